Background: an optimization exercise with open tools, aiming at small area and a short achievable clock period. Do not read the settings as production practice. At most, simulation tests tie the RTL to the original design; equivalence was not proved. Order is by start time. A run may have started before the one above it ended, and the first run may already hold edits. Some runs may be left out. An edit can pass the tests and still lose a function that they never use. Function not checked in runs 2 and 3: the RTL went through the layout flow alone. Power is estimated from default activity; no workload was simulated.

==> design.v <==
module ctrl( 
    input [6:0]Op,   
    input [6:0]Funct7,   
    input [2:0]Funct3,     
    input Zero,
    output RegWrite,  
    output MemWrite,  
    output [2:0]EXTOp,     
    output [4:0]ALUOp,     
    output [2:0]NPCOp,     
    output ALUSrc,    
    output [2:0]DMType,  
    output [1:0]WDSel     
    );
    wire rtype = ~Op[6] & Op[5] & Op[4] & ~Op[3] & ~Op[2] & Op[1] & Op[0];  
    wire i_add = rtype&~Funct7[6]&~Funct7[5]&~Funct7[4]&~Funct7[3]&~Funct7[2]&~Funct7[1]&~Funct7[0]&~Funct3[2]&~Funct3[1]&~Funct3[0];  
    wire i_sub = rtype&~Funct7[6]&Funct7[5]&~Funct7[4]&~Funct7[3]&~Funct7[2]&~Funct7[1]&~Funct7[0]&~Funct3[2]&~Funct3[1]&~Funct3[0];  
    wire i_sll = rtype&~Funct7[6]&~Funct7[5]&~Funct7[4]&~Funct7[3]&~Funct7[2]&~Funct7[1]&~Funct7[0]&~Funct3[2]&~Funct3[1]&Funct3[0];  
    wire i_slt = rtype&~Funct7[6]&~Funct7[5]&~Funct7[4]&~Funct7[3]&~Funct7[2]&~Funct7[1]&~Funct7[0]&~Funct3[2]&Funct3[1]&~Funct3[0];  
    wire i_sltu = rtype&~Funct7[6]&~Funct7[5]&~Funct7[4]&~Funct7[3]&~Funct7[2]&~Funct7[1]&~Funct7[0]&~Funct3[2]&Funct3[1]&Funct3[0];  
    wire i_xor = rtype&~Funct7[6]&~Funct7[5]&~Funct7[4]&~Funct7[3]&~Funct7[2]&~Funct7[1]&~Funct7[0]&Funct3[2]&~Funct3[1]&~Funct3[0];  
    wire i_srl = rtype&~Funct7[6]&~Funct7[5]&~Funct7[4]&~Funct7[3]&~Funct7[2]&~Funct7[1]&~Funct7[0]&Funct3[2]&~Funct3[1]&Funct3[0];  
    wire i_sra = rtype&~Funct7[6]&Funct7[5]&~Funct7[4]&~Funct7[3]&~Funct7[2]&~Funct7[1]&~Funct7[0]&Funct3[2]&~Funct3[1]&Funct3[0];  
    wire i_or = rtype&~Funct7[6]&~Funct7[5]&~Funct7[4]&~Funct7[3]&~Funct7[2]&~Funct7[1]&~Funct7[0]&Funct3[2]&Funct3[1]&~Funct3[0];  
    wire i_and = rtype&~Funct7[6]&~Funct7[5]&~Funct7[4]&~Funct7[3]&~Funct7[2]&~Funct7[1]&~Funct7[0]&Funct3[2]&Funct3[1]&Funct3[0];  
    wire itype_l = ~Op[6] & ~Op[5] & ~Op[4] & ~Op[3] & ~Op[2] & Op[1] & Op[0];  
    wire i_lb = itype_l & ~Funct3[2] & ~Funct3[1] & ~Funct3[0];  
    wire i_lh = itype_l & ~Funct3[2] & ~Funct3[1] & Funct3[0];   
    wire i_lw = itype_l & ~Funct3[2] & Funct3[1] & ~Funct3[0];   
    wire i_lbu = itype_l & Funct3[2] & ~Funct3[1] & ~Funct3[0];  
    wire i_lhu = itype_l & Funct3[2] & ~Funct3[1] & Funct3[0];  
    wire itype_r = ~Op[6] & ~Op[5] & Op[4] & ~Op[3] & ~Op[2] & Op[1] & Op[0];  
    wire i_addi = itype_r & ~Funct3[2] & ~Funct3[1] & ~Funct3[0];  
    wire i_slti = itype_r & ~Funct3[2] & Funct3[1] & ~Funct3[0];  
    wire i_sltiu = itype_r & ~Funct3[2] & Funct3[1] & Funct3[0];  
    wire i_xori = itype_r & Funct3[2] & ~Funct3[1] & ~Funct3[0];  
    wire i_ori = itype_r & Funct3[2] & Funct3[1] & ~Funct3[0];  
    wire i_andi = itype_r & Funct3[2] & Funct3[1] & Funct3[0];  
    wire itype_rs = itype_r & ~Funct3[1] & Funct3[0];  
    wire i_slli = itype_rs & ~Funct3[2];  
    wire i_srli = itype_rs & Funct3[2] & ~Funct7[5];  
    wire i_srai = itype_rs & Funct3[2] & Funct7[5];  
    wire stype = ~Op[6] & Op[5] & ~Op[4] & ~Op[3] & ~Op[2] & Op[1] & Op[0];  
    wire i_sw = stype & ~Funct3[2] & Funct3[1] & ~Funct3[0];  
    wire i_sb = stype & ~Funct3[2] & ~Funct3[1] & ~Funct3[0];  
    wire i_sh = stype & ~Funct3[2] & ~Funct3[1] & Funct3[0];  
    wire sbtype = Op[6] & Op[5] & ~Op[4] & ~Op[3] & ~Op[2] & Op[1] & Op[0];  
    wire i_beq = sbtype & ~Funct3[2] & ~Funct3[1] & ~Funct3[0];  
    wire i_bne = sbtype & ~Funct3[2] & ~Funct3[1] & Funct3[0];  
    wire i_blt = sbtype & Funct3[2] & ~Funct3[1] & ~Funct3[0];  
    wire i_bge = sbtype & Funct3[2] & ~Funct3[1] & Funct3[0];  
    wire i_bltu = sbtype & Funct3[2] & Funct3[1] & ~Funct3[0];  
    wire i_bgeu = sbtype & Funct3[2] & Funct3[1] & Funct3[0];  
    wire i_auipc =  ~Op[6] & ~Op[5] & Op[4] & ~Op[3] & Op[2] & Op[1] & Op[0];  
    assign RegWrite   = rtype | itype_r | itype_l | i_auipc ;  
    assign MemWrite   = stype;               
    assign ALUSrc     = itype_r | stype | itype_l | i_auipc;  
    assign WDSel[0] = itype_l;
    assign WDSel[1] = 1'b0;
    assign ALUOp[0] = i_add | i_addi | stype | itype_l;
    assign ALUOp[1] = i_add | i_addi | stype | itype_l | i_auipc;
    assign ALUOp[2] = i_sub | sbtype | i_srl | i_srli;
    assign ALUOp[3] = itype_rs | i_sll | i_srl | i_sra;
    assign ALUOp[4] = i_sra | i_srai;
    assign EXTOp[0] = stype | itype_rs | i_auipc;
    assign EXTOp[1] = itype_l | itype_r;
    assign EXTOp[2] = sbtype | i_auipc;
    assign DMType[2] = i_lbu;
    assign DMType[1] = i_lb | i_sb | i_lhu;
    assign DMType[0] = i_lh | i_sh | i_lb | i_sb;
    assign NPCOp[0] = ~Zero & i_bne;
    assign NPCOp[1] = 1'b0;
    assign NPCOp[2] = 1'b0;
endmodule
module EXT( 
    input [4:0] iimm_shamt,
    input [11:0]	iimm,  
    input [11:0]	simm,  
    input [11:0]	bimm,  
    input [19:0]	uimm,
    input [2:0]	 EXTOp,
    output reg [31:0] immout
    );
always @(*)
    case (EXTOp)
        3'b011:   immout<={27'b0,iimm_shamt[4:0]};
        3'b010:	if (iimm[11]>0) immout<={20'b11111111111111111111,iimm[11:0]};
                                else immout<={20'b0,iimm[11:0]};
        3'b001:	if (simm[11]>0) immout<={20'b11111111111111111111,simm[11:0]};
                                else immout<={20'b0,simm[11:0]};
        3'b100:    if (bimm[11]>0) immout<={19'b1111111111111111111,bimm[11:0],1'b0};
                                 else immout<={19'b0,bimm[11:0],1'b0};
        3'b101:	immout <= {uimm[19:0], 12'b0};
        default:	        immout <= 32'b0;
    endcase
endmodule
module alu(
    input signed[31:0] A, B,
    input [5:0]rom_addr,
    input [4:0]ALUOp,
    output reg signed[31:0] C,
    output reg [7:0]Zero
    );
    always @(*) begin
            case(ALUOp)
                5'b00011: C = A + B;
                5'b00010: C = (rom_addr << 2) + B;
                5'b00001: C = B;
                5'b00100: C = A - B;
                5'b01000: C = A << B;
                5'b01100: C = A >> B;
                5'b11000: C = A >>> B;
                default: C = 32'h00000000;
            endcase
            Zero = (C==0) ? 1 : 0;
    end
endmodule
module RF(
    input clk,
    input rstn,
    input RFWr,
    input [4:0]A1, A2, A3,
    input [31:0]WD,
    output [31:0]RD1, RD2,
    input [4:0]A4,
    output [31:0]RD4
    );
    reg [31:0] rf[31:1];
    integer i;
    always @(posedge clk or negedge rstn)
        if(!rstn) begin
            for(i = 1; i < 32; i = i+1)
                rf[i] <= i;
        end
        else if(RFWr) begin
            if(A3 != 5'b00000) rf[A3] <= WD;
        end
    assign RD1 = (A1 != 0) ? rf[A1] : 0;
    assign RD2 = (A2 != 0) ? rf[A2] : 0;
    assign RD4 = (A4 != 0) ? rf[A4] : 0;
endmodule
module dm(
    input clk,
    input rstn,
    input DMWr,
    input [5:0]addr,
    input [31:0]din,
    input [2:0]DMType,
    output reg [31:0]dout,
    input [2:0]addr2,
    output [7:0]dout2
);
reg [7:0] dmem[6:0];
integer i;
wire [6:0] a0 = {1'b0, addr};
wire [6:0] a1 = a0 + 7'd1;
wire [6:0] a2 = a0 + 7'd2;
wire [6:0] a3 = a0 + 7'd3;
wire [7:0] b0 = (a0 < 7'd7) ? dmem[a0[2:0]] : 8'h00;
wire [7:0] b1 = (a1 < 7'd7) ? dmem[a1[2:0]] : 8'h00;
wire [7:0] b2 = (a2 < 7'd7) ? dmem[a2[2:0]] : 8'h00;
wire [7:0] b3 = (a3 < 7'd7) ? dmem[a3[2:0]] : 8'h00;
always @(posedge clk or negedge rstn)
    if(!rstn) begin
        for(i = 0; i < 7; i = i+1)
            dmem[i] <= 8'h00;
    end
    else if(DMWr == 1'b1)
        case(DMType)
            3'b011: begin
                if(a0 < 7'd7) dmem[a0[2:0]] <= din[7:0];
            end
            3'b001: begin
                if(a0 < 7'd7) dmem[a0[2:0]] <= din[7:0];
                if(a1 < 7'd7) dmem[a1[2:0]] <= din[15:8];
            end
            3'b000: begin
                if(a0 < 7'd7) dmem[a0[2:0]] <= din[7:0];
                if(a1 < 7'd7) dmem[a1[2:0]] <= din[15:8];
                if(a2 < 7'd7) dmem[a2[2:0]] <= din[23:16];
                if(a3 < 7'd7) dmem[a3[2:0]] <= din[31:24];
            end
            default: ;
        endcase
always @(*)
    case(DMType)
        3'b011: dout = {{24{b0[7]}}, b0};
        3'b100: dout = {24'b0, b0};
        3'b001: dout = {{16{b1[7]}}, b1, b0};
        3'b010: dout = {16'b0, b1, b0};
        3'b000: dout = {b3, b2, b1, b0};
        default: dout = 32'h00000000;
    endcase
assign dout2 = (addr2 < 3'd7) ? dmem[addr2] : 8'h00;
endmodule
module SCPU_TOP(
    input clk,
    input rstn,
    input run,                    
    input hold,                   
    output [5:0]pc,               
    input [31:0]instr,            
    input [4:0]dbg_reg_addr,      
    output [31:0]dbg_reg_data,
    input [2:0]dbg_dm_addr,       
    output [7:0]dbg_dm_data
    );
    wire [31:0]immout;
    wire [2:0]NPCOp;
    reg [5:0]rom_addr;
    always @(posedge clk or negedge rstn) begin
        if(!rstn) rom_addr <= 6'b000000;
        else if(!hold && run == 1'b1)
            if (rom_addr == 6'b111111) rom_addr <= 6'b000000;
            else 
                case(NPCOp)
                    3'b000: rom_addr <= rom_addr + 1'b1;
                    3'b001: rom_addr <= rom_addr + (immout >> 2);
                    default: rom_addr <= rom_addr;
                endcase
        else rom_addr <= rom_addr;    
    end
    assign pc = rom_addr;
    wire [31:0]inst_in;
    wire [6:0]Op;
    wire [6:0]Funct7;
    wire [2:0]Funct3;
    wire RegWrite;
    wire MemWrite;
    wire [2:0]EXTOp;
    wire [4:0]ALUOp;
    wire ALUSrc;
    wire [2:0]DMType;
    wire [1:0]WDSel;
    wire [4:0]rs1;
    wire [4:0]rs2;
    wire [4:0]rd;
    reg [31:0]WD;
    wire [31:0]RD1;
    wire [31:0]RD2;
    wire [31:0]aluout;
    wire Zero;
    wire [31:0]dout;
    wire [4:0]iimm_shamt;
    wire [11:0]iimm;
    wire [11:0]simm;
    wire [11:0]bimm;
    wire [19:0]uimm;
    assign inst_in = instr;
    assign Op = inst_in[6:0];   
    assign Funct7 = inst_in[31:25];  
    assign Funct3 = inst_in[14:12];  
    assign rs1 = inst_in[19:15];   
    assign rs2 = inst_in[24:20];   
    assign rd = inst_in[11:7];   
    assign iimm_shamt = inst_in[24:20];
    assign iimm = inst_in[31:20];
    assign simm = {inst_in[31:25], inst_in[11:7]};
    assign bimm = {inst_in[31], inst_in[7], inst_in[30:25], inst_in[11:8]};
    assign uimm = inst_in[31:12];
    wire [31:0]B;
    assign B = (ALUSrc) ? immout : RD2;
    always @(*)
    begin
        case(WDSel)
            2'b00: WD = aluout;
            2'b01: WD = dout;
            default: WD = aluout;
        endcase
    end
    RF U_RF(
        .clk(clk),
        .rstn(rstn),
        .RFWr(RegWrite && !hold),
        .A1(rs1),
        .A2(rs2),
        .A3(rd),
        .WD(WD),
        .RD1(RD1),
        .RD2(RD2),
        .A4(dbg_reg_addr),
        .RD4(dbg_reg_data)
    );
    alu U_alu(
        .A(RD1),
        .B(B),
        .rom_addr(rom_addr),
        .ALUOp(ALUOp),
        .C(aluout),
        .Zero(Zero)
    );
    dm U_DM(
        .clk(clk),
        .rstn(rstn),
        .DMWr(MemWrite && !hold),
        .addr(aluout[5:0]),
        .din(RD2),
        .DMType(DMType),
        .dout(dout),
        .addr2(dbg_dm_addr),
        .dout2(dbg_dm_data)
    );
    EXT U_EXT(
        .iimm_shamt(iimm_shamt),
        .iimm(iimm),
        .simm(simm),
        .bimm(bimm),
        .uimm(uimm),
        .EXTOp(EXTOp),
        .immout(immout)
    );
    ctrl U_CTRL(
        .Op(Op),
        .Funct3(Funct3),
        .Funct7(Funct7),
        .Zero(Zero),
        .RegWrite(RegWrite),
        .MemWrite(MemWrite),
        .EXTOp(EXTOp),
        .ALUOp(ALUOp),
        .NPCOp(NPCOp),
        .ALUSrc(ALUSrc),
        .DMType(DMType),
        .WDSel(WDSel)
    );
endmodule
==> run.sh <==
#!/bin/bash
# synth_recipe.tcl (not shown) runs the flow's synth.tcl, then flattens the netlist and writes it again
# the make line also repeats each setting of config.mk as NAME=value (left out here)
make -C /OpenROAD-flow-scripts/flow DESIGN_CONFIG=/design/flow/config.mk WORK_HOME=/design/flow/orfs CLKGATE_MAP_FILE= SYNTH_SCRIPT=/design/flow/synth_recipe.tcl finish
==> config.mk <==
export PLATFORM = sky130hd
export DESIGN_NAME = SCPU_TOP
export DESIGN_NICKNAME = SCPU_TOP
export VERILOG_FILES = /design/flow/design.v
export SDC_FILE = /design/flow/constraint.sdc
export NUM_CORES = 4
export LEC_CHECK = 0
export CAP_MARGIN = 20
export CELL_PAD_IN_SITES_DETAIL_PLACEMENT = 2
export CELL_PAD_IN_SITES_GLOBAL_PLACEMENT = 4
export CORE_MARGIN = 2
export CORE_UTILIZATION = 20
export PLACE_DENSITY = 0.3
export SLEW_MARGIN = 20
==> constraint.sdc <==
create_clock -name core_clock -period 12.0 [get_ports {clk}]
set_input_delay 2.4000 -clock core_clock [delete_from_list [all_inputs] [get_ports {clk}]]
set_output_delay 2.4000 -clock core_clock [all_outputs]
set_load 0.01 [all_outputs]
==> flow_summary.ini, run 1 <==
[critical_path]
r2r-start = U_RF.rf[10][0]$_DFFE_PN0P_
path_max_fanout = 10
rrSetupSlack_ns = 2.15
endpoint_kind = register
path_class = in2reg
critPathLaunch = instr[23]
cp_common_cell = buf_4
cp.arrival_ns = 12.48
cp-start-kind = input port
worstPathRequired_ns = 12.81
r2r_end = rom_addr[5]$_DFFE_PN0P_
crit_slowest_cell = a2111oi_1
cp-endpoint = rom_addr[5]$_DFFE_PN0P_
max_stage_delay_ns = 0.52
reg2regPathDepth = 44

[synth]
synth.yosys.seq_area_share = 0.364
synth_cell_type_count = 110
synthesis.area_per_instance_um2 = 8.33
ys.flop_type = dfrtp_1
synth_cells = 8743
syn_nets = 8847
synth_seq_cells = 1054
synth_area_um2 = 72800
synth-edff-count = 0
ys_warn_count = 8
async_flop_share = 1.00

[drt]
ant_nets = 0
wl_per_cell_um = 53.8
via_per_inst = 6.37
wirelength_mm = 771
drc = 0
drt_first_pass_iters = 7
num_vias = 91319
drtIter0Drc = 11660

[global_routing]
grt_start_max_net_pins = 132
overflow = 0
antenna_found_initial = 113
grt_pass1_wl_mm = 990
grt.total_usage = 0.403
grt_pass1_vias = 90846

[timing]
tightest_slew_ns = 1.34
maxSlewViolCount = 0
fmax_mhz = 85.7
layout_setup_ws_ns = 0.329
hold_ws_ns = 0.541
slew_headroom = 0.105
setup_viol = 0
fin_crit_ns = 11.67
skew_ns = 0.0868
final.setup.tns_ns = 0
min_period_over_period = 0.973
hold_viol = 0

[clock_tree]
post_cts_buffers = 0
holdBufCountCts = 0
cts_tree = done
path_clk_slew_ns = 0.05
cts_buffers = 152
ctsResizeCount = 0
clock_latency_ns = 0.94
clockBufferDepth = 4
cts_root_buffer = clkbuf_16
clock_sinks = 1054
cts_max_level = 4

[finish]
final_cell_mix = nand2_1 (1237), buf_4 (1135), dfrtp_1 (974), o21ai_0 (915), a22oi_1 (756)
regArea_um2 = 26500
fin_nets = 9466
syn2layout_area_growth_pct = 29.1
finalNonFillerCells = 14330
multi_input_area_um2 = 44200
drive_gt1_frac = 0.222
layout_commonest_cell = nand2_1
fillers = 40743

[placement]
pre_cts_ws_ns = -0.700
gp_congestion = 1.01
hpwl_mm = 569
portBuffers = 89
place_inst = 14002

[power_and_ir_drop]
p_leak_nw = 40.2
internal_power_mw = 6.84
comb_power_share = 0.148
switching_share = 0.316
p_clk_frac = 0.484
seqPwrFrac = 0.368
ir_worst_vdd_mv = 0.0932
switchingPower_mw = 3.16
power.density_nw_per_um2 = 106

[floorplanning]
core_um2 = 362000
io_pins = 90
die_w_um = 607
die_area_um2 = 369000
initial_utilization = 0.201
fp.dieH_um = 607
rows = 221

[job]
maxCapViolations = 0

[worst_hold_path]
hold_path_class = reg2reg

[outcome]
status = complete, no violations
cells in the mapped netlist, drive strengths merged, types with 39 or more instances:
library cell  count  area [µm²]
a2111oi         161        1470
a211oi           54         428
a21oi           220        1100
a221oi          167        1460
a222oi           76         761
a22o            117        1020
a22oi           756        5680
a31oi            66         419
and3            504        3150
buf             163         866
clkbuf          713        2680
dfrtp           974       24400
dfstp            80        2100
ha               57         713
inv              76         285
mux2            200        2260
mux2i           191        1910
nand2          1272        4780
nand2b           39         244
nand3           248        1240
nand3b           41         308
nand4           182        1140
nor2            356        1340
nor3             78         407
nor4             65         422
o211ai           39         293
o21ai          1030        5160
o22ai            69         438
o31ai            79         593
or4              50         375
registers in the layout, indices dropped and copies added, names as in the netlist:
signal / count
U_RF.rf: 992
U_DM.dmem: 56
rom_addr: 6
kinds of logic after synthesis:
family                   synth area share
buffers and inverters              0.0526
XOR/XNOR                          0.00758
AND/OR/NAND/NOR                     0.207
flip-flops                          0.364
AO/OA/AOI/OAI                       0.299
adder cells (fa/ha/maj)            0.0106
multiplexers                       0.0597
stage by stage:
step	power [mW]	cell area [µm²]	utilization
floorplan	4.20	72800	-
CTS	10.0	93800	0.259
detailed placement	5.18	88800	0.245
finish	10.0	94000	0.259
global route	10.2	93900	0.259
global placement	5.17	88600	0.245
worst min path at each step:
stage | endpoint | slack (ns) | cells past startpoint | startpoint
final | U_RF.rf[23][2]$_DFFE_PN1P_ | 0.54 | 2 | U_RF.rf[23][2]$_DFFE_PN1P_
after global routing | U_RF.rf[15][0]$_DFFE_PN1P_ | 0.56 | 2 | U_RF.rf[15][0]$_DFFE_PN1P_
after CTS | U_RF.rf[15][0]$_DFFE_PN1P_ | 0.54 | 2 | U_RF.rf[15][0]$_DFFE_PN1P_
after detailed placement | U_RF.rf[15][0]$_DFFE_PN1P_ | 0.53 | 2 | U_RF.rf[15][0]$_DFFE_PN1P_
after global placement | U_RF.rf[23][2]$_DFFE_PN1P_ | 0.51 | 2 | U_RF.rf[23][2]$_DFFE_PN1P_
after floorplan | U_RF.rf[11][0]$_DFFE_PN1P_ | 0.47 | 2 | U_RF.rf[11][0]$_DFFE_PN1P_
layout make-up:
cell class,count,share of cell area
timing repair buffer,1341,0.126
sequential,1054,0.282
clock inverter,66,0.00852
inverter,77,0.00307
tap,4794,0.0638
multi-input combinational,6736,0.470
antenna,55,0.00146
clock buffer,207,0.0453
per-layer routing:
| metal | track usage | vias up | wire, µm |
|---|---|---|---|
| li1 | - | 34796 | - |
| met1 | 0.506 | 49004 | 313000 |
| met2 | 0.633 | 5589 | 342000 |
| met3 | 0.0731 | 1904 | 55200 |
| met4 | 0.265 | 26 | 60200 |
| met5 | 0 | - | 181 |
power groups by stage:
stage | Sequential, mW | Clock (mW) | Combinational [mW]
after floorplan | 3.70 | 0 | 0.504
after global placement | 3.75 | 0 | 1.42
after detailed placement | 3.75 | 0 | 1.43
after CTS | 3.68 | 4.91 | 1.44
after global routing | 3.68 | 5.05 | 1.50
final | 3.68 | 4.84 | 1.48
critical path, delay by kind of cell:
kind	cells	cell delay, ns
compound gates	12	3.08
buf+inv	7	1.06
mux	1	0.29
xor+xnor	2	0.35
simple gates	22	4.50
fa+ha+maj	3	0.74
==> inputs of run 2 (changes only) <==
==> design.v (replaced) <==
module ctrl(
    input [31:0] instr,
    output reg_wr,        
    output mem_wr,        
    output bne,           
    output sel_add,       
    output sub,           
    output use_imm,       
    output sel_sll,
    output sel_sr,        
    output arith,         
    output sh_reg,        
    output sel_ld,
    output sel_aui,
    output [2:0] ld_f3,
    output st_b,          
    output st_h           
    );
    wire [6:0] op = instr[6:0];
    wire [2:0] f3 = instr[14:12];
    wire [6:0] f7 = instr[31:25];
    wire rtype   = op == 7'b0110011;
    wire itype_l = op == 7'b0000011;
    wire itype_r = op == 7'b0010011;
    wire stype   = op == 7'b0100011;
    wire sbtype  = op == 7'b1100011;
    wire auipc   = op == 7'b0010111;
    wire f7z = f7 == 7'b0000000;
    wire f7s = f7 == 7'b0100000;
    assign reg_wr  = rtype | itype_r | itype_l | auipc;
    assign mem_wr  = stype;
    assign bne     = sbtype & (f3 == 3'b001);
    assign sub     = rtype & f7s & (f3 == 3'b000);
    assign sel_add = (rtype & (f7z | f7s) & (f3 == 3'b000)) | (itype_r & (f3 == 3'b000));
    assign use_imm = ~rtype;
    assign sel_sll = (rtype & f7z & (f3 == 3'b001)) | (itype_r & (f3 == 3'b001));
    assign sel_sr  = (rtype & (f7z | f7s) & (f3 == 3'b101)) | (itype_r & (f3 == 3'b101));
    assign arith   = f7[5];
    assign sh_reg  = rtype;
    assign sel_ld  = itype_l;
    assign sel_aui = auipc;
    assign ld_f3   = f3;
    assign st_b    = f3 == 3'b000;
    assign st_h    = f3 == 3'b001;
endmodule
module EXT(
    input [31:0] instr,
    output [31:0] iimm,
    output [5:0] mimm
    );
    wire store = instr[5];    
    assign iimm = {{20{instr[31]}}, instr[31:20]};
    assign mimm = store ? {instr[25], instr[11:7]} : instr[25:20];
endmodule
module alu(
    input [31:0] A,
    input [31:0] R2,        
    input [31:0] imm,       
    input use_imm,
    input sub,
    input [4:0] shamt,      
    input sh_reg,           
    input left,             
    input arith,
    output [31:0] sum,
    output [31:0] shl,
    output [31:0] shr
    );
    wire [31:0] B = use_imm ? imm : (sub ? ~R2 : R2);
    assign sum = A + B + {31'd0, sub};
    wire [4:0] s = sh_reg ? R2[4:0] : shamt;
    wire big = sh_reg & (|R2[31:5]);
    wire fill = arith & ~left & A[31];
    wire [31:0] Arev;
    genvar i;
    generate for (i = 0; i < 32; i = i + 1) begin : g_rev
        assign Arev[i] = A[31 - i];
    end endgenerate
    wire [31:0] x = left ? Arev : A;
    wire [31:0] r = $signed({fill, x}) >>> s;
    wire [31:0] rr = big ? {32{fill}} : r;
    assign shr = rr;
    generate for (i = 0; i < 32; i = i + 1) begin : g_out
        assign shl[i] = rr[31 - i];
    end endgenerate
endmodule
module RF(
    input clk,
    input rstn,
    input RFWr,
    input [4:0]A1, A2, A3,
    input [31:0]WD,
    output [31:0]RD1, RD2,
    input [4:0]A4,
    output [31:0]RD4
    );
    reg [31:0] rf[31:1];
    reg [31:1] wr;
    wire [31:0] we = RFWr ? (32'd1 << A3) : 32'd0;
    genvar g;
    generate for (g = 1; g < 32; g = g + 1) begin : g_reg
        always @(posedge clk)
            rf[g] <= ({32{we[g]}} & WD) | ({32{~we[g]}} & rf[g]);
        always @(posedge clk or negedge rstn)
            if (!rstn) wr[g] <= 1'b0;
            else wr[g] <= wr[g] | we[g];
    end endgenerate
    wire [31:0] oh1 = 32'd1 << A1;
    wire [31:0] oh2 = 32'd1 << A2;
    wire [31:0] oh4 = 32'd1 << A4;
    reg [31:0] v1, v2, v4;
    integer k;
    always @(*) begin
        v1 = 32'd0; v2 = 32'd0; v4 = 32'd0;
        for (k = 1; k < 32; k = k + 1) begin
            v1 = v1 | ({32{oh1[k] & wr[k]}} & rf[k]);
            v2 = v2 | ({32{oh2[k] & wr[k]}} & rf[k]);
            v4 = v4 | ({32{oh4[k] & wr[k]}} & rf[k]);
        end
    end
    assign RD1 = v1 | ({32{~|(oh1[31:1] & wr)}} & {27'd0, A1});
    assign RD2 = v2 | ({32{~|(oh2[31:1] & wr)}} & {27'd0, A2});
    assign RD4 = v4 | ({32{~|(oh4[31:1] & wr)}} & {27'd0, A4});
endmodule
module dm(
    input clk,
    input rstn,
    input DMWr,
    input [5:0] addr,
    input [31:0] din,
    input st_b,
    input st_h,
    input [2:0] ld_f3,
    output [31:0] dout,
    input [2:0] addr2,
    output [7:0] dout2
    );
    reg [7:0] dmem[6:0];
    reg [31:0] wrot;
    always @(*)
        case (addr[1:0])
            2'd0: wrot = din;
            2'd1: wrot = {din[23:0], din[31:24]};
            2'd2: wrot = {din[15:0], din[31:16]};
            default: wrot = {din[7:0], din[31:8]};
        endcase
    genvar j;
    generate for (j = 0; j < 7; j = j + 1) begin : g_byte
        wire [5:0] d = j - addr;    
        wire hit = (addr <= j) & (st_b ? (d == 6'd0) : st_h ? (d <= 6'd1) : (d <= 6'd3));
        always @(posedge clk or negedge rstn)
            if (!rstn) dmem[j] <= 8'h00;
            else if (DMWr && hit) dmem[j] <= wrot[8*(j%4) +: 8];
    end endgenerate
    wire [7:0] r0 = (addr == 6'd0) ? dmem[0] : (addr <= 6'd4) ? dmem[4] : 8'h00;
    wire [7:0] r1 = (addr <= 6'd1) ? dmem[1] : (addr <= 6'd5) ? dmem[5] : 8'h00;
    wire [7:0] r2 = (addr <= 6'd2) ? dmem[2] : (addr <= 6'd6) ? dmem[6] : 8'h00;
    wire [7:0] r3 = (addr <= 6'd3) ? dmem[3] : 8'h00;
    reg [31:0] w;
    always @(*)
        case (addr[1:0])
            2'd0: w = {r3, r2, r1, r0};
            2'd1: w = {r0, r3, r2, r1};
            2'd2: w = {r1, r0, r3, r2};
            default: w = {r2, r1, r0, r3};
        endcase
    wire word = ld_f3[1];
    wire half = ~ld_f3[1] & ld_f3[0];
    wire sgn  = ~ld_f3[2];
    wire s8  = sgn & w[7];
    wire s16 = sgn & w[15];
    assign dout[7:0]   = w[7:0];
    assign dout[15:8]  = word | half ? w[15:8] : {8{s8}};
    assign dout[31:16] = word ? w[31:16] : half ? {16{s16}} : {16{s8}};
    assign dout2 = (addr2 < 3'd7) ? dmem[addr2] : 8'h00;
endmodule
module SCPU_TOP(
    input clk,
    input rstn,
    input run,                    
    input hold,                   
    output [5:0]pc,               
    input [31:0]instr,            
    input [4:0]dbg_reg_addr,      
    output [31:0]dbg_reg_data,
    input [2:0]dbg_dm_addr,       
    output [7:0]dbg_dm_data
    );
    wire reg_wr, mem_wr, bne, sel_add, sub, use_imm, sel_sll, sel_sr;
    wire arith, sh_reg, sel_ld, sel_aui, st_b, st_h;
    wire [2:0] ld_f3;
    wire [31:0] iimm;
    wire [5:0] mimm;
    wire [31:0] RD1, RD2, sum, shl, shr, dout;
    ctrl U_CTRL(
        .instr(instr), .reg_wr(reg_wr), .mem_wr(mem_wr), .bne(bne),
        .sel_add(sel_add), .sub(sub), .use_imm(use_imm), .sel_sll(sel_sll),
        .sel_sr(sel_sr), .arith(arith), .sh_reg(sh_reg), .sel_ld(sel_ld),
        .sel_aui(sel_aui), .ld_f3(ld_f3), .st_b(st_b), .st_h(st_h)
    );
    EXT U_EXT(.instr(instr), .iimm(iimm), .mimm(mimm));
    reg [5:0] rom_addr;
    assign pc = rom_addr;
    wire [31:0] WD = ({32{sel_add}} & sum)
                   | ({32{sel_sll}} & shl)
                   | ({32{sel_sr}}  & shr)
                   | ({32{sel_ld}}  & dout)
                   | ({32{sel_aui}} & {instr[31:12], 4'd0, rom_addr, 2'd0});
    RF U_RF(
        .clk(clk), .rstn(rstn), .RFWr(reg_wr && !hold),
        .A1(instr[19:15]), .A2(instr[24:20]), .A3(instr[11:7]),
        .WD(WD), .RD1(RD1), .RD2(RD2),
        .A4(dbg_reg_addr), .RD4(dbg_reg_data)
    );
    alu U_alu(
        .A(RD1), .R2(RD2), .imm(iimm), .use_imm(use_imm), .sub(sub),
        .shamt(instr[24:20]), .sh_reg(sh_reg), .left(~instr[14]), .arith(arith),
        .sum(sum), .shl(shl), .shr(shr)
    );
    wire [5:0] maddr = RD1[5:0] + mimm;
    dm U_DM(
        .clk(clk), .rstn(rstn), .DMWr(mem_wr && !hold), .addr(maddr),
        .din(RD2), .st_b(st_b), .st_h(st_h), .ld_f3(ld_f3), .dout(dout),
        .addr2(dbg_dm_addr), .dout2(dbg_dm_data)
    );
    wire taken = bne & (RD1 != RD2);
    wire [5:0] boff = {instr[27:25], instr[11:9]};
    always @(posedge clk or negedge rstn)
        if (!rstn) rom_addr <= 6'd0;
        else if (!hold && run) begin
            if (rom_addr == 6'd63) rom_addr <= 6'd0;
            else if (taken) rom_addr <= rom_addr + boff;
            else rom_addr <= rom_addr + 6'd1;
        end
endmodule
==> config.mk (replaced) <==
export PLATFORM = sky130hd
export DESIGN_NAME = SCPU_TOP
export DESIGN_NICKNAME = SCPU_TOP
export VERILOG_FILES = /design/flow/design.v
export SDC_FILE = /design/flow/constraint.sdc
export NUM_CORES = 4
export LEC_CHECK = 0
export CAP_MARGIN = 20
export CORE_MARGIN = 2
export CORE_UTILIZATION = 50
export PLACE_DENSITY = 0.6
export SETUP_SLACK_MARGIN = 5
export SLEW_MARGIN = 20
==> flow_summary.ini, run 2 <==
[placement]
portBuffers = 89
pre_cts_ws_ns = 1.22
hpwl_mm = 309
place_area_um2 = 68300
gp_congestion = 1.25

[synth]
synth_area_leaders = edfxtp_1 (47%), a22oi_1 (5.9%), and3_1 (5.6%), nand3_1 (4.5%), dfrtp_1 (3.6%)
synth_seq_cells = 1085
muxShareOfSynthArea = 0.0335
synth_cell_type_count = 100
synth.yosys.seq_area_share = 0.503
synth-edff-count = 992
ys_warn_count = 5
yosys.area_share.simple = 0.203
synth_fa_ha_area_frac = 0.0101
synthXorXnorAreaFrac = 0.0126
synth.most_common_cell = edfxtp_1
synth_cells = 5930
synthesis.area_per_instance_um2 = 10.8
ys.flop_type = edfxtp_1
syn_nets = 6023
synth_area_um2 = 63800
synth.top_cell.area_share = 0.467
synth_top_cell_by_area = edfxtp_1
synth_compound_area_frac = 0.194
async_flop_share = 0.0857
synth_top_family_by_area = simple AND/OR/NAND/NOR gates
netlist_top_cells_count = edfxtp_1 (992), and3_1 (576), nand3_1 (572)

[outcome]
status = did not finish
haltStage = global routing (5_1_grt)
tool.error = [ERROR GRT-0116] Global routing finished with congestion. Check the congestion regions in the DRC Viewer.

[global_routing]
grt_pass1_vias = 83121
grt.total_usage = 0.891
grt_pass1_wl_mm = 807
grt_start_max_net_pins = 71
overflow = 813

[clock_tree]
cts_max_level = 3
cts_root_buffer = clkbuf_16
holdBufCountCts = 0
clock_sinks = 1085
clockBufferDepth = 3
cts_buffers = 112

[floorplanning]
rows = 131
fp.dieH_um = 361
io_pins = 90
initial_utilization = 0.502
die_w_um = 361
[run 2: how the worst min path moves through the flow]
| stage | cells after the start | slack [ns] | endpoint | from |
|---|---|---|---|---|
| after floorplan | 1 | 0.46 | U_RF.wr[16]$_DFF_PN0_ | U_RF.wr[16]$_DFF_PN0_ |
| after global placement | 1 | 0.54 | U_DM.dmem[5][3]$_DFFE_PN0P_ | U_DM.dmem[5][3]$_DFFE_PN0P_ |
| after detailed placement | 1 | 0.55 | U_DM.dmem[5][1]$_DFFE_PN0P_ | U_DM.dmem[5][1]$_DFFE_PN0P_ |
| after CTS | 1 | 0.56 | U_DM.dmem[5][1]$_DFFE_PN0P_ | U_DM.dmem[5][1]$_DFFE_PN0P_ |
[run 2: what timing repair did]
action | 4_1_cts
gates resized for setup | 1358
cloned | 110
setup buffers | 475
setup endpoints to repair | 1094
pin swaps | 303
[run 2: metal layers]
layer  overflow  global-route usage
met5         12               0.689
met4        280               0.827
met3        130               0.841
met2        299               0.948
met1         92               0.918
[run 2: cells by family after synthesis]
family | Yosys count
AO/OA/AOI/OAI | 1590
XOR/XNOR | 92
adder cells (fa/ha/maj) | 49
buffers and inverters | 646
flip-flops | 1085
multiplexers | 195
AND/OR/NAND/NOR | 2273
[run 2: through the flow]
step,instances,hold WS (ns)
after detailed placement,7476,0.547
after floorplan,5930,0.458
after CTS,8273,0.561
after global placement,7472,0.538
[run 2: power groups by stage]
stage	Sequential (mW)	Clock [mW]	Combinational, mW
2_1_floorplan	4.18	0	0.444
3_3_place_gp	4.19	0	0.789
3_5_place_dp	4.19	0	0.788
4_1_cts	4.11	3.59	1.09
==> inputs of run 3 (changes only) <==
--- a/design.v
+++ b/design.v
@@ -68,5 +68,5 @@
     );
     wire [31:0] B = use_imm ? imm : (sub ? ~R2 : R2);
-    assign sum = A + B + {31'd0, sub};
+    ksadd U_ADD(.a(A), .b(B), .cin(sub), .s(sum));
     wire [4:0] s = sh_reg ? R2[4:0] : shamt;
     wire big = sh_reg & (|R2[31:5]);
@@ -84,4 +84,28 @@
         assign shl[i] = rr[31 - i];
     end endgenerate
+endmodule
+module ksadd(
+    input [31:0] a,
+    input [31:0] b,
+    input cin,
+    output [31:0] s
+    );
+    wire [32:0] g [0:5];
+    wire [32:0] p [0:5];
+    assign g[0] = {a & b, cin};
+    assign p[0] = {a ^ b, 1'b0};
+    genvar l, i;
+    generate for (l = 0; l < 5; l = l + 1) begin : g_lvl
+        for (i = 0; i < 33; i = i + 1) begin : g_bit
+            if (i >= (1 << l)) begin : g_op
+                assign g[l+1][i] = g[l][i] | (p[l][i] & g[l][i - (1 << l)]);
+                assign p[l+1][i] = p[l][i] & p[l][i - (1 << l)];
+            end else begin : g_pass
+                assign g[l+1][i] = g[l][i];
+                assign p[l+1][i] = p[l][i];
+            end
+        end
+    end endgenerate
+    assign s = p[0][32:1] ^ g[5][31:0];
 endmodule
 module RF(
--- a/config.mk
+++ b/config.mk
@@ -8,6 +8,6 @@
 export CAP_MARGIN = 20
 export CORE_MARGIN = 2
-export CORE_UTILIZATION = 50
-export PLACE_DENSITY = 0.6
+export CORE_UTILIZATION = 38
+export PLACE_DENSITY = 0.5
 export SETUP_SLACK_MARGIN = 5
 export SLEW_MARGIN = 20
==> flow_summary.ini, run 3 <==
[clock_tree]
cts_max_level = 3
clock_sinks = 1085
clockBufferDepth = 3
cts_root_buffer = clkbuf_16
cts_buffers = 121

[floorplanning]
die_w_um = 412
io_pins = 90
initial_utilization = 0.383
fp.dieH_um = 412
rows = 149

[synth]
syn_nets = 5939
synth.yosys.seq_area_share = 0.507
synth_cell_type_count = 112
netlist_top_cells_count = edfxtp_1 (992), a22oi_1 (761), and3_1 (492)
synth_seq_cells = 1085
synth_area_um2 = 63300
synth_area_leaders = edfxtp_1 (47%), a22oi_1 (9.0%), and3_1 (4.9%), dfrtp_1 (3.7%), clkbuf_1 (2.6%)
async_flop_share = 0.0857
synthesis.area_per_instance_um2 = 10.8
ys_warn_count = 6
synth.most_common_cell = edfxtp_1
synth.top_cell.area_share = 0.470
synth-edff-count = 992
synth_cells = 5846
ys.flop_type = edfxtp_1
synth_top_cell_by_area = edfxtp_1

[placement]
place_inst = 7967
gp_congestion = 1.19
portBuffers = 89
place_area_um2 = 68800
hpwl_mm = 347

[global_routing]
grt_start_max_net_pins = 59
overflow = 3
grt.total_usage = 0.682

[outcome]
tool.error = [ERROR GRT-0232] Routing congestion too high. Check the congestion heatmap in the GUI.
status = did not finish
haltStage = global routing (5_1_grt)
-- run 3: cell types whose count changed after synthesis, sizes merged, moves of 20 or more --
cell,previous run,this run
nand3,572,267
a22oi,504,763
nand2,203,362
nor3,75,202
nand4,254,144
and3,576,496
a22o,163,117
or4,30,69
o21ai,157,123
or3,48,14
a221oi,156,129
a21oi,106,130
nor2,173,193
-- run 3: worst min path at each step --
stage                          startpoint                     to  slack (ns)  cells past startpoint
CTS                 U_RF.wr[27]$_DFF_PN0_  U_RF.wr[27]$_DFF_PN0_        0.57                      1
detailed placement  U_RF.wr[17]$_DFF_PN0_  U_RF.wr[17]$_DFF_PN0_        0.54                      1
global placement    U_RF.wr[17]$_DFF_PN0_  U_RF.wr[17]$_DFF_PN0_        0.54                      1
floorplan           U_RF.wr[25]$_DFF_PN0_  U_RF.wr[25]$_DFF_PN0_        0.46                      1
-- run 3: power by group through the flow --
stage	logic, mW	registers (mW)	clock network, mW
3_3_place_gp	0.820	4.19	0
4_1_cts	1.06	4.11	4.01
3_5_place_dp	0.817	4.19	0
2_1_floorplan	0.449	4.18	0
-- run 3: stage by stage --
stage / util / setup slack (ns)
3_5_place_dp: 0.417 / 0.670
3_3_place_gp: 0.416 / 0.800
4_1_cts: 0.496 / 4.32
2_1_floorplan: - / 4.01
-- run 3: routing by layer --
metal | overflow | track usage
met4 | 0 | 0.651
met2 | 0 | 0.820
met3 | 0 | 0.560
met1 | 3 | 0.679
met5 | 0 | 0.404
-- run 3: timing repair --
| action | 4_1_cts |
|---|---|
| gates cloned | 81 |
| setup endpoints to repair | 1094 |
| buffers inserted | 394 |
| hold buffers | 0 |
| pin swaps | 209 |
| hold endpoints to repair | 0 |
| gates resized for setup | 1082 |
-- run 3: cells by family after synthesis --
family          count (synthesis)  synth area share
compound gates               1750             0.214
mux                           188            0.0334
flops                        1085             0.507
simple gates                 2056             0.180
xor+xnor                       92            0.0127
fa+ha+maj                      50            0.0102
buf+inv                       625            0.0425
==> inputs of run 4 (changes only) <==
--- a/design.v
+++ b/design.v
@@ -78,5 +78,6 @@
     end endgenerate
     wire [31:0] x = left ? Arev : A;
-    wire [31:0] r = $signed({fill, x}) >>> s;
+    wire [63:0] xs = {{32{fill}}, x} >> s;
+    wire [31:0] r = xs[31:0];
     wire [31:0] rr = big ? {32{fill}} : r;
     assign shr = rr;
@@ -119,11 +120,13 @@
     output [31:0]RD4
     );
-    reg [31:0] rf[31:1];
+    wire [31:0] rf[31:1];
     reg [31:1] wr;
     wire [31:0] we = RFWr ? (32'd1 << A3) : 32'd0;
     genvar g;
     generate for (g = 1; g < 32; g = g + 1) begin : g_reg
+        reg [31:0] x;
         always @(posedge clk)
-            rf[g] <= ({32{we[g]}} & WD) | ({32{~we[g]}} & rf[g]);
+            if (we[g]) x <= WD;
+        assign rf[g] = x;
         always @(posedge clk or negedge rstn)
             if (!rstn) wr[g] <= 1'b0;
@@ -151,5 +154,6 @@
     input rstn,
     input DMWr,
-    input [5:0] addr,
+    input [5:0] x,
+    input [5:0] y,
     input [31:0] din,
     input st_b,
@@ -161,40 +165,47 @@
     );
     reg [7:0] dmem[6:0];
-    reg [31:0] wrot;
-    always @(*)
-        case (addr[1:0])
-            2'd0: wrot = din;
-            2'd1: wrot = {din[23:0], din[31:24]};
-            2'd2: wrot = {din[15:0], din[31:16]};
-            default: wrot = {din[7:0], din[31:8]};
-        endcase
-    genvar j;
+    wire [6:0] e;
+    genvar j, k;
+    generate for (j = 0; j < 7; j = j + 1) begin : g_e
+        wire [5:0] t = j - y;
+        assign e[j] = (x == t);
+    end endgenerate
     generate for (j = 0; j < 7; j = j + 1) begin : g_byte
-        wire [5:0] d = j - addr;    
-        wire hit = (addr <= j) & (st_b ? (d == 6'd0) : st_h ? (d <= 6'd1) : (d <= 6'd3));
+        wire [3:0] ek;
+        for (k = 0; k < 4; k = k + 1) begin : g_k
+            if (k <= j) begin : g_in
+                assign ek[k] = e[j - k];
+            end else begin : g_out
+                assign ek[k] = 1'b0;
+            end
+        end
+        wire hit = ek[0] | (~st_b & ek[1]) | (~st_b & ~st_h & (ek[2] | ek[3]));
+        wire [7:0] wd = ({8{ek[0]}} & din[7:0]) | ({8{ek[1]}} & din[15:8]) |
+                        ({8{ek[2]}} & din[23:16]) | ({8{ek[3]}} & din[31:24]);
         always @(posedge clk or negedge rstn)
             if (!rstn) dmem[j] <= 8'h00;
-            else if (DMWr && hit) dmem[j] <= wrot[8*(j%4) +: 8];
-    end endgenerate
-    wire [7:0] r0 = (addr == 6'd0) ? dmem[0] : (addr <= 6'd4) ? dmem[4] : 8'h00;
-    wire [7:0] r1 = (addr <= 6'd1) ? dmem[1] : (addr <= 6'd5) ? dmem[5] : 8'h00;
-    wire [7:0] r2 = (addr <= 6'd2) ? dmem[2] : (addr <= 6'd6) ? dmem[6] : 8'h00;
-    wire [7:0] r3 = (addr <= 6'd3) ? dmem[3] : 8'h00;
-    reg [31:0] w;
-    always @(*)
-        case (addr[1:0])
-            2'd0: w = {r3, r2, r1, r0};
-            2'd1: w = {r0, r3, r2, r1};
-            2'd2: w = {r1, r0, r3, r2};
-            default: w = {r2, r1, r0, r3};
-        endcase
+            else if (DMWr && hit) dmem[j] <= wd;
+    end endgenerate
+    wire [7:0] b [0:3];
+    generate for (k = 0; k < 4; k = k + 1) begin : g_ld
+        wire [55:0] terms;
+        for (j = 0; j < 7; j = j + 1) begin : g_j
+            if (j >= k) begin : g_in
+                assign terms[8*j +: 8] = {8{e[j - k]}} & dmem[j];
+            end else begin : g_out
+                assign terms[8*j +: 8] = 8'h00;
+            end
+        end
+        assign b[k] = terms[7:0] | terms[15:8] | terms[23:16] | terms[31:24] |
+                      terms[39:32] | terms[47:40] | terms[55:48];
+    end endgenerate
     wire word = ld_f3[1];
     wire half = ~ld_f3[1] & ld_f3[0];
     wire sgn  = ~ld_f3[2];
-    wire s8  = sgn & w[7];
-    wire s16 = sgn & w[15];
-    assign dout[7:0]   = w[7:0];
-    assign dout[15:8]  = word | half ? w[15:8] : {8{s8}};
-    assign dout[31:16] = word ? w[31:16] : half ? {16{s16}} : {16{s8}};
+    wire s8  = sgn & b[0][7];
+    wire s16 = sgn & b[1][7];
+    assign dout[7:0]   = b[0];
+    assign dout[15:8]  = word | half ? b[1] : {8{s8}};
+    assign dout[31:16] = word ? {b[3], b[2]} : half ? {16{s16}} : {16{s8}};
     assign dout2 = (addr2 < 3'd7) ? dmem[addr2] : 8'h00;
 endmodule
@@ -242,7 +253,6 @@
         .sum(sum), .shl(shl), .shr(shr)
     );
-    wire [5:0] maddr = RD1[5:0] + mimm;
     dm U_DM(
-        .clk(clk), .rstn(rstn), .DMWr(mem_wr && !hold), .addr(maddr),
+        .clk(clk), .rstn(rstn), .DMWr(mem_wr && !hold), .x(RD1[5:0]), .y(mimm),
         .din(RD2), .st_b(st_b), .st_h(st_h), .ld_f3(ld_f3), .dout(dout),
         .addr2(dbg_dm_addr), .dout2(dbg_dm_data)
--- a/config.mk
+++ b/config.mk
@@ -7,7 +7,10 @@
 export LEC_CHECK = 0
 export CAP_MARGIN = 20
+export CELL_PAD_IN_SITES_DETAIL_PLACEMENT = 1
+export CELL_PAD_IN_SITES_GLOBAL_PLACEMENT = 2
 export CORE_MARGIN = 2
-export CORE_UTILIZATION = 38
-export PLACE_DENSITY = 0.5
+export CORE_UTILIZATION = 25
+export PLACE_DENSITY = 0.33
 export SETUP_SLACK_MARGIN = 5
 export SLEW_MARGIN = 20
+export TNS_END_PERCENT = 0
==> flow_summary.ini, run 4 <==
[outcome]
status = finished with violations
violatedChecks = antenna violations

[critical_path]
path_max_fanout = 31
max_stage_delay_ns = 0.73
cp-start-kind = input port
path_class = in2reg
cp_common_cell = buf_4
crit_slowest_cell = and2_1
cp.arrival_ns = 8.53
cp_top_family = simple AND/OR/NAND/NOR gates
endpoint_kind = register
path_buf_inv = 6
worstPathRequired_ns = 12.58
path_cells = buf_16, buf_12, nor2_4, buf_12, and2_1, a22oi_1, and4_1, o2111ai_2, buf_4, a21bo_2, buf_4, nor2_1, a311oi_1, or2_2, o21ai_0, or3b_2, nand4_1, buf_4

[drt]
drtIter0Drc = 18090
via_per_inst = 7.88
ant_nets = 8
drt_first_pass_iters = 13
drc = 0
num_vias = 83654
wirelength_mm = 713
wl_per_cell_um = 67.2

[timing]
maxSlewViolCount = 0
fmax_mhz = 126
tightest_slew_ns = 1.25
hold_viol = 0
fin_crit_ns = 7.95
setup_viol = 0
min_period_over_period = 0.663
skew_ns = 0.0909
final.setup.tns_ns = 0
slew_headroom = 0.157
rsz0062_at_grt = true

[power_and_ir_drop]
p_clk_frac = 0.478
switching_share = 0.284
ir_worst_vdd_mv = 0.117
seqPwrFrac = 0.416
finalPower_mw = 9.88
power.density_nw_per_um2 = 116
p_leak_nw = 32.4
switchingPower_mw = 2.81
comb_power_share = 0.106
internal_power_mw = 7.07

[synth]
synth_area_um2 = 65800
synth.yosys.seq_area_share = 0.488
synthesis.area_per_instance_um2 = 10.4
ys_warn_count = 5
synth-edff-count = 992
async_flop_share = 0.0857
synth_seq_cells = 1085
synth.top_cell.area_share = 0.453
netlist_top_cells_count = edfxtp_1 (992), and3_1 (794), nand3_1 (775)
ys.flop_type = edfxtp_1
synth_area_leaders = edfxtp_1 (45%), and3_1 (7.5%), nand3_1 (5.9%), a22oi_1 (4.5%), dfrtp_1 (3.5%)
syn_nets = 6394
synth_top_cell_by_area = edfxtp_1
synth_cell_type_count = 106
synth_cells = 6303
synth.most_common_cell = edfxtp_1

[finish]
final_cell_mix = edfxtp_1 (992), nand3_1 (771), and3_1 (735), buf_4 (626), a22oi_1 (397)
top_register = U_RF.g.x
largest_reg_flops = 992
layout_commonest_cell = edfxtp_1
fin_nets = 6822
fillers = 28643
fin_area_um2 = 85100
drive_gt1_frac = 0.241
syn2layout_area_growth_pct = 29.3
reg_top3 = U_RF.g.x: 992 flops, U_DM.dmem: 56 flops, U_RF.wr: 31 flops

[clock_tree]
clock_latency_ns = 0.92
cts_root_buffer = clkbuf_16
cts_tree = done
cts_buffers = 153
cts_max_level = 4
clockBufferDepth = 4
path_clk_slew_ns = 0.05
clock_sinks = 1085

[global_routing]
antenna_found_initial = 179
overflow = 0
grt_pass1_vias = 72692
grt_pass1_wl_mm = 872
grt.total_usage = 0.511
grt_start_max_net_pins = 76

[placement]
portBuffers = 89
hpwl_mm = 446
place_area_um2 = 73900
gp_congestion = 1.04

[floorplanning]
rows = 188
die_w_um = 517
core_um2 = 262000
die_area_um2 = 267000
io_pins = 90
initial_utilization = 0.251
fp.dieH_um = 517

[worst_hold_path]
hold_path_class = reg2reg

[job]
maxCapViolations = 0
## run 4: final timing paths
kind	startpoint	to	slack, ns	cells past startpoint
max	instr[24]	U_RF.g_reg[3].x[13]$_DFFE_PP_	4.05	18
max in group asynchronous	rstn	U_DM.dmem[5][7]$_DFFE_PN0P_	8.94	2
min in group asynchronous	rstn	rom_addr[5]$_DFFE_PN0P_	1.69	1
min	U_DM.dmem[0][5]$_DFFE_PN0P_	U_DM.dmem[0][5]$_DFFE_PN0P_	0.52	2
min reg2reg	U_DM.dmem[0][5]$_DFFE_PN0P_	U_DM.dmem[0][5]$_DFFE_PN0P_	0.52	2
max reg2reg	U_RF.wr[14]$_DFF_PN0_	U_RF.g_reg[9].x[30]$_DFFE_PP_	5.09	27
## run 4: worst register-to-register path, cell delays in order, from the launching register on
cell       delay (ns)
dfrtp_1          0.35
buf_4            0.58
nand2_1          0.50
nor3_1           0.99
a2111oi_0        0.21
nand4_1          0.16
buf_4            0.16
nor2_4           0.05
buf_12           0.14
xor2_1           0.21
o21ai_0          0.12
ha_1             0.37
o21a_1           0.15
o21ai_1          0.09
nor3_1           0.16
o211ai_1         0.11
buf_4            0.17
a31oi_4          0.23
a2111oi_4        0.12
o211ai_1         0.34
nand4b_1         0.14
buf_4            0.19
o21ai_1          0.21
xor2_1           0.11
nand2_1          0.14
o311ai_4         0.13
buf_12           0.19
bufbuf_16        0.35
## run 4: cells by family after synthesis
family / synth area share
AND/OR/NAND/NOR: 0.234
flip-flops: 0.488
buffers and inverters: 0.0424
multiplexers: 0.0217
XOR/XNOR: 0.0152
adder cells (fa/ha/maj): 0.00916
AO/OA/AOI/OAI: 0.190
## run 4: through the flow
stage	utilization	instances	hold slack [ns]	setup slack (ns)
2_1_floorplan	-	6303	0.460	4.61
3_3_place_gp	0.282	9766	0.487	0.408
3_5_place_dp	0.282	9767	0.511	0.751
4_1_cts	0.317	10274	0.520	4.42
5_1_grt	0.323	10394	0.546	4.17
6_report	0.325	10615	0.524	4.05
## run 4: routing by layer
layer	vias to the layer above	track usage	share of wire
met5	-	0.0159	0.0016
met4	51	0.475	0.11
met3	3619	0.256	0.15
met2	10254	0.699	0.39
met1	42552	0.572	0.35
li1	27178	-	-
## run 4: final cells by class
type	instances	area (µm²)	share of cell area
antenna	260	651	0.00765
timing repair buffer	904	8930	0.105
clock inverter	79	797	0.00937
multi-input combinational	4522	33900	0.398
sequential	1085	32100	0.378
clock buffer	185	4050	0.0476
tap	3515	4400	0.0517
inverter	65	244	0.00287
## run 4: timing repair
item / CTS / global route
cloned: 26 / 10
pin swaps: 113 / 42
hold buffers: 0 / 0
resized for setup: 592 / 117
setup buffers: 217 / 70
endpoints found under the setup margin: 1531 / 1578
## run 4: power groups by stage
stage	registers (mW)	logic, mW	clock network (mW)
floorplan	4.18	0.366	0
global placement	4.18	0.862	0
detailed placement	4.18	0.857	0
global route	4.11	1.02	4.80
finish	4.11	1.04	4.73
CTS	4.11	0.950	4.70
==> inputs of run 5 (changes only) <==
==> flow/run.sh (new file) <==
#!/bin/bash
# Standard ORFS flow, except that the combinational logic of the standard
# synthesis is re-mapped by ABC (flow/remap.abc) before floorplanning.
# Registers (instances, names, cell types) are left exactly as the
# standard synthesis made them.
set -euo pipefail
R=orfs/results/sky130hd/SCPU_TOP/base
O=orfs/objects/sky130hd/SCPU_TOP/base
LIB=$FLOW_HOME/platforms/sky130hd/lib/sky130_fd_sc_hd__tt_025C_1v80.lib

# 1. standard synthesis
bash standard.sh synth > synth_std.log 2>&1

# 2. re-map the combinational cells
python3 flow/mkcells.py $LIB comb_cells.v > mkcells.log 2>&1
DU=""
for c in probe_p_8 probec_p_8 lpflow_bleeder_1 lpflow_clkbufkapwr_1 lpflow_clkbufkapwr_16 \
    lpflow_clkbufkapwr_2 lpflow_clkbufkapwr_4 lpflow_clkbufkapwr_8 lpflow_clkinvkapwr_1 \
    lpflow_clkinvkapwr_16 lpflow_clkinvkapwr_2 lpflow_clkinvkapwr_4 lpflow_clkinvkapwr_8 \
    lpflow_decapkapwr_12 lpflow_decapkapwr_3 lpflow_decapkapwr_4 lpflow_decapkapwr_6 \
    lpflow_decapkapwr_8 lpflow_inputiso0n_1 lpflow_inputiso0p_1 lpflow_inputiso1n_1 \
    lpflow_inputiso1p_1 lpflow_inputisolatch_1 lpflow_isobufsrc_1 lpflow_isobufsrc_16 \
    lpflow_isobufsrc_2 lpflow_isobufsrc_4 lpflow_isobufsrc_8 lpflow_isobufsrckapwr_16 \
    lpflow_lsbuf_lh_hl_isowell_tap_1 lpflow_lsbuf_lh_hl_isowell_tap_2 \
    lpflow_lsbuf_lh_hl_isowell_tap_4 lpflow_lsbuf_lh_isowell_4 lpflow_lsbuf_lh_isowell_tap_1 \
    lpflow_lsbuf_lh_isowell_tap_2 lpflow_lsbuf_lh_isowell_tap_4; do
  DU="$DU -dont_use sky130_fd_sc_hd__$c"
done
cp $R/1_2_yosys.v synth_std.v
cat > remap.ys <<EOY
read_liberty -lib $LIB
read_verilog -overwrite comb_cells.v
read_verilog synth_std.v
hierarchy -check -top $FLOW_TOP
flatten
opt -purge
techmap
opt -fast -purge
abc -script flow/remap.abc -liberty $LIB $DU -constr $O/abc.constr -D 4000
opt_clean -purge
setundef -zero
splitnets
opt_clean -purge
hilomap -singleton -hicell sky130_fd_sc_hd__conb_1 HI -locell sky130_fd_sc_hd__conb_1 LO
insbuf -buf sky130_fd_sc_hd__buf_4 A X
read_liberty -lib -ignore_redef $LIB
check -assert -mapped
stat -liberty $LIB
write_verilog -noattr -nohex -nodec remapped.v
EOY
yosys -l remap.log -s remap.ys > /dev/null 2>&1
cp remapped.v $R/1_2_yosys.v
rm -f $R/1_synth.odb $R/1_synth.sdc

# 3. the rest of the standard flow
bash standard.sh "BUFFER_PORTS_ARGS=-buffer_cell sky130_fd_sc_hd__buf_4" finish > flow_std.log 2>&1
==> flow/mkcells.py (new file) <==
# Writes Verilog models of the liberty's combinational cells (from their
# "function" attributes), so Yosys can re-map the synthesized logic.
import re, sys
txt = open(sys.argv[1]).read()
out = []
for c in re.split(r'\n\s*cell\s*\(', txt)[1:]:
    name = re.match(r'\s*"?(\w+)"?\s*\)', c).group(1)
    if re.search(r'\bff\s*\(|\blatch\s*\(|statetable', c):
        continue
    ins, outs, ok = [], [], True
    for pm in re.finditer(r'pin\s*\(\s*"?(\w+)"?\s*\)\s*\{', c):
        pn, start = pm.group(1), pm.end()
        nxt = c.find('pin (', start)
        chunk = c[start: nxt if nxt > 0 else len(c)]
        d = re.search(r'direction\s*:\s*"?(\w+)"?', chunk)
        if not d:
            continue
        if d.group(1) == 'input':
            ins.append(pn)
        elif d.group(1) == 'output':
            f = re.search(r'function\s*:\s*"([^"]*)"', chunk)
            if not f:
                ok = False
                break
            outs.append((pn, f.group(1)))
        else:
            ok = False
            break
    if not ok or not outs:
        continue
    def conv(f):
        f = f.replace('!', '~').replace('+', '|').replace('*', '&')
        f = re.sub(r'\)\s*\(', ')&(', f)
        f = re.sub(r'(\w)\s+(?=[\w(~])', r'\1&', f)
        return f
    s = 'module %s(%s);\n' % (name, ', '.join(ins + [o for o, _ in outs]))
    for i in ins:
        s += '  input %s;\n' % i
    for o, f in outs:
        s += '  output %s;\n  assign %s = %s;\n' % (o, o, conv(f))
    out.append(s + 'endmodule\n')
open(sys.argv[2], 'w').write('\n'.join(out))
==> flow/remap.abc (new file) <==
&get -n
&st
&dch
&nf -p
&put
buffer -c
topo
stime -c
upsize -c
dnsize -c
==> standard.sh (new file) <==
#!/bin/bash
# synth_recipe.tcl (not shown) runs the flow's synth.tcl, then flattens the netlist and writes it again
# the make line also repeats each setting of config.mk as NAME=value (left out here)
make -C /OpenROAD-flow-scripts/flow DESIGN_CONFIG=/design/flow/config.mk WORK_HOME=/design/flow/orfs CLKGATE_MAP_FILE= SYNTH_SCRIPT=/design/flow/synth_recipe.tcl "${@:-finish}"
--- a/config.mk
+++ b/config.mk
@@ -11,4 +11,5 @@
 export CORE_MARGIN = 2
 export CORE_UTILIZATION = 25
+export CTS_BUF_LIST = sky130_fd_sc_hd__clkbuf_8
 export PLACE_DENSITY = 0.33
 export SETUP_SLACK_MARGIN = 5
removed: run.sh
==> flow_summary.ini, run 5 <==
[placement]
hpwl_mm = 362
gp_congestion = 0.979
portBuffers = 89

[timing]
slew_headroom = 0.193
skew_ns = 0.0947
fin_crit_ns = 7.50
tightest_slew_ns = 1.21
final.setup.tns_ns = 0
maxSlewViolCount = 0
rsz0062_at_grt = true
setup_viol = 0
fmax_mhz = 133
min_period_over_period = 0.625
hold_ws_ns = 0.548
hold_viol = 0

[synth]
synth_cells = 5407
synth_area_um2 = 60400
syn_nets = 5451
synthesis.area_per_instance_um2 = 11.2
ys_warn_count = 5

[critical_path]
endpoint_kind = register
path_cells = buf_6, nor3b_4, buf_4, and2_2, buf_6, a2111oi_0, nand4_1, or3_1, buf_4, nand3_1, nand2_1, nor2_1, or2_2, nor2_1, nor2_1, a221o_1, inv_1, a222oi_1, o311ai_4, buf_12, buf_12
rrSetupSlack_ns = 5.36
max_stage_delay_ns = 0.91
cp.arrival_ns = 8.26
cp_top_family = simple AND/OR/NAND/NOR gates
r2r_end = U_RF.g_reg[26].x[29]$_DFFE_PP_
crit_slowest_cell = a2111oi_0
reg2regPathDepth = 24
cp_common_cell = nor2_1
worstPathRequired_ns = 12.75
path_max_fanout = 19
path_buf_inv = 7
cp-start-kind = input port
r2r-start = U_RF.wr[22]$_DFF_PN0_
path_class = in2reg

[global_routing]
grt.total_usage = 0.471
overflow = 0
grt_pass1_vias = 64378
grt_pass1_wl_mm = 743
antenna_found_initial = 100
grt_start_max_net_pins = 56

[floorplanning]
die_w_um = 496
rows = 180
die_area_um2 = 246000
core_um2 = 240000
io_pins = 90
fp.dieH_um = 496
initial_utilization = 0.251

[power_and_ir_drop]
power.density_nw_per_um2 = 112
p_leak_nw = 27.0
ir_worst_vdd_mv = 0.0806

[clock_tree]
cts_buffers = 204
clock_latency_ns = 1.08
clockBufferDepth = 3
cts_max_level = 4
clock_sinks = 1085
cts_root_buffer = clkbuf_8
path_clk_slew_ns = 0.06
cts_tree = done

[drt]
drt_first_pass_iters = 13
num_vias = 69941
wirelength_mm = 597
ant_nets = 0
wl_per_cell_um = 63.2
drc = 0
via_per_inst = 7.41
drtIter0Drc = 15372

[finish]
top_register = U_RF.g.x
reg_top3 = U_RF.g.x: 992 flops, U_DM.dmem: 56 flops, U_RF.wr: 31 flops
drive_gt1_frac = 0.273
largest_reg_flops = 992
fin_nets = 6028
layout_commonest_cell = edfxtp_1
final_cell_mix = edfxtp_1 (992), buf_4 (616), a22oi_1 (560), nand2_1 (429), a222oi_1 (326)
syn2layout_area_growth_pct = 29.1
fillers = 26072

[outcome]
status = complete, no violations

[job]
maxCapViolations = 0

[worst_hold_path]
hold_path_class = reg2reg
hold_path_end = U_DM.dmem[0][0]$_DFFE_PN0P_
hp-start = U_DM.dmem[0][0]$_DFFE_PN0P_
hold-path-cell-count = 1
## run 5: report_power, final
part	switching (mW)	total (mW)	internal [mW]
combinational	0.520	0.759	0.239
sequential	0.0363	4.12	4.09
clock	1.94	3.88	1.94
## run 5: worst max path at each step
stage,from,end,slack [ns],cells past startpoint
floorplan,instr[17],U_RF.g_reg[10].x[25]$_DFFE_PP_,4.35,22
global placement,instr[18],U_RF.g_reg[15].x[27]$_DFFE_PP_,1.64,18
detailed placement,instr[18],U_RF.g_reg[24].x[27]$_DFFE_PP_,1.62,18
CTS,dbg_reg_addr[1],dbg_reg_data[1],4.80,10
global route,instr[16],U_RF.g_reg[13].x[0]$_DFFE_PP_,4.61,18
finish,instr[17],U_RF.g_reg[15].x[3]$_DFFE_PP_,4.50,21
## run 5: per-stage QoR
step / utilization / power (mW) / setup slack (ns) / cells / instance area, µm²
2_1_floorplan: - / 4.49 / 4.35 / 5407 / 60800
3_3_place_gp: 0.275 / 4.82 / 1.64 / 8502 / 66200
3_5_place_dp: 0.276 / 4.81 / 1.62 / 8515 / 66400
4_1_cts: 0.320 / 8.74 / 4.80 / 9315 / 76900
5_1_grt: 0.324 / 8.91 / 4.61 / 9368 / 77800
6_report: 0.325 / 8.76 / 4.50 / 9445 / 78000
## run 5: timing repair
action / 4_1_cts / 5_1_grt
hold buffers: 0 / 0
setup buffers: 378 / 32
gates resized for setup: 567 / 98
pin swaps: 162 / 57
endpoints found under the setup margin: 1086 / 1067
hold endpoints to repair: 0 / 0
gates cloned: 35 / 3
## run 5: layout make-up
| class | instances | area, µm² | area share |
|---|---|---|---|
| clock buffer | 206 | 2840 | 0.0363 |
| inverter | 31 | 129 | 0.00165 |
| multi-input combinational | 3799 | 28300 | 0.363 |
| antenna | 95 | 238 | 0.00305 |
| clock inverter | 181 | 1300 | 0.0166 |
| sequential | 1085 | 32100 | 0.412 |
| timing repair buffer | 863 | 9110 | 0.117 |
| tap | 3185 | 3990 | 0.0511 |
## run 5: layer usage
layer / track usage / vias to the layer above / part of all wire
met3: 0.192 / 2483 / 0.13
met5: 0.00946 / - / 0.0020
met2: 0.670 / 7296 / 0.41
li1: - / 23909 / -
met4: 0.404 / 38 / 0.11
met1: 0.545 / 36215 / 0.36
## run 5: worst reg2reg max path, stage by stage (launching register included)
cell and delay, ns:
dfrtp_1 0.85, and3b_2 0.57, and2_4 0.32, buf_4 0.15, buf_12 0.11, buf_4 0.37
a22oi_1 0.14, nand3_1 0.18, a2111oi_4 0.07, nor3b_4 0.18, buf_4 0.23, a31o_2 0.29
a211oi_4 0.28, o211ai_1 0.20, a211oi_2 0.41, o2111a_2 0.33, o31ai_4 0.10, a31oi_4 0.23
a31oi_4 0.14, o21a_4 0.28, o211ai_1 0.25, and3_1 0.25, o31ai_4 0.07, buf_12 0.18
buf_16 0.19
==> inputs of run 6 (changes only) <==
--- a/config.mk
+++ b/config.mk
@@ -7,10 +7,10 @@
 export LEC_CHECK = 0
 export CAP_MARGIN = 20
-export CELL_PAD_IN_SITES_DETAIL_PLACEMENT = 1
-export CELL_PAD_IN_SITES_GLOBAL_PLACEMENT = 2
+export CELL_PAD_IN_SITES_DETAIL_PLACEMENT = 2
+export CELL_PAD_IN_SITES_GLOBAL_PLACEMENT = 4
 export CORE_MARGIN = 2
-export CORE_UTILIZATION = 25
+export CORE_UTILIZATION = 20
 export CTS_BUF_LIST = sky130_fd_sc_hd__clkbuf_8
-export PLACE_DENSITY = 0.33
+export PLACE_DENSITY = 0.3
 export SETUP_SLACK_MARGIN = 5
 export SLEW_MARGIN = 20
==> flow_summary.ini, run 6 <==
[outcome]
status = complete, no violations

[critical_path]
crit_slowest_cell = a222oi_1
cp_top_family = simple AND/OR/NAND/NOR gates
path_class = in2out
cp.arrival_ns = 5.16
max_stage_delay_ns = 0.59
worstPathRequired_ns = 9.60
path_cells = buf_8, and3b_2, and3_4, buf_12, a222oi_1, and4_1, nand4_1, buf_4
endpoint_kind = primary output
path_buf_inv = 3
path_max_fanout = 18
cp-start-kind = input port

[clock_tree]
clock_sinks = 1085
path_clk_slew_ns = 0.06
cts_root_buffer = clkbuf_8
cts_max_level = 4
clockBufferDepth = 4
cts_tree = done
clock_latency_ns = 1.15
cts_buffers = 225
holdBufCountCts = 0

[timing]
min_period_over_period = 0.630
final.setup.tns_ns = 0
skew_ns = 0.179
slew_headroom = 0.197
fmax_mhz = 132
setup_viol = 0
tightest_slew_ns = 1.21
rsz0062_at_grt = true
hold_viol = 0
maxSlewViolCount = 0
fin_crit_ns = 7.56

[global_routing]
antenna_found_initial = 111
grt_pass1_wl_mm = 815
grt_start_max_net_pins = 55
overflow = 0
grt.total_usage = 0.415
grt_pass1_vias = 66286

[placement]
hpwl_mm = 419
gp_congestion = 0.925
portBuffers = 89

[synth]
syn_nets = 5451
synth_area_um2 = 60400
synthesis.area_per_instance_um2 = 11.2
ys_warn_count = 5
synth_cells = 5407

[drt]
drt_first_pass_iters = 13
ant_nets = 0
num_vias = 68945
drtIter0Drc = 13269
via_per_inst = 6.65
drc = 0
wl_per_cell_um = 63.8
wirelength_mm = 662

[finish]
final_util = 0.270
top_register = U_RF.g.x
largest_reg_flops = 992
reg_top3 = U_RF.g.x: 992 flops, U_DM.dmem: 56 flops, U_RF.wr: 31 flops
fin_nets = 6234
drive_gt1_frac = 0.298
final_cell_mix = edfxtp_1 (992), buf_4 (776), a22oi_1 (556), nand2_1 (431), a222oi_1 (326)
layout_commonest_cell = edfxtp_1
syn2layout_area_growth_pct = 34.3

[floorplanning]
core_um2 = 300000
die_area_um2 = 306000
rows = 201
fp.dieH_um = 554
initial_utilization = 0.201
io_pins = 90
die_w_um = 554

[worst_hold_path]
hold_path_class = reg2reg

[power_and_ir_drop]
p_leak_nw = 28.3
power.density_nw_per_um2 = 114
ir_worst_vdd_mv = 0.0894
finalPower_mw = 9.22

[job]
maxCapViolations = 0
run 6: metal layers:
| layer | vias up | wire length [µm] | track usage |
|---|---|---|---|
| met5 | - | 327 | 0 |
| met4 | 44 | 57800 | 0.298 |
| met3 | 1882 | 65200 | 0.113 |
| met2 | 5636 | 288000 | 0.635 |
| met1 | 37157 | 251000 | 0.502 |
| li1 | 24226 | - | - |
run 6: cell type report:
class	count	area (µm²)
Antenna cell	46	115
Clock buffer	239	3290
Clock inverter	167	1190
Fill cell	32560	219000
Inverter	31	131
Multi-Input combinational cell	3784	28500
Sequential cell	1085	32100
Tap cell	3958	4950
Timing Repair Buffer	1063	10800
run 6: stage by stage:
step	instance area, µm²	setup slack (ns)	hold WS, ns	std cells
after floorplan	60800	4.35	0.458	5407
after global placement	68100	-0.0702	0.498	9373
after detailed placement	68300	0.909	0.507	9382
after CTS	78900	4.69	0.533	10191
after global routing	81000	4.50	0.563	10332
final	81100	4.44	0.531	10373
run 6: repair_timing:
item / in CTS / in global routing
resized for setup: 520 / 179
setup endpoints to repair: 1086 / 1075
pin swaps: 165 / 107
cloned: 14 / 10
endpoints found under the hold margin: 0 / 0
buffers inserted: 389 / 125
run 6: worst paths after layout:
kind | start | to | slack, ns | depth (start not counted)
setup / recovery | dbg_reg_addr[1] | dbg_reg_data[31] | 4.44 | 8
hold / removal | U_RF.wr[16]$_DFF_PN0_ | U_RF.wr[16]$_DFF_PN0_ | 0.53 | 1
setup reg to reg | U_RF.wr[13]$_DFF_PN0_ | U_RF.g_reg[4].x[29]$_DFFE_PP_ | 5.35 | 22
hold reg to reg | U_RF.wr[16]$_DFF_PN0_ | U_RF.wr[16]$_DFF_PN0_ | 0.53 | 1
max in group asynchronous | rstn | U_DM.dmem[5][5]$_DFFE_PN0P_ | 9.58 | 2
min in group asynchronous | rstn | U_DM.dmem[5][3]$_DFFE_PN0P_ | 1.20 | 1
run 6: where the power goes:
| group | internal (mW) | switching, mW | leakage [nW] |
|---|---|---|---|
| clock | 2.22 | 2.04 | 2.51 |
| sequential | 4.09 | 0.0331 | 8.87 |
| combinational | 0.265 | 0.574 | 16.9 |
| total | 6.57 | 2.65 | 28.3 |
==> inputs of run 7 (changes only) <==
--- a/config.mk
+++ b/config.mk
@@ -11,5 +11,5 @@
 export CORE_MARGIN = 2
 export CORE_UTILIZATION = 20
-export CTS_BUF_LIST = sky130_fd_sc_hd__clkbuf_8
+export CTS_BUF_LIST = sky130_fd_sc_hd__clkbuf_4 sky130_fd_sc_hd__clkbuf_8
 export PLACE_DENSITY = 0.3
 export SETUP_SLACK_MARGIN = 5
==> flow_summary.ini, run 7 <==
[outcome]
status = complete, no violations

[worst_hold_path]
hold-path-cell-count = 1
hold_path_class = reg2reg
hp-start = U_RF.wr[16]$_DFF_PN0_
hold_path_end = U_RF.wr[16]$_DFF_PN0_

[finish]
fin_area_um2 = 81600
final_cell_mix = edfxtp_1 (992), buf_4 (787), a22oi_1 (557), nand2_1 (431), a222oi_1 (326)
top_register = U_RF.g.x
final_util = 0.272
syn2layout_area_growth_pct = 35.0
reg_top3 = U_RF.g.x: 992 flops, U_DM.dmem: 56 flops, U_RF.wr: 31 flops
fin_nets = 6249
layout_commonest_cell = edfxtp_1
fillers = 32553
drive_gt1_frac = 0.309
finalNonFillerCells = 10408
largest_reg_flops = 992

[critical_path]
cp.arrival_ns = 5.17
path_class = in2out
reg2regPathDepth = 22
cp-start-kind = input port
r2r_end = U_RF.g_reg[8].x[18]$_DFFE_PP_
r2r-start = U_RF.wr[2]$_DFF_PN0_
path_max_fanout = 6
worstPathRequired_ns = 9.60
endpoint_kind = primary output
rrSetupSlack_ns = 5.40

[timing]
fin_crit_ns = 7.57
hold_ws_ns = 0.531
setup_viol = 0
rsz0062_at_grt = true
skew_ns = 0.183
fmax_mhz = 132
maxSlewViolCount = 0
slew_headroom = 0.208
hold_viol = 0
tightest_slew_ns = 1.19
min_period_over_period = 0.631

[global_routing]
grt_pass1_wl_mm = 816
grt.total_usage = 0.416
use_met2 = 0.631
busiest_layer = met2
antenna_found_initial = 106
grt_start_max_net_pins = 55
grtUsageMet1 = 0.499
grt_pass1_vias = 66347
overflow = 0
grt_util_met3 = 0.118

[drt]
wirelength_mm = 662
via_per_inst = 6.69
wl_per_cell_um = 63.6
num_vias = 69594
drtIter0Drc = 12847
ant_nets = 0
drt_first_pass_iters = 10
drc = 0

[floorplanning]
die_w_um = 554
initial_utilization = 0.201
rows = 201
core_um2 = 300000
die_area_um2 = 306000
io_pins = 90
fp.dieH_um = 554

[power_and_ir_drop]
p_leak_nw = 28.4
ir_worst_vdd_mv = 0.0892
power.density_nw_per_um2 = 115
finalPower_mw = 9.40

[clock_tree]
path_clk_slew_ns = 0.06
clock_sinks = 1085
cts_buffers = 225
holdBufCountCts = 0
cts_max_level = 4
clockBufferDepth = 4
clock_latency_ns = 1.18
cts_root_buffer = clkbuf_8
cts_tree = done

[synth]
synth_cells = 5407
synth_area_um2 = 60400
syn_nets = 5451
ys_warn_count = 5
synthesis.area_per_instance_um2 = 11.2

[placement]
gp_congestion = 0.925
portBuffers = 89
place_area_um2 = 68300
place_inst = 9382
hpwl_mm = 419

[job]
maxCapViolations = 0
-- run 7: worst max path at each step --
stage | start | endpoint | slack, ns | cells past startpoint
2_1_floorplan | instr[17] | U_RF.g_reg[10].x[25]$_DFFE_PP_ | 4.35 | 22
3_3_place_gp | instr[23] | U_RF.g_reg[27].x[30]$_DFFE_PP_ | -0.07 | 18
3_5_place_dp | instr[23] | U_RF.g_reg[16].x[1]$_DFFE_PP_ | 0.91 | 18
4_1_cts | dbg_reg_addr[4] | dbg_reg_data[31] | 4.69 | 11
5_1_grt | instr[20] | U_RF.g_reg[26].x[18]$_DFFE_PP_ | 4.56 | 25
6_report | dbg_reg_addr[3] | dbg_reg_data[31] | 4.43 | 11
-- run 7: critical path, cell delays in order --
cell	delay (ns)
buf_16	0.11
nor2_4	0.05
buf_12	0.14
buf_6	0.15
and3_4	0.23
buf_6	0.17
buf_6	0.16
a222oi_1	0.59
and4_1	0.33
nand4_1	0.46
buf_4	0.34
-- run 7: area by class of cell --
cell class / count / area [µm²] / area share
Timing Repair Buffer: 1078 / 11000 / 0.135
Sequential cell: 1085 / 32100 / 0.394
Multi-Input combinational cell: 3784 / 28500 / 0.350
Tap cell: 3958 / 4950 / 0.0607
Clock buffer: 295 / 3710 / 0.0455
Inverter: 31 / 135 / 0.00166
Antenna cell: 66 / 165 / 0.00202
Clock inverter: 111 / 976 / 0.0120
-- run 7: metrics by stage --
stage               setup WS (ns)  TNS (ns)
detailed placement          0.909         0
global placement          -0.0702     -2.12
floorplan                    4.35         0
global route                 4.56         0
CTS                          4.69         0
finish                       4.43         0
-- run 7: repair_timing --
action,in CTS,in global routing
gates resized for setup,518,188
endpoints found under the setup margin,1086,1075
cloned,14,8
setup buffers,404,127
hold endpoints to repair,0,0
pin swaps,163,106
-- run 7: per-layer routing --
metal | up-vias | part of all wire
met4 | 24 | 0.086
met5 | - | 0.00031
li1 | 24283 | -
met2 | 5970 | 0.43
met1 | 37393 | 0.38
met3 | 1924 | 0.099
-- run 7: where the power goes --
part	switching [mW]	internal, mW
Sequential	0.0331	4.09
Clock	2.04	2.39
Combinational	0.575	0.267

## port drivers added, routing unchanged
The results above use ideal ports. As a check the final layouts listed here were re-extracted and re-timed, cells and wires unchanged. Step 1 (the two cells are an assumption about what drives the block):
set clk [get_ports {clk}]
set_driving_cell -lib_cell sky130_fd_sc_hd__clkbuf_16 $clk
set_driving_cell -lib_cell sky130_fd_sc_hd__buf_2 [delete_from_list [all_inputs] $clk]
Step 2 adds t to the input delays and takes it off the output delays; t is the mean of the earliest and latest rising clock arrival at the registers after step 1. Input paths then give back, and output paths get back, about the clock's delay inside the block. a / b / c = no drivers / after step 1 / after step 2; a / b = the first two.
| run | t (ns) | slack for setup (ns) | hold slack, ns | latest minus earliest clock arrival (ns) | cell pins on the clock port's net |
|---|---|---|---|---|---|
| run 1 | 1.006 | 0.329 / 0.212 / -0.795 | 0.541 / 0.541 / 0.541 | 0.087 / 0.087 | 1 |
| run 4 | 0.977 | 4.048 / 3.850 / 2.874 | 0.524 / 0.524 / 0.524 | 0.091 / 0.091 | 1 |
| run 5 | 1.140 | 4.495 / 4.413 / 3.409 | 0.548 / 0.548 / 0.548 | 0.094 / 0.095 | 1 |
| run 6 | 1.161 | 4.440 / 4.372 / 3.215 | 0.531 / 0.531 / 0.531 | 0.179 / 0.179 | 1 |
| run 7 | 1.190 | 4.427 / 4.296 / 3.106 | 0.531 / 0.531 / 0.531 | 0.183 / 0.183 | 1 |
With both steps, setup timing fails in run 1, where it was met with ideal ports. For run 7, which loses most, drivers alone change the setup slack by -0.131 ns; drivers and shift together by -1.321 ns.
